What follows belongs to an exercise in optimizing a design on an open flow for small area; a production flow would make more cautious choices.
RTL that was checked went through simulation tests only; none was proved equivalent to the original.
Order is by start time. A run may have started before the one above it ended, and the first run may already hold edits.
The series may have gaps, and a smaller design here may also do less where the tests do not look.
For runs 1 and 8, only the layout was checked, not whether the RTL still works.
The clock cells of runs 8 to 15 come from the design's own scripts or RTL, not from TritonCTS.
No driver is modelled on the clock port, so clock power and skew are understated where the tree is cut down; a real chip needs a root buffer or a tree.
Power is estimated from default activity; no workload was simulated.

==> flow/design.v <==
`timescale 1ns/1ps
module bcd2sseg (
        input  wire  [3:0] bcd,
        output logic [6:0] sseg
    );
    localparam SSEG_0 = 7'b1000000;
    localparam SSEG_1 = 7'b1111001;
    localparam SSEG_2 = 7'b0100100;
    localparam SSEG_3 = 7'b0110000;
    localparam SSEG_4 = 7'b0011001;
    localparam SSEG_5 = 7'b0010010;
    localparam SSEG_6 = 7'b0000010;
    localparam SSEG_7 = 7'b1111000;
    localparam SSEG_8 = 7'b0000000;
    localparam SSEG_9 = 7'b0010000;
    localparam SSEG_X = SSEG_2 | SSEG_5;
    always_comb
        case(bcd)
            4'd0 : sseg    = SSEG_0;
            4'd1 : sseg    = SSEG_1;
            4'd2 : sseg    = SSEG_2;
            4'd3 : sseg    = SSEG_3;
            4'd4 : sseg    = SSEG_4;
            4'd5 : sseg    = SSEG_5;
            4'd6 : sseg    = SSEG_6;
            4'd7 : sseg    = SSEG_7;
            4'd8 : sseg    = SSEG_8;
            4'd9 : sseg    = SSEG_9;
            default : sseg = SSEG_X;
        endcase
endmodule
`timescale 1ns / 1ps
module bin2bcd (
        input  wire  [15:0] bin,   
        output logic [3:0]  bcd0,  
        output logic [3:0]  bcd1,
        output logic [3:0]  bcd2,   
        output logic [3:0]  bcd3
    );
    integer i;
    always_comb begin
        bcd0 = 0;
        bcd1 = 0;
        bcd2 = 0;
        bcd3 = 0;
        for ( i = 15; i >= 0; i = i - 1 ) begin
            if( bcd0 > 4 ) bcd0 = bcd0 + 3;
            if( bcd1 > 4 ) bcd1 = bcd1 + 3;
            if( bcd2 > 4 ) bcd2 = bcd2 + 3;
            if( bcd3 > 4 ) bcd3 = bcd3 + 3;
            { bcd3[3:0], bcd2[3:0], bcd1[3:0], bcd0[3:0] } =
            { bcd3[2:0],bcd2[3:0], bcd1[3:0], bcd0[3:0],bin[i] };
        end
    end
endmodule
`timescale 1ns / 1ns
module clk_divider
    #(
        parameter TARGET_FREQ = 0,  
        parameter BASE_COUNT  = 1_000_000  
    )
    (
        input  wire  clk100MHz,  
        input  wire  rst,        
        output logic clk_div,    
        output wire  tick        
    );
    localparam LOOP_COUNTER_AT = BASE_COUNT / (TARGET_FREQ * 2) ;
    logic [$clog2(LOOP_COUNTER_AT+1)-1:0] count;
    assign tick = (count == (LOOP_COUNTER_AT - 1)) && !clk_div;
    always_ff @(posedge clk100MHz, posedge rst) begin
        if(rst) begin : counter_reset
            count   <= '0;
            clk_div <= 1'b0;
        end
        else begin : counter_operate
            if (count == (LOOP_COUNTER_AT - 1)) begin : counter_loop
                count   <= '0;
                clk_div <= ~clk_div;
            end
            else begin : counter_increment
                count   <= count + 1;
                clk_div <= clk_div;
            end
        end
    end
endmodule
`timescale 1ns / 1ps
module top_clk_divider
    #(
        parameter BASE_COUNT = 1_000_000  
    )
    (
    input wire clk100MHz,  
    input wire rst,        
    output logic clk_logic,  
    output logic clk_disp,   
    output wire tick_logic,  
    output wire tick_disp    
    );
    clk_divider 
    #(
        .TARGET_FREQ(1),
        .BASE_COUNT(BASE_COUNT)  
    ) u_clk_divider_main (
        .clk100MHz(clk100MHz),
        .rst(rst),
        .clk_div(clk_logic),  
        .tick(tick_logic)
    );
    clk_divider 
    #(
        .TARGET_FREQ(8),
        .BASE_COUNT(BASE_COUNT)  
    ) u_clk_divider_dis (
        .clk100MHz(clk100MHz),
        .rst(rst),
        .clk_div(clk_disp),  
        .tick(tick_disp)
    );
endmodule
`timescale 1ns / 1ps
module counter
    #(parameter N = 16)
    (
        input  wire          clk,     
        input  wire          rst,     
        input  wire          en,      
        input  wire          start,   
        input  wire          stop,    
        output logic [N-1:0] counter_value
    ) ;
    typedef enum bit { STATE_IDLE, STATE_COUNT } STATE_T;
    STATE_T state;
    STATE_T state_nxt;
    always_ff @(posedge clk, posedge rst) begin : state_blk
        if(rst) begin
            state <= STATE_IDLE;
        end
        else if(en) begin
            state <= state_nxt;
        end
    end
    always_comb begin : state_nxt_blk
        case({start,stop})
            2'b00: state_nxt   = state;
            2'b10: state_nxt   = STATE_COUNT;
            2'b01: state_nxt   = STATE_IDLE;
            default: state_nxt = state;  
        endcase
    end
    logic [N-1:0] counter_value_nxt;
    always_ff @(posedge clk, posedge rst) begin : counter_blk
        if(rst) begin
            counter_value <= '0;
        end
        else if(en) begin
            counter_value <= counter_value_nxt;
        end
    end
    always_comb begin : counter_value_nxt_blk
        case(state_nxt)  
            STATE_IDLE:  counter_value_nxt = counter_value;
            STATE_COUNT: counter_value_nxt = N'(counter_value + 1);
        endcase
    end
endmodule
`timescale 1ns/1ps
module ring_counter
    # ( parameter
        SIZE     = 4,  
        INIT_VAL = 1   
    )
    (
        input  wire             clk,  
        input  wire             rst,  
        input  wire             en,   
        output logic [SIZE-1:0] ring  
    );
    always_ff @(posedge clk, posedge rst)
        if(rst)
            ring <= INIT_VAL;                                    
        else if(en)
            ring <= { ring[SIZE-2:0], ring[SIZE-1] };  
endmodule
`timescale 1ns/1ps
module sseg_mux (
        input  wire  [3:0] sel,          
        input  wire  [3:0] bcd0,
        input  wire  [3:0] bcd1,
        input  wire  [3:0] bcd2,
        input  wire  [3:0] bcd3,
        output logic [3:0] bcd_selected
    );
    always_comb
        case(sel)
            4'b1110: bcd_selected = bcd0;
            4'b1101: bcd_selected = bcd1;
            4'b1011: bcd_selected = bcd2;
            4'b0111: bcd_selected = bcd3;
            default: bcd_selected = 4'bxxxx;
        endcase
endmodule
`timescale 1ns / 1ps
module sseg_x4 (
        input  wire       clk,  
        input  wire       rst,        
        input  wire       en,         
        input  wire [3:0] bcd0,       
        input  wire [3:0] bcd1,
        input  wire [3:0] bcd2,
        input  wire [3:0] bcd3,
        output wire [6:0] sseg_ca,    
        output wire [3:0] sseg_an     
    );
    wire [3:0] bcd_selected;  
    ring_counter
    #(
        .SIZE(4),           
        .INIT_VAL(4'b1110)  
    )
    u_ring_counter
    (
        .clk(clk),
        .rst(rst),
        .en(en),
        .ring(sseg_an)
    );
    sseg_mux u_sseg_mux
    (
        .sel(sseg_an),
        .bcd0(bcd0),
        .bcd1(bcd1),
        .bcd2(bcd2),
        .bcd3(bcd3),
        .bcd_selected(bcd_selected)
    );
    bcd2sseg u_bcd2sseg
    (
        .bcd (bcd_selected),
        .sseg(sseg_ca)
    );
endmodule
`timescale 1ns / 1ps
module pwm_module (
    input wire clk,             
    input wire rst,             
    input wire en,              
    input wire [7:0] duty_cycle,  
    output reg pwm_out          
);
    reg [7:0] counter;      
    always @(posedge clk or posedge rst) begin
        if (rst) begin
            counter <= 0;
            pwm_out <= 0;
        end else if (en) begin
            if (counter < duty_cycle) begin
                pwm_out <= 1;
            end else begin
                pwm_out <= 0;
            end
            if (counter >= 255) begin
                counter <= 0;
            end else begin
                counter <= counter + 1;
            end
        end
    end
endmodule
`timescale 1ns / 1ps
module anode_pwm_control(
    input wire [3:0] sseg_an_control,  
    input wire pwm,                    
    output wire [3:0] sseg_an          
);
    assign sseg_an[0] = sseg_an_control[0] | pwm;
    assign sseg_an[1] = sseg_an_control[1] | pwm;
    assign sseg_an[2] = sseg_an_control[2] | pwm;
    assign sseg_an[3] = sseg_an_control[3] | pwm;
endmodule
`timescale 1ns / 1ps
module minutes_counter(
    input wire clk,          
    input wire rst,          
    input wire en,           
    output reg [9:0] minutes_led   
);
    reg [12:0] minute_count;   
   always @(posedge clk or posedge rst) begin
    if (rst) begin
        minute_count <= 0;
        minutes_led <= 0;
    end else if (!en) begin
        minute_count <= minute_count;
    end else if (minute_count >= 6000) begin   
        minute_count <= 0;
        minutes_led <= minutes_led << 1 | 1'b1;   
        if (minutes_led == 8'b11111111) begin   
            minutes_led <= 0;   
        end
    end else begin
        minute_count <= minute_count + 1;
    end
end
endmodule
`timescale 1ns / 1ps
module stopwatch
    (
        input  wire       clk100MHz,  
        input  wire       rst,        
        input  wire       start,      
        input  wire       stop,       
        input  wire [7:0] sw,
        output wire [6:0] sseg_ca,    
        output wire [3:0] sseg_an,     
        output wire [9:0]   LED
    );
    wire        clk100Hz;     
    wire        clk400Hz;
    wire        tick100Hz;    
    wire        tick400Hz;    
    top_clk_divider #(.BASE_COUNT(64)) u_clk_divider_top
    (
        .clk100MHz(clk100MHz),  
        .rst (rst),             
        .clk_logic (clk100Hz),
        .clk_disp (clk400Hz),
        .tick_logic (tick100Hz),
        .tick_disp (tick400Hz)
    );
    wire [15:0] counter_bin;  
    counter #(.N(16)) u_counter
    (
        .clk (clk100MHz),  
        .rst (rst),       
        .en (tick100Hz),
        .start (start),   
        .stop (stop),     
        .counter_value(counter_bin)
    );
    wire [3:0]  bcd0;         
    wire [3:0]  bcd1;
    wire [3:0]  bcd2;         
    wire [3:0]  bcd3;
    bin2bcd u_bin2bcd
    (
        .bin (counter_bin),
        .bcd0(bcd0),
        .bcd1(bcd1),
        .bcd2(bcd2),
        .bcd3(bcd3)
    );
    wire [3:0] sseg_an_control;
    sseg_x4 u_sseg_x4
    (
        .clk (clk100MHz),  
        .rst (rst),       
        .en (tick400Hz),
        .bcd0 (bcd0),     
        .bcd1 (bcd1),
        .bcd2 (bcd2),
        .bcd3 (bcd3),
        .sseg_ca(sseg_ca),
        .sseg_an(sseg_an_control)
    );
    wire pwm;
    pwm_module u_pwm
    (
        .clk (clk100MHz),
        .rst (rst),
        .en (tick400Hz),
        .duty_cycle (sw),
        .pwm_out (pwm)
    );
    anode_pwm_control u_anode
    (
        .sseg_an_control (sseg_an_control),
        .pwm (pwm),
        .sseg_an (sseg_an)
    );
    minutes_counter u_minutes
    (
        .clk (clk100MHz),
        .rst (rst),
        .en (tick100Hz),
        .minutes_led (LED)
    );         
endmodule
==> flow/run.sh <==
#!/bin/bash
# synth_recipe.tcl (not shown) runs the flow's synth.tcl, then flattens the netlist and writes it again
# the make line also repeats each setting of config.mk as NAME=value (left out here)
make -C /OpenROAD-flow-scripts/flow DESIGN_CONFIG=/design/flow/config.mk WORK_HOME=/design/flow/orfs CLKGATE_MAP_FILE= SYNTH_SCRIPT=/design/flow/synth_recipe.tcl finish
==> flow/config.mk <==
export PLATFORM = sky130hd
export DESIGN_NAME = stopwatch
export DESIGN_NICKNAME = stopwatch
export VERILOG_FILES = /design/flow/design.v
export SDC_FILE = /design/flow/constraint.sdc
export NUM_CORES = 4
export LEC_CHECK = 0
export CAP_MARGIN = 20
export CORE_MARGIN = 2
export CORE_UTILIZATION = 40
export SLEW_MARGIN = 20
==> flow/constraint.sdc <==
create_clock -name core_clock -period 12.5 [get_ports {clk100MHz}]
set_input_delay 2.5000 -clock core_clock [delete_from_list [all_inputs] [get_ports {clk100MHz}]]
set_output_delay 2.5000 -clock core_clock [all_outputs]
set_load 0.01 [all_outputs]
==> results of run 1 <==
[cell usage after synthesis, types with 16 or more instances]
master / n
xnor2_1: 40
dfrtp_1: 61
nor4_1: 20
a31oi_1: 24
nand2b_1: 17
buf_2: 20
and3_1: 16
inv_1: 52
nor2_1: 100
clkbuf_1: 28
ha_1: 46
a21oi_1: 50
o211ai_1: 17
mux2i_1: 25
nand4_1: 24
nand3_1: 43
nor3_1: 42
o21ai_0: 54
nand2_1: 95
[state kept, by name, indices dropped and copies added (netlist names), 3 cells and up]
| register | count |
|---|---|
| u_clk_divider_top.u_clk_divider_dis.count | 3 |
| u_minutes.minutes_led | 10 |
| u_pwm.counter | 8 |
| u_minutes.minute_count | 13 |
| u_sseg_x4.u_ring_counter.ring | 4 |
| u_clk_divider_top.u_clk_divider_main.count | 6 |
| u_counter.counter_value | 16 |
[final timing paths]
| kind | start | to | slack [ns] | cells after the start |
|---|---|---|---|---|
| min in group asynchronous | rst | u_clk_divider_top.u_clk_divider_main.count[0] | 2.73 | 3 |
| min reg2reg | u_clk_divider_top.u_clk_divider_dis.count[0] | u_clk_divider_top.u_clk_divider_dis.count[0] | 0.42 | 1 |
| min | u_clk_divider_top.u_clk_divider_dis.count[0] | u_clk_divider_top.u_clk_divider_dis.count[0] | 0.42 | 1 |
| max in group asynchronous | rst | u_counter.counter_value[8] | 9.24 | 3 |
| max reg2reg | u_clk_divider_top.u_clk_divider_main.count[0] | u_counter.counter_value[15] | 9.38 | 9 |
| max | u_counter.counter_value[13] | sseg_ca[4] | 0.71 | 40 |
[placed cells by master (no fill, tap or decap), types with 17 or more instances in the layout]
master / netlist / layout
nand4_1: 24 / 24
o21ai_0: 54 / 53
nand2b_1: 17 / 17
nand3_1: 43 / 43
xnor2_1: 40 / 38
nand2_1: 95 / 94
a31oi_1: 24 / 23
a21oi_1: 50 / 49
mux2i_1: 25 / 22
buf_4: 5 / 45
inv_1: 52 / 51
nor4_1: 20 / 19
nor3_1: 42 / 40
nor2_1: 100 / 99
o211ai_1: 17 / 17
dfrtp_1: 61 / 61
clkdlybuf4s50_1: 0 / 32
ha_1: 46 / 43
[critical path: cells and delay by family (launching register included)]
family,cells,cell delay [ns]
AOI/OAI and AO/OA,16,4.05
muxes,2,0.29
xor gates and xnor gates,1,0.16
DFF,1,0.34
buffers and inverters,8,1.38
adders and majority gates,5,1.30
and+or+nand+nor,8,1.43
[timing repair]
action                                 CTS  global route
setup endpoints to repair                3             7
endpoints found under the hold margin    0             0
pin swaps                                0             4
setup buffers                            0            10
resized for setup                        1            27
[routing by layer]
metal,wire length (microns),vias up,GRT usage (%),share of wire [%]
met2,9730,293,30.3,46
li1,-,4295,-,-
met1,10100,4000,26.5,48
met3,947,29,1.21,4.5
met5,0,-,0,0
met4,325,0,5.38,1.5
[metrics by stage]
stage	util (%)	hold WS [ns]
global placement	43.7	0.420
finish	46.2	0.425
detailed placement	43.7	0.423
floorplan	-	0.406
global route	46.2	0.477
CTS	45.2	0.430
[power by group through the flow]
stage          combinational [mW]  clock, mW  sequential [mW]
6_report                   0.0503      0.267            0.210
3_5_place_dp               0.0490          0            0.214
2_1_floorplan              0.0297          0            0.213
3_3_place_gp               0.0486          0            0.214
4_1_cts                    0.0493      0.274            0.210
5_1_grt                    0.0569      0.281            0.210
[layout make-up]
cell class                 count  area, sq um
timing repair buffer          77          658
tap                          275          344
inverter                      54          203
multi-input combinational    934         6590
fill                        2032        11300
sequential                    64         1610
clock inverter                 6         82.6
clock buffer                  10          239
[kinds of logic (layout without fill, tap and decap cells)]
logic type,Yosys count,count (layout),synth area share [%]
xor gates and xnor gates,53,53,5.49
buffers and inverters,115,147,6.23
DFF,64,64,18.7
muxes,41,41,5.10
AOI/OAI and AO/OA,361,361,32.1
adders and majority gates,46,46,6.70
and+or+nand+nor,433,433,25.7
==> impl_metrics.ini, run 1 <==
[detailed_routing]
drt_wl_total_microns = 21100
vias = 8617
wire_per_inst_microns = 14.9
drt_iter0_markers = 891
drtAntennaViolNets = 0
dr.pass1.iters = 5
drc = 0
routed_via_density = 6.07

[cells_and_area]
antenna-diode-count = 0
final_area_sq_um = 9720
drive_gt1_share_pct = 14.5
finalNetCount = 1198
stdcell_count = 1420
syn2layout_area_growth_pct = 13.1

[timing]
timing.fmax_mhz = 84.8
relSlewSlack_pct = 44.6
hold_violations = 0
finalSetupTns_ns = 0
worstMarginPinSlew_ns = 0.824
min_period_ns = 11.79
setup_viol = 0
worst_slack_ns = 0.714
final_max_slew_viol_count = 0
post-route-period-util_pct = 94.3
final.setup_skew_ns = 0.00441

[run_status]
status = no timing/DRC/antenna violations

[synthesis]
synth_cell_type_count = 109
ys_top_cells_by_area = dfrtp_1 18%, ha_1 6.7%, nor2_1 4.4%, nand2_1 4.2%, xnor2_1 4.1%
syn_area_per_cell_sq_um = 7.72
synth_edf_count = 0
yosysTopAreaCell = dfrtp_1
synth_seq_cells = 64
syn_inst = 1113
synth-main-ff-cell = dfrtp_1
yosysWarnings = 9
synth_top_area_share_pct = 17.8
ys_seq_area_share_pct = 18.7
async_flop_share_pct = 100
synthesis.area_sq_um = 8590

[global_routing]
antenna_found_initial = 0
grt_pass1_wl_microns = 36300
grt_usage_pct = 18.6
grt_pass1_vias = 7784
grt.overflow.total = 0
grt_max_degree = 65

[worst_setup_path]
worstSetupEndpointType = output pin
critPathMaxFanout = 14
cpPeakStageDelay_ns = 0.52
required_ns = 10.00
arrival_ns = 9.29
path_class = flop to output pin
slowest_stage = clkdlybuf4s50_1
critPathMostFrequentCell = inv_1
cp-start-kind = flop

[floorplanning]
io_pins = 33
core_sq_um = 21000
fp.dieH_microns = 151
rows = 53
die_w_microns = 151
fp.dieArea_sq_um = 22700
initial_utilization_pct = 40.9

[power_and_ir_drop]
p_int_mw = 0.414
p_switching_mw = 0.114
p_sw_share_pct = 21.5
power_density_nw_per_um2 = 54.3
combinationalPowerShare_pct = 9.5
p_clk_share_pct = 50.6
ir_drop_mv = 0.0905
power_mw = 0.528
pwr-share-seq_pct = 39.8
p_leak_nw = 3.89

[clocking]
hold_buffers = 0
numClockSinks = 64
path_clk_slew_ns = 0.05
clk_latency_ns = 0.32
cts_buffers = 9
cts_tree = built
cts_max_level = 3
ctsLongestPathBuffers = 2
cts_root_buf = clkbuf_16

[place]
place_ws_ns = 0.262
portBuffers = 32
gp_congestion = 0.939
dp_hpwl_microns = 15400
post_dp_cell_area_sq_um = 9180
placed_cells = 1394

[job]
cap_viol_max_count = 0

[min_path]
hp-class = flop to flop
==> run 2: changes to the inputs <==
==> flow/design.v (replaced) <==
`timescale 1ns/1ps
module bcd2sseg (
        input  wire  [3:0] bcd,
        output logic [6:0] sseg
    );
    localparam SSEG_0 = 7'b1000000;
    localparam SSEG_1 = 7'b1111001;
    localparam SSEG_2 = 7'b0100100;
    localparam SSEG_3 = 7'b0110000;
    localparam SSEG_4 = 7'b0011001;
    localparam SSEG_5 = 7'b0010010;
    localparam SSEG_6 = 7'b0000010;
    localparam SSEG_7 = 7'b1111000;
    localparam SSEG_8 = 7'b0000000;
    localparam SSEG_9 = 7'b0010000;
    localparam SSEG_X = SSEG_2 | SSEG_5;
    always_comb
        case(bcd)
            4'd0 : sseg    = SSEG_0;
            4'd1 : sseg    = SSEG_1;
            4'd2 : sseg    = SSEG_2;
            4'd3 : sseg    = SSEG_3;
            4'd4 : sseg    = SSEG_4;
            4'd5 : sseg    = SSEG_5;
            4'd6 : sseg    = SSEG_6;
            4'd7 : sseg    = SSEG_7;
            4'd8 : sseg    = SSEG_8;
            4'd9 : sseg    = SSEG_9;
            default : sseg = SSEG_X;
        endcase
endmodule
`timescale 1ns / 1ps
module stopwatch
    (
        input  wire       clk100MHz,  
        input  wire       rst,        
        input  wire       start,      
        input  wire       stop,       
        input  wire [7:0] sw,         
        output wire [6:0] sseg_ca,    
        output wire [3:0] sseg_an,    
        output wire [9:0] LED         
    );
    logic [10:0] t;
    wire tick_disp  = &t[2:0];
    wire tick_count = (t[5:0] == 6'd35);
    always_ff @(posedge clk100MHz, posedge rst)
        if (rst) t <= 11'd4;
        else     t <= t + 11'd1;
    logic       running;
    logic [3:0] d0, d1, d2, d3;   
    logic [2:0] d4;               
    wire run_nxt = (start & ~stop) | (running & ~(stop & ~start));
    wire inc     = tick_count & run_nxt;
    wire c0   = inc & (d0 == 4'd9);
    wire c1   = c0 & (d1 == 4'd9);
    wire c2   = c1 & (d2 == 4'd9);
    wire c3   = c2 & (d3 == 4'd9);
    wire wrap = (d4 == 3'd6) & (d3 == 4'd5) & (d2 == 4'd5) & (d1 == 4'd3) & (d0 == 4'd5);
    always_ff @(posedge clk100MHz, posedge rst)
        if (rst) running <= 1'b0;
        else if (tick_count) running <= run_nxt;
    always_ff @(posedge clk100MHz, posedge rst)
        if (rst) begin
            d0 <= '0; d1 <= '0; d2 <= '0; d3 <= '0; d4 <= '0;
        end
        else if (inc) begin
            if (wrap) begin
                d0 <= '0; d1 <= '0; d2 <= '0; d3 <= '0; d4 <= '0;
            end
            else begin
                d0 <= c0 ? 4'd0 : d0 + 4'd1;
                if (c0) d1 <= c1 ? 4'd0 : d1 + 4'd1;
                if (c1) d2 <= c2 ? 4'd0 : d2 + 4'd1;
                if (c2) d3 <= c3 ? 4'd0 : d3 + 4'd1;
                if (c3) d4 <= d4 + 3'd1;
            end
        end
    wire [1:0] pos = t[4:3];
    logic [3:0] digit;
    always_comb
        case (pos)
            2'd0: digit = d0;
            2'd1: digit = d1;
            2'd2: digit = d2;
            default: digit = d3;
        endcase
    bcd2sseg u_bcd2sseg (.bcd(digit), .sseg(sseg_ca));
    logic pwm_flag;
    always_ff @(posedge clk100MHz, posedge rst)
        if (rst) pwm_flag <= 1'b0;
        else if (tick_disp) pwm_flag <= (t[10:3] < sw);
    assign sseg_an[0] = ~(pos == 2'd0) | pwm_flag;
    assign sseg_an[1] = ~(pos == 2'd1) | pwm_flag;
    assign sseg_an[2] = ~(pos == 2'd2) | pwm_flag;
    assign sseg_an[3] = ~(pos == 2'd3) | pwm_flag;
    logic [12:0] minute_count;
    logic [3:0]  step;           
    always_ff @(posedge clk100MHz, posedge rst)
        if (rst) begin
            minute_count <= '0;
            step         <= '0;
        end
        else if (tick_count) begin
            if (minute_count == 13'd6000) begin
                minute_count <= '0;
                step         <= step[3] ? 4'd0 : step + 4'd1;
            end
            else
                minute_count <= minute_count + 13'd1;
        end
    genvar i;
    generate
        for (i = 0; i < 8; i = i + 1) begin : g_led
            assign LED[i] = (step > i);
        end
    endgenerate
    assign LED[9:8] = 2'b00;
endmodule
==> run 2 against run 1 <==
Maximum frequency grew 130%. First-iteration DRC count shrank 81%. Core utilization grew 0.53 points. Critical path depth shrank 34. Worst hold slack gained 0.040 ns. Largest power group is now sequential cells. Still clean on timing, DRC and antenna. Clock power shrank 63%. Register-to-register slack gained 0.22 ns. Non-clock buffer count shrank 47. Combinational power shrank about 80%.
==> impl_metrics.ini, run 2 <==
[timing]
final_max_slew_viol_count = 0
finalSetupTns_ns = 0
min_period_ns = 5.21
hold_violations = 0
setup_viol = 0
rsz0062_at_grt = false
relSlewSlack_pct = 41.9
timing.fmax_mhz = 192
holdWs_ns = 0.465
worstMarginPinSlew_ns = 0.870
final.setup_skew_ns = 0.00671
post-route-period-util_pct = 41.7

[worst_setup_path]
reg2reg_slack_ns = 9.60
cpPeakStageDelay_ns = 0.69
worst-path-buf-inv = 2
crit_chain = mux4_2 -> inv_1 -> ha_1 -> nor2_1 -> a211oi_1 -> clkdlybuf4s50_1
required_ns = 10.00
worstSetupEndpointType = output pin
crit_path_start = t[4]
crit_family = flip-flops
reg2reg_from = t[4]
cp-start-kind = flop
critPathMaxFanout = 12
slowest_stage = dfrtp_1
path_class = flop to output pin
arrival_ns = 2.71

[clocking]
cts_root_buf = clkbuf_8
cts_resized = 0
ctsLongestPathBuffers = 2
numClockSinks = 49
path_clk_slew_ns = 0.10
hold_buffers = 0
cts_max_level = 2
postCtsSetupRepairBufs = 0
cts_tree = built
cts_buffers = 5
clk_latency_ns = 0.31

[power_and_ir_drop]
power_density_nw_per_um2 = 74.6
power_mw = 0.267
ir_drop_mv = 0.0316
p_leak_nw = 1.54

[min_path]
hp-start = t[0]
hp-class = flop to flop

[floorplanning]
fp.dieH_microns = 92.3
io_pins = 33
die_w_microns = 92.3
initial_utilization_pct = 40.8
rows = 32
core_sq_um = 7650
fp.dieArea_sq_um = 8520

[synthesis]
synth-main-ff-cell = dfrtp_1
muxShareOfSynthArea_pct = 3.53
syn_area_per_cell_sq_um = 9.31
ys_top_cells_by_area = dfrtp_1 39%, ha_1 11%, nand2_1 3.9%, nor2_1 3.5%, o21ai_0 3.4%
synth_top_area_share_pct = 38.5
synth_seq_cells = 49
async_flop_share_pct = 100
synth.most_common_cell = dfrtp_1
syn_inst = 335
synth_xor_area_share_pct = 4.49
yosysTopAreaCell = dfrtp_1
yosysWarnings = 2
synth_top_family_by_area = simple AND/OR/NAND/NOR gates
synth_cell_type_count = 51
synth_edf_count = 0
synth_compound_area_share_pct = 12.4
ys_seq_area_share_pct = 39.4
synthAdderAreaFrac_pct = 11.2
synth-simple-area-share_pct = 23.8
synthesis.area_sq_um = 3120
ys_top_cells_by_count = 48 x dfrtp_1, 32 x nand2_1, 29 x nor2_1, 28 x ha_1, 24 x inv_1

[global_routing]
grt_pass1_vias = 2352
grt_max_degree = 50
grt.overflow.total = 0
antenna_found_initial = 0
grt_pass1_wl_microns = 10800
grt_usage_pct = 15.6

[cells_and_area]
finalNetCount = 401
antenna-diode-count = 0
drive_gt1_share_pct = 5.80
stdcell_count = 464
final_common_cell = dfrtp_1
syn2layout_area_growth_pct = 14.6
post-route-util_pct = 46.8
regMostFlops = minute_count
largest_reg_flops = 13
final_cell_mix = 48 x dfrtp_1, 32 x nand2_1, 30 x clkdlybuf4s50_1, 29 x nor2_1, 28 x ha_1
top_regs = minute_count (13), t (11)

[detailed_routing]
drt_iter0_markers = 172
vias = 2441
dr.pass1.iters = 4
wire_per_inst_microns = 13.0
drtAntennaViolNets = 0
drc = 0
routed_via_density = 5.26
drt_wl_total_microns = 6010

[job]
cap_viol_max_count = 0

[place]
placed_cells = 456
dp_hpwl_microns = 4290
portBuffers = 30
gp_congestion = 0.826

[run_status]
status = no timing/DRC/antenna violations
-- run 2: changes by cell type after synthesis, moves of 18 or more --
cell	change
a31oi_1	-20
buf_2	-18
clkbuf_1	-22
mux2i_1	-23
ha_1	-18
inv_1	-28
nor2_1	-71
a21oi_1	-43
nand3_1	-23
nand2_1	-63
nor3_1	-37
o21ai_0	-33
xnor2_1	-31
-- run 2: per-layer routing --
layer,wire [microns],vias to the layer above,GRT usage [%]
met1,3090,1154,22.2
met2,2650,45,24.1
li1,-,1234,-
met4,88,0,4.98
met3,177,8,2.93
met5,0,-,0
-- run 2: kinds of logic after synthesis --
family	after synthesis
AND/OR/NAND/NOR	135
AO/OA/AOI/OAI	64
flip-flops	49
buffers and inverters	36
adder cells (fa/ha/maj)	28
XOR/XNOR	16
multiplexers	6
other	1
-- run 2: power breakdown --
part / total [mW] / switching [mW] / internal (mW)
Clock: 0.0975 / 0.0577 / 0.0398
Sequential: 0.159 / 0.000445 / 0.159
Combinational: 0.00994 / 0.00534 / 0.00460
-- run 2: final cells by class --
| type | count | area (sq um) |
|---|---|---|
| Sequential cell | 49 | 1230 |
| Timing Repair Buffer | 30 | 300 |
| Clock inverter | 3 | 21.3 |
| Tap cell | 102 | 128 |
| Multi-Input combinational cell | 251 | 1740 |
| Fill cell | 751 | 4070 |
| Clock buffer | 5 | 68.8 |
| Inverter | 24 | 91.3 |
-- run 2: final timing paths --
| path | end | depth (start not counted) |
|---|---|---|
| max in group asynchronous | step[1] | 2 |
| setup / recovery | sseg_ca[3] | 6 |
| hold / removal | t[0] | 1 |
| setup reg to reg | d2[0] | 5 |
| min in group asynchronous | d3[1] | 2 |
| hold reg to reg | t[0] | 1 |
-- run 2: stage by stage --
step	instance area (sq um)	worst slack (ns)
2_1_floorplan	3120	8.15
3_3_place_gp	3480	7.66
3_5_place_dp	3480	7.61
4_1_cts	3570	7.25
5_1_grt	3580	7.08
6_report	3580	7.29
==> run 3: changes to the inputs <==
==> flow/design.v (replaced) <==
`timescale 1ns/1ps
module bcd2sseg (
        input  wire  [3:0] bcd,
        output logic [6:0] sseg
    );
    wire a = bcd[3], b = bcd[2], c = bcd[1], d = bcd[0];
    wire seg_a = a | c | (b & d) | (~b & ~d);
    wire seg_b = ~b | (~c & ~d) | (c & d);
    wire seg_c = b | ~c | d;
    wire seg_d = a | (~b & ~d) | (~b & c) | (c & ~d) | (b & ~c & d);
    wire seg_e = (~b & ~d) | (c & ~d);
    wire seg_f = a | (~c & ~d) | (b & ~c) | (b & ~d);
    wire seg_g = a | (b & ~c) | (~b & c) | (c & ~d);
    assign sseg = ~{seg_g, seg_f, seg_e, seg_d, seg_c, seg_b, seg_a};
endmodule
`timescale 1ns / 1ps
module stopwatch
    (
        input  wire       clk100MHz,  
        input  wire       rst,        
        input  wire       start,      
        input  wire       stop,       
        input  wire [7:0] sw,         
        output wire [6:0] sseg_ca,    
        output wire [3:0] sseg_an,    
        output wire [9:0] LED         
    );
    logic [10:0] t;
    wire tick_disp  = &t[2:0];
    wire tick_count = t[5] & ~t[4] & ~t[3] & ~t[2] & t[1] & t[0];  
    always_ff @(posedge clk100MHz, posedge rst)
        if (rst) t <= 11'd4;
        else     t <= t + 11'd1;
    logic       running;
    logic [3:0] d0, d1, d2, d3;   
    logic [2:0] d4;               
    wire run_nxt = (start & ~stop) | (running & ~(stop & ~start));
    wire inc     = tick_count & run_nxt;
    wire c0 = inc & d0[3] & d0[0];
    wire c1 = c0  & d1[3] & d1[0];
    wire c2 = c1  & d2[3] & d2[0];
    wire c3 = c2  & d3[3] & d3[0];
    wire wrap = inc & d4[2] & d4[1] & (d3 == 4'd5) & (d2 == 4'd5) & (d1 == 4'd3) & (d0 == 4'd5);
    function automatic [3:0] dec_inc(input [3:0] d);
        dec_inc[0] = ~d[0];
        dec_inc[1] = d[1] ^ (d[0] & ~d[3]);
        dec_inc[2] = d[2] ^ (d[0] & d[1]);
        dec_inc[3] = (d[3] & ~d[0]) | (d[2] & d[1] & d[0]);
    endfunction
    always_ff @(posedge clk100MHz, posedge rst)
        if (rst) running <= 1'b0;
        else if (tick_count) running <= run_nxt;
    always_ff @(posedge clk100MHz, posedge rst)
        if (rst) begin
            d0 <= '0; d1 <= '0; d2 <= '0; d3 <= '0; d4 <= '0;
        end
        else if (wrap) begin
            d0 <= '0; d1 <= '0; d2 <= '0; d3 <= '0; d4 <= '0;
        end
        else begin
            if (inc) d0 <= dec_inc(d0);
            if (c0)  d1 <= dec_inc(d1);
            if (c1)  d2 <= dec_inc(d2);
            if (c2)  d3 <= dec_inc(d3);
            if (c3)  d4 <= d4 + 3'd1;
        end
    wire [1:0] pos = t[4:3];
    logic [3:0] digit;
    always_comb
        case (pos)
            2'd0: digit = d0;
            2'd1: digit = d1;
            2'd2: digit = d2;
            default: digit = d3;
        endcase
    bcd2sseg u_bcd2sseg (.bcd(digit), .sseg(sseg_ca));
    logic pwm_flag;
    always_ff @(posedge clk100MHz, posedge rst)
        if (rst) pwm_flag <= 1'b0;
        else if (tick_disp) pwm_flag <= (t[10:3] < sw);
    assign sseg_an[0] =  t[4] |  t[3] | pwm_flag;
    assign sseg_an[1] =  t[4] | ~t[3] | pwm_flag;
    assign sseg_an[2] = ~t[4] |  t[3] | pwm_flag;
    assign sseg_an[3] = ~t[4] | ~t[3] | pwm_flag;
    logic [12:0] minute_count;   
    logic [3:0]  step;           
    wire [13:0] minute_sum = {1'b0, minute_count} + {13'd0, tick_count};
    wire        minute_wrap = minute_sum[13];
    always_ff @(posedge clk100MHz, posedge rst)
        if (rst) begin
            minute_count <= 13'd2191;
            step         <= '0;
        end
        else begin
            minute_count <= minute_sum[12:0] | (minute_wrap ? 13'd2191 : 13'd0);
            if (minute_wrap) step <= step[3] ? 4'd0 : step + 4'd1;
        end
    assign LED[0] = step[3] | step[2] | step[1] | step[0];
    assign LED[1] = step[3] | step[2] | step[1];
    assign LED[2] = step[3] | step[2] | (step[1] & step[0]);
    assign LED[3] = step[3] | step[2];
    assign LED[4] = step[3] | (step[2] & (step[1] | step[0]));
    assign LED[5] = step[3] | (step[2] & step[1]);
    assign LED[6] = step[3] | (step[2] & step[1] & step[0]);
    assign LED[7] = step[3];
    assign LED[9:8] = 2'b00;
endmodule
==> run 3 against run 2 <==
Still clean. Cell count shrank 12%. Register-to-register slack gained 0.18 ns. Die area shrank 9.6%. First-iteration DRC count shrank 44%.
==> impl_metrics.ini, run 3 <==
[clocking]
ctsLongestPathBuffers = 2
cts_buffers = 5
cts_max_level = 2
numClockSinks = 49
postCtsSetupRepairBufs = 0
hold_buffers = 0
clk_latency_ns = 0.30
cts_resized = 0
path_clk_slew_ns = 0.10
cts_root_buf = clkbuf_8
cts_tree = built

[detailed_routing]
drc = 0
dr.pass1.iters = 4
routed_via_density = 5.02
drt_wl_total_microns = 5180
drtAntennaViolNets = 0
wire_per_inst_microns = 12.6
drt_iter0_markers = 96
vias = 2057

[timing]
final_max_slew_viol_count = 0
rsz0062_at_grt = false
holdWs_ns = 0.469
worstMarginPinSlew_ns = 0.852
min_period_ns = 5.04
finalSetupTns_ns = 0
hold_violations = 0
final.setup_skew_ns = 0.00485
setup_viol = 0
timing.fmax_mhz = 198
relSlewSlack_pct = 43.2
post-route-period-util_pct = 40.4

[global_routing]
grt_max_degree = 50
antenna_found_initial = 0
grt_pass1_wl_microns = 9160
grt_usage_pct = 14.6
grt.overflow.total = 0
grt_pass1_vias = 1993

[cells_and_area]
final_area_sq_um = 3250
drive_gt1_share_pct = 8.92
post-route-util_pct = 47.9
final_cell_mix = 42 x dfrtp_1, 36 x nand2_1, 30 x clkdlybuf4s50_1, 18 x inv_1
final_common_cell = dfrtp_1
largest_reg_flops = 13
syn2layout_area_growth_pct = 15.9
finalNetCount = 339
regMostFlops = minute_count
antenna-diode-count = 0
top_regs = minute_count (13), t (11)

[floorplanning]
die_w_microns = 87.7
io_pins = 33
fp.dieArea_sq_um = 7700
fp.dieH_microns = 87.7
core_sq_um = 6790
rows = 30
initial_utilization_pct = 41.3

[synthesis]
muxShareOfSynthArea_pct = 3.35
ys_seq_area_share_pct = 44.0
synth_top_area_share_pct = 37.5
synth_compound_area_share_pct = 11.3
synth.most_common_cell = dfrtp_1
yosysWarnings = 1
yosysTopAreaCell = dfrtp_1
syn_area_per_cell_sq_um = 9.64
synthAdderAreaFrac_pct = 6.24
synth-main-ff-cell = dfrtp_1
synth_edf_count = 0
synth_seq_cells = 49
ys_top_cells_by_area = dfrtp_1 37%, dfstp_2 6.6%, ha_1 6.2%, xnor2_1 5.3%, nand2_1 4.8%
async_flop_share_pct = 100
ys_top_cells_by_count = 42 x dfrtp_1, 36 x nand2_1, 19 x inv_1
synth_xor_area_share_pct = 7.49
synthesis.area_sq_um = 2810
syn_inst = 291
synth_cell_type_count = 48
synth-simple-area-share_pct = 21.5
synth_top_family_by_area = simple AND/OR/NAND/NOR gates

[worst_setup_path]
slowest_stage = mux4_2
path_class = flop to output pin
cp-start-kind = flop
required_ns = 10.00
worstSetupEndpointType = output pin
reg2reg_slack_ns = 9.78
worst-path-buf-inv = 1
reg2reg_to = step[0]
rr_worst_depth = 9
reg2reg_from = t[3]
critPathMaxFanout = 12
arrival_ns = 2.54
cpPeakStageDelay_ns = 0.66
crit_chain = mux4_2 -> xor2_1 -> nand2_1 -> a21oi_1 -> clkdlybuf4s50_1
crit_family = multiplexers

[place]
dp_hpwl_microns = 3610
post_dp_cell_area_sq_um = 3140
portBuffers = 30
gp_congestion = 0.842

[power_and_ir_drop]
p_switching_mw = 0.0629
pwr-share-seq_pct = 55.6
p_sw_share_pct = 22.0
power_density_nw_per_um2 = 88.1
ir_drop_mv = 0.0388
p_int_mw = 0.223
p_leak_nw = 1.54
power_mw = 0.286
p_clk_share_pct = 41.0
combinationalPowerShare_pct = 3.4

[run_status]
status = no timing/DRC/antenna violations

[min_path]
hp-start = minute_count[8]
hold_depth = 1
holdPathEnd = minute_count[8]
hp-class = flop to flop

[job]
cap_viol_max_count = 0
-- run 3: cell count changes after synthesis, sizes merged, moves of 8 or more --
| cell | change |
|---|---|
| ha | -14 |
| o21ai | -13 |
| nor2 | -12 |
| xnor2 | +8 |
-- run 3: worst max-delay path by stage --
stage | start | endpoint | slack (ns) | cells past startpoint
after floorplan | t[3] | sseg_ca[3] | 8.39 | 5
after global placement | t[3] | sseg_ca[3] | 7.82 | 5
after detailed placement | t[3] | sseg_ca[3] | 7.80 | 5
after CTS | t[3] | sseg_ca[3] | 7.43 | 5
after global routing | t[3] | sseg_ca[3] | 7.28 | 5
final | t[3] | sseg_ca[3] | 7.46 | 5
-- run 3: cell families after synthesis --
kind of cell	after synthesis
AND/OR/NAND/NOR	115
AO/OA/AOI/OAI	49
flip-flops	49
buffers and inverters	35
XOR/XNOR	24
adder cells (fa/ha/maj)	14
multiplexers	4
other	1
-- run 3: per-stage QoR --
step / worst slack (ns) / std cells
3_3_place_gp: 7.82 / 402
3_5_place_dp: 7.80 / 402
6_report: 7.46 / 410
4_1_cts: 7.43 / 410
5_1_grt: 7.28 / 410
2_1_floorplan: 8.39 / 292
-- run 3: final cells by class --
type                    instances  area [sq um]
flip-flops and latches         49          1230
fillers                       658          3540
multi-input cells             208          1410
inverters                      19          72.6
repair buffers                 30           300
well taps                      96           120
clock buffers                   5          68.8
clock inverters                 3          46.3
-- run 3: layer usage --
metal  track usage [%]  routed length (microns)  vias up
met1              20.1                     2720      971
met3              2.83                      169        4
met2              24.0                     2250       33
met4              3.36                       46        0
li1                  -                        -     1049
met5                 0                        0        -
-- run 3: power groups by stage --
| stage | combinational, mW | sequential [mW] | clock, mW |
|---|---|---|---|
| floorplan | 0.00554 | 0.162 | 0 |
| global placement | 0.0101 | 0.162 | 0 |
| detailed placement | 0.0102 | 0.162 | 0 |
| CTS | 0.0103 | 0.159 | 0.123 |
| global route | 0.0116 | 0.159 | 0.129 |
| finish | 0.00981 | 0.159 | 0.117 |
==> run 4: changes to the inputs <==
==> flow/flow/run.sh (new file) <==
#!/bin/bash
# Standard layout, logged.
bash standard.sh > standard.log 2>&1
==> flow/standard.sh (new file) <==
#!/bin/bash
# synth_recipe.tcl (not shown) runs the flow's synth.tcl, then flattens the netlist and writes it again
# the make line also repeats each setting of config.mk as NAME=value (left out here)
make -C /OpenROAD-flow-scripts/flow DESIGN_CONFIG=/design/flow/config.mk WORK_HOME=/design/flow/orfs CLKGATE_MAP_FILE= SYNTH_SCRIPT=/design/flow/synth_recipe.tcl "${@:-finish}"
removed: flow/run.sh
==> run 4 against run 3 <==
Total power did not move. Worst hold slack did not move. First-iteration DRC count is the same. Die area unchanged. Synthesized area unchanged. Largest cell class unchanged. Setup slack did not move. Critical path depth unchanged. Synthesized cell count stayed put. Cell count is the same. Still clean. Sequential cell count stayed put. Clock skew stayed put.
==> impl_metrics.ini, run 4 <==
[synthesis]
ys_seq_area_share_pct = 44.0
ys_top_cells_by_area = dfrtp_1 37%, dfstp_2 6.6%, ha_1 6.2%, xnor2_1 5.3%, nand2_1 4.8%
yosysTopAreaCell = dfrtp_1
synth_seq_cells = 49
ys_top_cells_by_count = 42 x dfrtp_1, 36 x nand2_1, 19 x inv_1
synthesis.area_sq_um = 2810
synth_top_area_share_pct = 37.5
syn_area_per_cell_sq_um = 9.64
synth-main-ff-cell = dfrtp_1
async_flop_share_pct = 100
synth.most_common_cell = dfrtp_1
syn_inst = 291
synth_edf_count = 0
yosysWarnings = 1
synth_cell_type_count = 48

[detailed_routing]
drc = 0
dr.pass1.iters = 4
wire_per_inst_microns = 12.6
drtAntennaViolNets = 0
routed_via_density = 5.02
drt_iter0_markers = 96
drt_wl_total_microns = 5180
vias = 2057

[place]
post_dp_cell_area_sq_um = 3140
gp_congestion = 0.842
dp_hpwl_microns = 3610
portBuffers = 30

[clocking]
hold_buffers = 0
postCtsSetupRepairBufs = 0
cts_max_level = 2
cts_buffers = 5
path_clk_slew_ns = 0.10
numClockSinks = 49
cts_root_buf = clkbuf_8
ctsLongestPathBuffers = 2
cts_resized = 0
clk_latency_ns = 0.30
cts_tree = built

[global_routing]
grtUsageMet2_pct = 24.0
use_met1_pct = 20.1
grt.overflow.total = 0
grt_max_degree = 50
busiest_layer = met2
grt_pass1_wl_microns = 9160
grt_usage_pct = 14.6
grt_pass1_vias = 1993
use_met3_pct = 2.83
antenna_found_initial = 0

[cells_and_area]
drive_gt1_share_pct = 8.92
top_regs = minute_count (13), t (11)
multiInputGateArea_sq_um = 1410
seqCellArea_sq_um = 1230
largest_reg_flops = 13
final_area_sq_um = 3250
final_common_cell = dfrtp_1
antenna-diode-count = 0
fillers = 658
final_cell_mix = 42 x dfrtp_1, 36 x nand2_1, 30 x clkdlybuf4s50_1, 18 x inv_1
syn2layout_area_growth_pct = 15.9
finalNetCount = 339
regMostFlops = minute_count

[run_status]
status = no timing/DRC/antenna violations

[power_and_ir_drop]
p_leak_nw = 1.54
ir_drop_mv = 0.0388
power_mw = 0.286
power_density_nw_per_um2 = 88.1

[worst_setup_path]
critPathMaxFanout = 12
reg2reg_from = t[3]
arrival_ns = 2.54
path_class = flop to output pin
reg2reg_to = step[0]
worstSetupEndpointType = output pin
rr_worst_depth = 9
required_ns = 10.00
cp-start-kind = flop
reg2reg_slack_ns = 9.78

[timing]
post-route-period-util_pct = 40.4
final_max_slew_viol_count = 0
rsz0062_at_grt = false
min_period_ns = 5.04
relSlewSlack_pct = 43.2
hold_violations = 0
finalSetupTns_ns = 0
final.setup_skew_ns = 0.00485
setup_viol = 0
timing.fmax_mhz = 198
worstMarginPinSlew_ns = 0.852

[floorplanning]
core_sq_um = 6790
rows = 30
io_pins = 33
die_w_microns = 87.7
initial_utilization_pct = 41.3
fp.dieH_microns = 87.7
fp.dieArea_sq_um = 7700

[min_path]
hp-start = minute_count[8]
hold_depth = 1
hp-class = flop to flop
holdPathEnd = minute_count[8]

[job]
cap_viol_max_count = 0
run 4: stage by stage:
stage | cells | hold slack, ns | setup WS, ns | util (%)
6_report | 410 | 0.469 | 7.46 | 47.9
5_1_grt | 410 | 0.493 | 7.28 | 47.9
4_1_cts | 410 | 0.474 | 7.43 | 47.8
3_5_place_dp | 402 | 0.456 | 7.80 | 46.2
3_3_place_gp | 402 | 0.462 | 7.82 | 46.2
2_1_floorplan | 292 | 0.438 | 8.39 | -
run 4: where the power goes:
group | switching, mW | internal [mW]
combinational | 0.00522 | 0.00460
sequential | 0.000363 | 0.159
clock | 0.0574 | 0.0600
total | 0.0629 | 0.223
run 4: cell families after synthesis:
kind of cell | share of synthesized area, %
AOI/OAI and AO/OA | 11.3
xor gates and xnor gates | 7.49
adders and majority gates | 6.24
buffers and inverters | 5.89
DFF | 44.0
muxes | 3.35
other | 0.134
and+or+nand+nor | 21.5
run 4: metal layers:
| metal | vias up | share of wire, % |
|---|---|---|
| li1 | 1049 | - |
| met1 | 971 | 52 |
| met2 | 33 | 43 |
| met3 | 4 | 3.3 |
| met4 | 0 | 0.89 |
| met5 | - | 0 |
run 4: critical path, cell delays in order, from the launching register on:
cell and delay, ns:
dfrtp_1 0.64, mux4_2 0.66, xor2_1 0.18, nand2_1 0.08, a21oi_1 0.14, clkdlybuf4s50_1 0.54
run 4: layout make-up:
class | instances | share of cell area (%)
clock buffer | 5 | 2.12
clock inverter | 3 | 1.42
inverter | 19 | 2.23
multi-input combinational | 208 | 43.3
sequential | 49 | 38.0
tap | 96 | 3.69
timing repair buffer | 30 | 9.23
run 4: worst max path at each step:
stage,from,endpoint,cells after the start
floorplan,t[3],sseg_ca[3],5
global placement,t[3],sseg_ca[3],5
detailed placement,t[3],sseg_ca[3],5
CTS,t[3],sseg_ca[3],5
global route,t[3],sseg_ca[3],5
finish,t[3],sseg_ca[3],5
==> run 5: changes to the inputs <==
==> flow/flow/run.sh (replaced) <==
#!/bin/bash
# Standard ORFS layout with area-oriented changes:
#  - synthesis: the standard synthesis script, with an area-oriented ABC script
#  - port buffers: buf_1 instead of the default buffer
#  - CTS: clkbuf_4/clkbuf_8 tree, no dummy loads
#  - after CTS: downsize gates that have slack
set -euo pipefail
here=$(pwd)
rm -rf "$here/scripts_area"
cp -r "$FLOW_HOME/scripts" "$here/scripts_area"
cp "$here/flow/abc_area.script" "$here/scripts_area/abc_speed.script"
bash standard.sh synth SCRIPTS_DIR="$here/scripts_area" > "$here/synth.log" 2>&1
bash standard.sh finish \
  BUFFER_PORTS_ARGS="-buffer_cell sky130_fd_sc_hd__buf_1" \
  CTS_ARGS="-sink_clustering_enable -repair_clock_nets -buf_list {sky130_fd_sc_hd__clkbuf_4 sky130_fd_sc_hd__clkbuf_8} -dont_use_dummy_load" \
  POST_CTS_TCL="$here/flow/post_cts.tcl" > "$here/layout.log" 2>&1
==> flow/flow/abc_area.script (new file) <==
strash
balance
rewrite
refactor
balance
rewrite
rewrite -z
balance
refactor -z
rewrite -z
balance
dch -f
map -a
==> flow/flow/post_cts.tcl (new file) <==
# Downsize cells off the critical path (there is ample slack), then re-legalize.
estimate_parasitics -placement
repair_timing -recover_power 100 -verbose
detailed_placement
check_placement -verbose
==> run 5 against run 4 <==
Maximum frequency increased by 3.1%. Count of clock-buffer cells in the layout stayed put. Combinational power is 14% lower. Synthesized area shrank 7.5%. Setup slack gained 0.15 ns. Worst hold slack better by 0.0072 ns. Cell count up 2.2%. First-iteration DRC count is 31% lower. Critical path type unchanged. Total power is 12% lower. Wire length fell by 0.25%. Largest power group unchanged. Largest cell class is now sequential cells. Die area fell by 7.2%. Clock skew rose by 0.015 ns.
==> impl_metrics.ini, run 5 <==
[global_routing]
antenna_found_initial = 0
grt_max_degree = 50
grt_pass1_wl_microns = 9000
grt_pass1_vias = 1954
grt.overflow.total = 0
grt_usage_pct = 15.5

[place]
gp_congestion = 0.839
portBuffers = 30
place_ws_ns = 7.65
dp_hpwl_microns = 3900
post_dp_cell_area_sq_um = 2780

[timing]
setup_viol = 0
rsz0062_at_grt = false
relSlewSlack_pct = 60.0
timing.fmax_mhz = 204
holdWs_ns = 0.476
min_period_ns = 4.89
worstMarginPinSlew_ns = 0.594
final.setup_skew_ns = 0.0203
post-route-period-util_pct = 39.2
worst_slack_ns = 7.61
finalSetupTns_ns = 0
final_max_slew_viol_count = 0
hold_violations = 0

[clocking]
numClockSinks = 49
clk_latency_ns = 0.30
path_clk_slew_ns = 0.09
cts_tree = built

[worst_setup_path]
required_ns = 10.00
critPathMostFrequentCell = clkinv_1
arrival_ns = 2.39
cpPeakStageDelay_ns = 0.47
critPathMaxFanout = 7
path_class = flop to output pin
reg2reg_to = d4[1]
rr_worst_depth = 13
crit_family = compound AO/OA/AOI/OAI gates
worst-path-buf-inv = 4
cp-start-kind = flop
reg2reg_slack_ns = 9.29
reg2reg_from = t[4]
crit_chain = clkinv_1 -> nor2_1 -> clkinv_1 -> o221ai_1 -> o21a_1 -> clkinv_1 -> a21oi_1 -> a21oi_1 -> nor3_1 -> buf_1
worstSetupEndpointType = output pin
slowest_stage = dfrtp_1

[cells_and_area]
regMostFlops = minute_count
final_common_cell = clkinv_1
finalNetCount = 370
largest_reg_flops = 13
top_regs = minute_count (13), t (11)
post-route-util_pct = 45.5
antenna-diode-count = 0
final_area_sq_um = 2870
drive_gt1_share_pct = 5.26
final_cell_mix = 49 x clkinv_1, 42 x dfrtp_1, 41 x nor2_1, 39 x nand2_1, 30 x buf_1
syn2layout_area_growth_pct = 10.8

[min_path]
holdPathEnd = t[10]
hp-start = t[10]
hold_depth = 1
hp-class = flop to flop

[synthesis]
ys_seq_area_share_pct = 47.6
async_flop_share_pct = 100
yosysWarnings = 1
synth_seq_cells = 49
syn_inst = 308
ys_top_cells_by_count = 50 x clkinv_1, 42 x dfrtp_1, 41 x nor2_1, 39 x nand2_1, 22 x a21oi_1
synth_cell_type_count = 28
synthesis.area_sq_um = 2590
syn_area_per_cell_sq_um = 8.42
synth.most_common_cell = clkinv_1
synth_edf_count = 0
ys_top_cells_by_area = dfrtp_1 41%, clkinv_1 7.2%, dfstp_2 7.1%, ha_1 6.8%, nor2_1 5.9%
yosysTopAreaCell = dfrtp_1
synth-main-ff-cell = dfrtp_1
synth_top_area_share_pct = 40.5

[job]
cap_viol_max_count = 0

[power_and_ir_drop]
power_density_nw_per_um2 = 87.7
ir_drop_mv = 0.0383
p_leak_nw = 1.17

[floorplanning]
die_w_microns = 84.5
fp.dieArea_sq_um = 7140
rows = 29
initial_utilization_pct = 41.1
io_pins = 33
core_sq_um = 6310
fp.dieH_microns = 84.5

[run_status]
status = no timing/DRC/antenna violations

[detailed_routing]
drc = 0
dr.pass1.iters = 6
routed_via_density = 4.99
drt_iter0_markers = 66
vias = 2090
drt_wl_total_microns = 5170
drtAntennaViolNets = 0
wire_per_inst_microns = 12.3
==> run 5: changes by cell type in the layout (fill, tap and decap cells not counted), moves of 5 or more <==
cell             change
and3_1               -9
inv_1               -18
buf_1               +30
nand2b_1             -6
o22ai_1              +5
a21o_1               -9
nor3_1               +8
xnor2_1             -10
clkdlybuf4s50_1     -30
nor2_1              +24
clkinv_1            +49
a21oi_1             +15
==> run 5: area by class of cell <==
cell class                      instances  area, sq um
Fill cell                             652         3440
Sequential cell                        49         1230
Multi-Input combinational cell        207         1150
Inverter                               50          189
Timing Repair Buffer                   31          133
Tap cell                               77         96.3
Clock buffer                            5         68.8
==> run 5: cell families (layout without fill, tap and decap cells) <==
| kind of cell | Yosys count | in the layout | share of synthesized area, % |
|---|---|---|---|
| XOR/XNOR | 14 | 14 | 4.73 |
| other | 1 | 2 | 0.145 |
| flip-flops | 49 | 49 | 47.6 |
| buffers and inverters | 53 | 86 | 8.10 |
| adder cells (fa/ha/maj) | 14 | 14 | 6.75 |
| AO/OA/AOI/OAI | 61 | 61 | 13.4 |
| AND/OR/NAND/NOR | 116 | 116 | 19.3 |
==> run 5: worst max path at each step <==
stage / startpoint / to / slack [ns] / depth (start not counted)
floorplan: start / d4[1] / 8.07 / 12
global placement: start / d4[1] / 7.72 / 13
detailed placement: start / d4[1] / 7.65 / 13
global route: t[4] / sseg_ca[3] / 7.40 / 10
finish: t[4] / sseg_ca[3] / 7.61 / 10
==> run 5: worst reg2reg max path, stage by stage, from the launching register on <==
cell and delay [ns]:
dfrtp_1 0.46, nor2_1 0.29, clkinv_1 0.20, nor2_1 0.22, nand2_1 0.14, nor3_1 0.17
clkinv_1 0.14, nor3_1 0.25, clkinv_1 0.13, nor3_1 0.30, clkinv_1 0.14, nor3_1 0.31
nor2_1 0.13, a22o_2 0.22
==> run 5: through the flow <==
stage | power (mW) | std cells
after global placement | 0.170 | 413
after detailed placement | 0.170 | 413
after global routing | 0.264 | 419
final | 0.252 | 419
after floorplan | 0.168 | 309
==> run 5: report_power, final <==
group | internal (mW) | switching [mW] | total [mW] | leakage (nW)
combinational | 0.00279 | 0.00567 | 0.00846 | 0.539
sequential | 0.159 | 0.000200 | 0.159 | 0.591
clock | 0.0362 | 0.0484 | 0.0846 | 0.0359
==> run 5: layer usage <==
layer | share of wire, % | vias up | global-route usage (%) | wire, microns
met5 | 0 | - | 0 | 0
met4 | 0.79 | 0 | 4.33 | 41
met3 | 3.4 | 2 | 2.95 | 176
met2 | 45 | 40 | 24.2 | 2340
met1 | 50 | 963 | 22.0 | 2610
li1 | - | 1085 | - | -
==> run 6: changes to the inputs <==
==> flow/flow/run.sh (replaced) <==
#!/bin/bash
# Standard ORFS layout (standard.sh) with area-oriented changes:
#  - synthesis: the standard synthesis script, with an area-oriented ABC
#    script (flow/abc_area.script) in place of the speed-oriented one
#  - port buffers: buf_1 instead of the default buffer
#  - CTS: small clock buffers, no dummy loads
#  - after CTS: downsize gates that have slack (flow/post_cts.tcl)
# Each tool's output goes to ORFS's logs plus synth.log / layout.log here.
set -euo pipefail
here=$(pwd)
CTS_BUFS="sky130_fd_sc_hd__clkbuf_16"
CTS_EXTRA="-sink_clustering_size 50 -sink_clustering_max_diameter 500"
rm -rf "$here/scripts_area"
cp -r "$FLOW_HOME/scripts" "$here/scripts_area"
cp "$here/flow/abc_area.script" "$here/scripts_area/abc_speed.script"
bash standard.sh synth SCRIPTS_DIR="$here/scripts_area" > "$here/synth.log" 2>&1
bash standard.sh finish \
  BUFFER_PORTS_ARGS="-buffer_cell sky130_fd_sc_hd__buf_1" \
  CTS_ARGS="-sink_clustering_enable -repair_clock_nets -buf_list {$CTS_BUFS} -dont_use_dummy_load $CTS_EXTRA" \
  POST_CTS_TCL="$here/flow/post_cts.tcl" > "$here/layout.log" 2>&1
==> flow/flow/abc_area.script (replaced) <==
strash
balance
rewrite
refactor
balance
rewrite
rewrite -z
balance
refactor -z
rewrite -z
balance
dc2
dch -f
map -a
==> run 6 against run 5 <==
Critical path type unchanged. Largest cell class unchanged. Register-to-register slack got worse by 0.70 ns. Clock skew shrank 0.0048 ns. Design area is 0.83% higher. Setup slack lost 0.21 ns. Wire length decreased by 7.5%. Global-route usage down 1.2 points.
==> impl_metrics.ini, run 6 <==
[run_status]
status = no timing/DRC/antenna violations

[worst_setup_path]
critPathMostFrequentCell = clkinv_1
crit_chain = clkinv_1 -> nor2_1 -> clkinv_1 -> o21ai_0 -> clkinv_1 -> o21ai_0 -> nor3_1 -> buf_1
critPathMaxFanout = 8
worst-path-buf-inv = 4
arrival_ns = 2.60
crit_family = compound AO/OA/AOI/OAI gates
cpPeakStageDelay_ns = 0.51
worstSetupEndpointType = output pin
reg2reg_to = step[3]
required_ns = 10.00
path_class = flop to output pin
rr_worst_depth = 14
reg2reg_from = t[3]
slowest_stage = o21ai_0
reg2reg_slack_ns = 8.59
cp-start-kind = flop

[synthesis]
muxShareOfSynthArea_pct = 0
synth_xor_area_share_pct = 4.79
syn_inst = 299
synth_top_family_by_area = simple AND/OR/NAND/NOR gates
synth.most_common_cell = clkinv_1
synth-simple-area-share_pct = 18.3
ys_top_cells_by_count = 49 x clkinv_1, 42 x dfrtp_1, 36 x nor2_1, 35 x nand2_1, 23 x a21oi_1
async_flop_share_pct = 100
syn_area_per_cell_sq_um = 8.57
synth_cell_type_count = 27
synthesis.area_sq_um = 2560
synth_edf_count = 0
yosysWarnings = 1
yosysTopAreaCell = dfrtp_1
synth-main-ff-cell = dfrtp_1
synth_top_area_share_pct = 41.0
synth_seq_cells = 49
ys_seq_area_share_pct = 48.2
synth_compound_area_share_pct = 13.6
ys_top_cells_by_area = dfrtp_1 41%, clkinv_1 7.2%, dfstp_2 7.2%, ha_1 6.8%, nor2_1 5.3%
synthAdderAreaFrac_pct = 6.84

[power_and_ir_drop]
p_sw_share_pct = 19.6
p_clk_share_pct = 42.1
p_switching_mw = 0.0569
pwr-share-seq_pct = 55.0
power_mw = 0.290
p_int_mw = 0.233
p_leak_nw = 1.22
combinationalPowerShare_pct = 2.9
ir_drop_mv = 0.0564
power_density_nw_per_um2 = 99.9

[global_routing]
grt.overflow.total = 0
grt_max_degree = 50
grt_pass1_wl_microns = 8230
grt_pass1_vias = 1853
grt_usage_pct = 14.3
antenna_found_initial = 0

[timing]
finalSetupTns_ns = 0
final.setup_skew_ns = 0.0155
rsz0062_at_grt = false
final_max_slew_viol_count = 0
relSlewSlack_pct = 47.1
post-route-period-util_pct = 40.8
hold_violations = 0
timing.fmax_mhz = 196
worstMarginPinSlew_ns = 0.788
min_period_ns = 5.10
setup_viol = 0

[detailed_routing]
dr.pass1.iters = 4
drc = 0
drt_iter0_markers = 131
drt_wl_total_microns = 4780
vias = 2017
drtAntennaViolNets = 0
routed_via_density = 4.92
wire_per_inst_microns = 11.7

[place]
portBuffers = 30
post_dp_cell_area_sq_um = 2750
dp_hpwl_microns = 3630
gp_congestion = 0.841

[clocking]
cts_tree = built
path_clk_slew_ns = 0.07
numClockSinks = 49
clk_latency_ns = 0.29

[floorplanning]
io_pins = 33
fp.dieH_microns = 84.0
initial_utilization_pct = 40.8
core_sq_um = 6280
fp.dieArea_sq_um = 7060
die_w_microns = 84.0
rows = 29

[min_path]
holdPathEnd = t[10]
hp-class = flop to flop
hold_depth = 1
hp-start = t[10]

[cells_and_area]
antenna-diode-count = 0
final_common_cell = clkinv_1
finalNetCount = 361
largest_reg_flops = 13
regMostFlops = minute_count
final_cell_mix = 48 x clkinv_1, 42 x dfrtp_1, 36 x nor2_1, 35 x nand2_1, 30 x buf_1
syn2layout_area_growth_pct = 13.1
post-route-util_pct = 46.2
drive_gt1_share_pct = 5.71
top_regs = minute_count (13), t (11)
final_area_sq_um = 2900
fillers = 620

[job]
cap_viol_max_count = 0
-- run 6: cell count changes after synthesis, moves of 2 or more --
cell      before  now
nor2_1        41   36
xnor2_1        7    5
o21bai_1       2    0
nand4_1        5    2
and3_2         1    3
a31oi_1        3    1
o21a_1         2    5
xor2_1         7    9
o221ai_1       2    0
nand2_1       39   35
-- run 6: logic make-up (layout without fill, tap and decap cells) --
group                      Yosys count  in the layout
AOI/OAI and AO/OA                   62             62
xor gates and xnor gates            14             14
adders and majority gates           14             14
buffers and inverters               52             85
DFF                                 49             49
other                                1              2
and+or+nand+nor                    107            107
-- run 6: metrics by stage --
| stage | setup WS, ns | hold WS (ns) | cells |
|---|---|---|---|
| final | 7.40 | 0.477 | 410 |
| after global routing | 7.10 | 0.489 | 410 |
| after detailed placement | 7.67 | 0.473 | 404 |
| after global placement | 7.81 | 0.464 | 404 |
| after floorplan | 8.10 | 0.449 | 300 |
-- run 6: worst max path at each step --
stage	to	cells after the start	from
2_1_floorplan	sseg_ca[3]	8	t[3]
5_1_grt	sseg_ca[3]	9	t[3]
3_3_place_gp	d4[0]	14	start
3_5_place_dp	d4[0]	14	start
6_report	sseg_ca[3]	8	t[3]
-- run 6: area by class of cell --
type                       instances  area [sq um]  area share [%]
multi-input combinational        199          1120            38.8
tap                               77          96.3            3.32
sequential                        49          1230            42.6
timing repair buffer              31           133            4.58
clock buffer                       5           125            4.32
inverter                          49           185            6.39
-- run 6: worst reg2reg max path: cells and delay by family, from the launching register on --
family / cells / cell delay [ns]
and+or+nand+nor: 10 / 2.51
DFF: 1 / 0.46
buffers and inverters: 2 / 0.45
adders and majority gates: 1 / 0.30
AOI/OAI and AO/OA: 1 / 0.06
-- run 6: routing by layer --
| metal | part of all wire (%) | global-route usage, % |
|---|---|---|
| met1 | 48 | 18.4 |
| met2 | 46 | 23.4 |
| met3 | 4.7 | 3.76 |
| met4 | 1.6 | 4.69 |
| met5 | 0 | 0 |
-- run 6: power groups by stage --
stage | clock network, mW | registers [mW] | logic (mW)
floorplan | 0 | 0.162 | 0.00555
global placement | 0 | 0.162 | 0.00786
detailed placement | 0 | 0.162 | 0.00796
global route | 0.131 | 0.159 | 0.00978
finish | 0.122 | 0.159 | 0.00833
==> run 7: changes to the inputs <==
==> flow/flow/run.sh (replaced) <==
#!/bin/bash
# Standard ORFS layout (standard.sh) with area-oriented changes:
#  - synthesis: the standard synthesis script, with an area-oriented ABC
#    script (flow/abc_area.script) in place of the speed-oriented one, and
#    without the half/full-adder extraction (ADDER_MAP_FILE empty), so that
#    ABC maps all the logic (register names and types are unchanged)
#  - port buffers: buf_1 instead of the default buffer
#  - CTS: small clock buffers, no dummy loads
#  - after CTS: downsize gates that have slack (flow/post_cts.tcl)
# Each tool's output goes to ORFS's logs plus synth.log / layout.log here.
set -euo pipefail
here=$(pwd)
CTS_BUFS="sky130_fd_sc_hd__clkbuf_8"
CTS_EXTRA=""
rm -rf "$here/scripts_area"
cp -r "$FLOW_HOME/scripts" "$here/scripts_area"
cp "$here/flow/abc_area.script" "$here/scripts_area/abc_speed.script"
bash standard.sh synth SCRIPTS_DIR="$here/scripts_area" ADDER_MAP_FILE= > "$here/synth.log" 2>&1
bash standard.sh finish \
  BUFFER_PORTS_ARGS="-buffer_cell sky130_fd_sc_hd__buf_1" \
  CTS_ARGS="-sink_clustering_enable -repair_clock_nets -buf_list {$CTS_BUFS} -dont_use_dummy_load $CTS_EXTRA" \
  POST_CTS_TCL="$here/flow/post_cts.tcl" > "$here/layout.log" 2>&1
==> flow/flow/abc_area.script (replaced) <==
strash
balance
rewrite
refactor
balance
rewrite
rewrite -z
balance
refactor -z
rewrite -z
balance
dc2
&get -n
&dch -f
&nf -p -R 1000
&put
==> run 7 against run 6 <==
Clock skew fell by 0.0030 ns. Total power shrank 13%. Global-route usage is 0.45 points higher. Sequential power hardly changed. Sequential share of layout area grew 3.8 points. Combinational power increased by 1%. Largest cell class unchanged. Cell count fell by 15%.
==> impl_metrics.ini, run 7 <==
[synthesis]
synth_compound_area_share_pct = 14.7
synth-simple-area-share_pct = 20.1
synth_top_family_by_area = simple AND/OR/NAND/NOR gates
ys_seq_area_share_pct = 51.9
synth_cell_type_count = 37
synth_xor_area_share_pct = 5.89
synthAdderAreaFrac_pct = 0
async_flop_share_pct = 100
syn_inst = 238
ys_top_cells_by_area = dfrtp_1 44%, dfstp_2 7.7%, a21oi_1 5.5%, xnor2_1 4.4%, mux4_2 3.8%
muxShareOfSynthArea_pct = 3.78
yosysWarnings = 1
synth_edf_count = 0
synthesis.area_sq_um = 2380
syn_area_per_cell_sq_um = 10.0
synth-main-ff-cell = dfrtp_1
synth_top_area_share_pct = 44.1
yosysTopAreaCell = dfrtp_1
ys_top_cells_by_count = 42 x dfrtp_1, 26 x a21oi_1, 23 x nor2_1, 16 x clkinv_1, 12 x xnor2_1
synth.most_common_cell = dfrtp_1
synth_seq_cells = 49

[clocking]
path_clk_slew_ns = 0.08
cts_tree = built
numClockSinks = 49
clk_latency_ns = 0.30

[place]
placed_cells = 341
post_dp_cell_area_sq_um = 2570
dp_hpwl_microns = 3130
gp_congestion = 0.767
portBuffers = 30
place_ws_ns = 7.57

[detailed_routing]
dr.pass1.iters = 4
vias = 1799
routed_via_density = 5.18
wire_per_inst_microns = 12.7
drt_iter0_markers = 112
drc = 0
drt_wl_total_microns = 4400
drtAntennaViolNets = 0

[timing]
worst_slack_ns = 7.74
post-route-period-util_pct = 38.1
worstMarginPinSlew_ns = 0.573
setup_viol = 0
finalSetupTns_ns = 0
final.setup_skew_ns = 0.0125
hold_violations = 0
min_period_ns = 4.76
timing.fmax_mhz = 210
holdWs_ns = 0.467
relSlewSlack_pct = 61.7
rsz0062_at_grt = false
final_max_slew_viol_count = 0

[cells_and_area]
regMostFlops = minute_count
final_cell_mix = 42 x dfrtp_1, 30 x buf_1, 26 x a21oi_1, 23 x nor2_1, 15 x clkinv_1
antenna-diode-count = 0
largest_reg_flops = 13
fillers = 553
final_common_cell = dfrtp_1
post-route-util_pct = 45.4
final_area_sq_um = 2660
drive_gt1_share_pct = 6.25
stdcell_count = 347
top_regs = minute_count (13), t (11)
syn2layout_area_growth_pct = 11.7
finalNetCount = 286

[power_and_ir_drop]
power_mw = 0.253
power_density_nw_per_um2 = 95.0
ir_drop_mv = 0.0650
p_leak_nw = 1.15

[floorplanning]
rows = 28
fp.dieArea_sq_um = 6590
fp.dieH_microns = 81.2
die_w_microns = 81.2
core_sq_um = 5850
initial_utilization_pct = 40.7
io_pins = 33

[global_routing]
grt_pass1_wl_microns = 7400
grt_pass1_vias = 1579
grt.overflow.total = 0
grt_usage_pct = 14.7
grt_max_degree = 50
antenna_found_initial = 0

[worst_setup_path]
crit_family = flip-flops
required_ns = 10.00
path_class = flop to output pin
cp-start-kind = flop
worstSetupEndpointType = output pin
reg2reg_slack_ns = 9.00
arrival_ns = 2.26
critPathMaxFanout = 12
cpPeakStageDelay_ns = 0.66
worst-path-buf-inv = 1
crit_chain = mux4_2 -> nor2b_1 -> nor2_1 -> a21oi_1 -> nor3_1 -> buf_1
slowest_stage = dfrtp_1

[run_status]
status = no timing/DRC/antenna violations

[min_path]
hp-class = flop to flop

[job]
cap_viol_max_count = 0
## run 7: cell count changes in the layout (fill, tap and decap cells not counted), sizes merged, moves of 8 or more
cell    change
nand2      -27
nor2       -13
clkinv     -33
o21ai      -12
a21o        +8
ha         -14
nor2b      +10
## run 7: final cells by class
| type | instances | area [sq um] | share of cell area [%] |
|---|---|---|---|
| clock buffers | 5 | 68.8 | 2.59 |
| repair buffers | 31 | 133 | 4.99 |
| flip-flops and latches | 49 | 1230 | 46.4 |
| multi-input cells | 171 | 1070 | 40.1 |
| well taps | 75 | 93.8 | 3.53 |
| inverters | 16 | 61.3 | 2.31 |
## run 7: cell families after synthesis
logic type      count (synthesis)
simple gates                   90
compound gates                 59
flops                          49
buf+inv                        19
xor+xnor                       16
mux                             4
other cells                     1
## run 7: final timing paths
| path | start | cells past startpoint | endpoint |
|---|---|---|---|
| worst max-delay path | t[3] | 6 | sseg_ca[3] |
| worst min-delay path | minute_count[5] | 1 | minute_count[5] |
| worst max register to register | t[3] | 12 | step[3] |
| worst min register to register | minute_count[5] | 1 | minute_count[5] |
| max in group asynchronous | rst | 3 | minute_count[7] |
| min in group asynchronous | rst | 2 | t[7] |
## run 7: metal layers
layer  part of all wire [%]  global-route usage (%)  up-vias  routed length [microns]
li1                       -                       -      914                        -
met1                     46                    20.1      843                     2020
met2                     48                    22.7       34                     2110
met3                    3.9                    3.22        8                      171
met4                    2.2                    6.27        0                       96
met5                      0                       0        -                        0
## run 7: worst reg2reg max path: cells and delay by family, from the launching register on
kind / cells / cell delay [ns]
simple gates: 11 / 2.67
xor+xnor: 1 / 0.18
flops: 1 / 0.56
## run 7: where the power goes
part | leakage (nW) | switching [mW] | total, mW | internal [mW]
Clock | 0.0359 | 0.0474 | 0.0836 | 0.0362
Sequential | 0.621 | 0.00112 | 0.160 | 0.159
Combinational | 0.496 | 0.00548 | 0.00841 | 0.00293
==> run 8: changes to the inputs <==
--- a/flow/design.v
+++ b/flow/design.v
@@ -27,9 +27,11 @@
     );
     logic [10:0] t;
+    logic [10:0] t_q;            
+    assign t = t_q ^ 11'd4;
     wire tick_disp  = &t[2:0];
     wire tick_count = t[5] & ~t[4] & ~t[3] & ~t[2] & t[1] & t[0];  
     always_ff @(posedge clk100MHz, posedge rst)
-        if (rst) t <= 11'd4;
-        else     t <= t + 11'd1;
+        if (rst) t_q <= 11'd0;
+        else     t_q <= (t + 11'd1) ^ 11'd4;
     logic       running;
     logic [3:0] d0, d1, d2, d3;   
@@ -84,4 +86,6 @@
     assign sseg_an[3] = ~t[4] | ~t[3] | pwm_flag;
     logic [12:0] minute_count;   
+    logic [12:0] minute_q;       
+    assign minute_count = minute_q ^ 13'd2191;
     logic [3:0]  step;           
     wire [13:0] minute_sum = {1'b0, minute_count} + {13'd0, tick_count};
@@ -89,9 +93,9 @@
     always_ff @(posedge clk100MHz, posedge rst)
         if (rst) begin
-            minute_count <= 13'd2191;
+            minute_q     <= 13'd0;
             step         <= '0;
         end
         else begin
-            minute_count <= minute_sum[12:0] | (minute_wrap ? 13'd2191 : 13'd0);
+            minute_q     <= (minute_sum[12:0] | (minute_wrap ? 13'd2191 : 13'd0)) ^ 13'd2191;
             if (minute_wrap) step <= step[3] ? 4'd0 : step + 4'd1;
         end
--- a/flow/flow/run.sh
+++ b/flow/flow/run.sh
@@ -6,6 +6,8 @@
 #    ABC maps all the logic (register names and types are unchanged)
 #  - port buffers: buf_1 instead of the default buffer
-#  - CTS: small clock buffers, no dummy loads
-#  - after CTS: downsize gates that have slack (flow/post_cts.tcl)
+#  - CTS: no dummy loads; after CTS (flow/post_cts.tcl) the clock tree is
+#    rebuilt as one level of clock buffers driven by the clock port
+#    (flow/recluster.tcl), the reset inverter is sized to drive all the
+#    reset pins, and gates with slack are downsized
 # Each tool's output goes to ORFS's logs plus synth.log / layout.log here.
 set -euo pipefail
==> flow/flow/post_cts.tcl (replaced) <==
# After CTS (sourced by ORFS's cts.tcl as POST_CTS_TCL).
source [file join [file dirname [info script]] recluster.tcl]

# 1. Clock: one level of clock buffers driven by the clock port, in place of
#    CTS's root buffer plus leaf buffers.
recluster_clock clk100MHz 4 sky130_fd_sc_hd__clkbuf_8

# 2. The inverter that drives the flip-flops' active-low reset pins gets a
#    size that drives them all within the slew limit, so that no buffer is
#    added to that net later.
set block [ord::get_db_block]
foreach inst [$block getInsts] {
  set m [[$inst getMaster] getName]
  if { ![string match "sky130_fd_sc_hd__*inv_*" $m] } { continue }
  set onet [[$inst findITerm Y] getNet]
  if { $onet eq "NULL" } { continue }
  set n 0
  foreach it [$onet getITerms] {
    set p [[$it getMTerm] getName]
    if { $p eq "RESET_B" || $p eq "SET_B" } { incr n }
  }
  if { $n >= 16 } {
    puts "post_cts: [$inst getName] ($m) drives $n reset pins, sized to inv_4"
    replace_cell [get_cells [$inst getName]] sky130_fd_sc_hd__inv_4
  }
}

detailed_placement
check_placement -verbose
estimate_parasitics -placement
repair_timing -recover_power 100
detailed_placement
check_placement -verbose
estimate_parasitics -placement
report_clock_skew
report_check_types -max_slew -max_capacitance -violators
==> flow/flow/recluster.tcl (new file) <==
# Rebuild the clock network that CTS made as K clock buffers, each driven
# directly by the clock port and each driving one cluster of the clock sinks
# (clusters from k-means on the sink locations). All the clock sinks see one
# buffer level, as in the CTS tree.
proc recluster_clock { port_name k buf_master } {
  set block [ord::get_db_block]
  set port_net [$block findNet $port_name]
  # collect the CTS buffers (transitively) and the sinks
  set bufs {}
  set sinks {}
  set todo [list $port_net]
  while { [llength $todo] > 0 } {
    set net [lindex $todo 0]
    set todo [lrange $todo 1 end]
    foreach it [$net getITerms] {
      if { ![$it isInputSignal] && [$it getIoType] ne "INPUT" } { continue }
      set inst [$it getInst]
      set m [[$inst getMaster] getName]
      if { [string match "sky130_fd_sc_hd__clkbuf_*" $m] } {
        lappend bufs $inst
        lappend todo [[$inst findITerm X] getNet]
      } else {
        lappend sinks $it
      }
    }
  }
  # sink locations
  set pts {}
  foreach s $sinks {
    set bb [[$s getInst] getBBox]
    lappend pts [list [expr {([$bb xMin] + [$bb xMax]) / 2}] [expr {([$bb yMin] + [$bb yMax]) / 2}]]
  }
  set n [llength $pts]
  # k-means, seeded with points spread along the sorted x order
  set order [lsort -integer -index 0 [lmap p $pts {lindex $p 0}]]
  set cents {}
  for { set c 0 } { $c < $k } { incr c } {
    set idx [expr {int(($c + 0.5) * $n / $k)}]
    set ys [lsort -integer [lmap p $pts {lindex $p 1}]]
    lappend cents [list [lindex [lsort -integer [lmap p $pts {lindex $p 0}]] $idx] [lindex $ys [expr {$n / 2}]]]
  }
  set assign {}
  for { set iter 0 } { $iter < 50 } { incr iter } {
    set assign {}
    foreach p $pts {
      set best 0; set bd 1e30
      for { set c 0 } { $c < $k } { incr c } {
        set dx [expr {[lindex $p 0] - [lindex $cents $c 0]}]
        set dy [expr {[lindex $p 1] - [lindex $cents $c 1]}]
        set d [expr {double($dx) * $dx + double($dy) * $dy}]
        if { $d < $bd } { set bd $d; set best $c }
      }
      lappend assign $best
    }
    set newc {}
    for { set c 0 } { $c < $k } { incr c } {
      set sx 0; set sy 0; set m 0
      foreach p $pts a $assign {
        if { $a == $c } { incr sx [lindex $p 0]; incr sy [lindex $p 1]; incr m }
      }
      if { $m > 0 } { lappend newc [list [expr {$sx / $m}] [expr {$sy / $m}]] } else { lappend newc [lindex $cents $c] }
    }
    set cents $newc
  }
  # remove the CTS buffers and their nets
  foreach b $bufs {
    set onet [[$b findITerm X] getNet]
    foreach it [$onet getITerms] { $it disconnect }
    [$b findITerm A] disconnect
    odb::dbInst_destroy $b
    odb::dbNet_destroy $onet
  }
  # new buffers
  set master [[ord::get_db] findMaster $buf_master]
  for { set c 0 } { $c < $k } { incr c } {
    set inst [odb::dbInst_create $block $master "clkbuf_cl_${c}_${port_name}"]
    set net [odb::dbNet_create $block "clknet_cl_${c}_${port_name}"]
    $net setSigType CLOCK
    [$inst findITerm A] connect $port_net
    [$inst findITerm X] connect $net
    set cnt 0
    foreach s $sinks a $assign {
      if { $a == $c } { $s connect $net; incr cnt }
    }
    $inst setLocation [lindex $cents $c 0] [lindex $cents $c 1]
    $inst setPlacementStatus PLACED
    puts "recluster_clock: $buf_master clkbuf_cl_${c}_${port_name} drives $cnt sinks"
  }
}
==> run 8 against run 7 <==
Clock power is about 20% lower. Highest routed layer unchanged. First-iteration DRC count is 46% lower. Global-route usage is 0.39 points higher. Core utilization is 1.3 points higher. Synthesized area is 1.2% lower. Via count is 3.8% lower. Sequential cell count stayed put. Largest power group unchanged. Critical path depth is 6 higher. Wire length is 1.2% lower.
==> impl_metrics.ini, run 8 <==
[global_routing]
grt_max_degree = 50
use_met1_pct = 21.0
busiest_layer = met2
use_met3_pct = 4.49
grt_pass1_vias = 1625
grt_usage_pct = 15.1
antenna_found_initial = 0
grt.overflow.total = 0
grtUsageMet2_pct = 23.3
grt_pass1_wl_microns = 7540

[synthesis]
yosysTopAreaCell = dfrtp_1
synth_cell_type_count = 35
synth-main-ff-cell = dfrtp_1
synth_top_area_share_pct = 52.1
async_flop_share_pct = 100
ys_top_cells_by_area = dfrtp_1 52%, nor2_1 5.6%, a21oi_1 5.3%, mux4_2 3.8%, xnor2_1 3.7%
ys_seq_area_share_pct = 52.1
synth.most_common_cell = dfrtp_1
yosysWarnings = 1
syn_inst = 241
synth_edf_count = 0
synthesis.area_sq_um = 2350
syn_area_per_cell_sq_um = 9.76
ys_top_cells_by_count = 49 x dfrtp_1, 35 x nor2_1, 25 x a21oi_1, 15 x clkinv_1
synth_seq_cells = 49

[cells_and_area]
fillers = 554
syn2layout_area_growth_pct = 11.3
regMostFlops = minute_q
final_common_cell = dfrtp_1
top_regs = minute_q (13), t_q (11)
final_cell_mix = 49 x dfrtp_1, 35 x nor2_1, 30 x buf_1, 25 x a21oi_1, 14 x clkinv_1
largest_reg_flops = 13
antenna-diode-count = 0
finalNetCount = 289
drive_gt1_share_pct = 3.64
stdcell_count = 347

[place]
placed_cells = 342
gp_congestion = 0.757
dp_hpwl_microns = 3090
portBuffers = 30
place_ws_ns = 7.69

[timing]
post-route-period-util_pct = 37.5
holdWs_ns = 0.469
worstMarginPinSlew_ns = 0.532
rsz0062_at_grt = false
relSlewSlack_pct = 64.2
final.setup_skew_ns = 0.0305
final_max_slew_viol_count = 0
min_period_ns = 4.69
setup_viol = 0
hold_violations = 0
worst_slack_ns = 7.81
timing.fmax_mhz = 213
finalSetupTns_ns = 0

[clocking]
clk_latency_ns = 0.15
path_clk_slew_ns = 0.09
numClockSinks = 49

[min_path]
hp-class = flop to flop

[floorplanning]
die_w_microns = 80.7
fp.dieH_microns = 80.7
initial_utilization_pct = 41.9
core_sq_um = 5610
io_pins = 33
rows = 27
fp.dieArea_sq_um = 6510

[power_and_ir_drop]
p_sw_share_pct = 18.5
power_density_nw_per_um2 = 89.6
p_clk_share_pct = 28.4
p_switching_mw = 0.0435
combinationalPowerShare_pct = 3.3
pwr-share-seq_pct = 68.3
ir_drop_mv = 0.0584
p_leak_nw = 1.10
p_int_mw = 0.191

[detailed_routing]
drc = 0
drt_iter0_markers = 61
routed_via_density = 4.99
drt_wl_total_microns = 4350
drtAntennaViolNets = 0
vias = 1731
wire_per_inst_microns = 12.5
dr.pass1.iters = 4

[job]
cap_viol_max_count = 0

[worst_setup_path]
critPathMaxFanout = 8
path_class = input pin to flop
cp-start-kind = input pin
arrival_ns = 4.69
required_ns = 12.51
worstSetupEndpointType = flop

[run_status]
status = no timing/DRC/antenna violations
==> run 8: changes by cell type in the layout (fill, tap and decap cells not counted), sizes merged, moves of 3 or more <==
cell and delta:
o21ai -4, xor2 +3, nand2 +4, dfrtp +7, a21o -5, nor2b -4
nor2 +12, dfstp -7, a31oi -3
==> run 8: power groups by stage <==
stage	registers, mW	clock network (mW)	logic [mW]
3_3_place_gp	0.163	0	0.00731
3_5_place_dp	0.163	0	0.00731
6_report	0.160	0.0667	0.00785
2_1_floorplan	0.163	0	0.00509
5_1_grt	0.160	0.0750	0.00927
==> run 8: layer usage <==
layer | up-vias | wire [microns] | part of all wire [%]
met2 | 43 | 1880 | 43
met3 | 2 | 205 | 4.7
met1 | 786 | 2220 | 51
met4 | 0 | 37 | 0.85
met5 | - | 0 | 0
li1 | 900 | - | -
==> run 8: critical path, stage by stage <==
cell and delay (ns):
buf_1 0.09, nor2_1 0.05, nor2_1 0.08, a21oi_1 0.05, nor2_1 0.24, and2_0 0.31
and3_1 0.27, and3_1 0.31, and3_1 0.31, and3_1 0.27, and3_1 0.17, nor3_1 0.04
==> run 8: path summary, 6_finish.rpt <==
path                           end  slack, ns  startpoint  cells after the start
hold / removal              t_q[1]       0.47      t_q[1]                      1
max in group asynchronous    d2[1]       9.65         rst                      3
setup reg to reg           step[3]       8.96      t_q[3]                     13
setup / recovery             d4[2]       7.81       start                     12
min in group asynchronous  step[1]       2.33         rst                      2
hold reg to reg             t_q[1]       0.47      t_q[1]                      1
==> run 8: kinds of logic (layout without fill, tap and decap cells) <==
logic type               Yosys count  count (layout)  synth area share (%)
other                              1               2                 0.159
flip-flops                        49              49                  52.1
multiplexers                       4               4                  3.83
XOR/XNOR                          17              17                  6.33
adder cells (fa/ha/maj)            1               1                 0.426
AO/OA/AOI/OAI                     48              48                  12.1
buffers and inverters             18              51                  3.35
AND/OR/NAND/NOR                  103             103                  21.7
==> run 8: cell type report <==
class / count / area, sq um / area share (%)
buffer: 4 / 55.1 / 2.10
multi-input combinational: 175 / 1050 / 40.1
timing repair buffer: 32 / 136 / 5.21
sequential: 49 / 1230 / 46.8
inverter: 15 / 60.1 / 2.29
tap: 72 / 90.1 / 3.44
==> run 8: through the flow <==
stage | utilization, % | instance area [sq um] | power, mW
2_1_floorplan | - | 2360 | 0.168
3_3_place_gp | 45.4 | 2540 | 0.171
3_5_place_dp | 45.4 | 2540 | 0.171
5_1_grt | 46.7 | 2620 | 0.245
6_report | 46.7 | 2620 | 0.235
==> run 9: changes to the inputs <==
--- a/flow/design.v
+++ b/flow/design.v
@@ -43,5 +43,6 @@
     wire c2 = c1  & d2[3] & d2[0];
     wire c3 = c2  & d3[3] & d3[0];
-    wire wrap = inc & d4[2] & d4[1] & (d3 == 4'd5) & (d2 == 4'd5) & (d1 == 4'd3) & (d0 == 4'd5);
+    wire wrap = inc & d4[2] & d4[1] & d3[2] & d3[0] & d2[2] & d2[0]
+                    & d1[1] & d1[0] & d0[2] & d0[0];
     function automatic [3:0] dec_inc(input [3:0] d);
         dec_inc[0] = ~d[0];
--- a/flow/flow/post_cts.tcl
+++ b/flow/flow/post_cts.tcl
@@ -4,7 +4,12 @@
 # 1. Clock: one level of clock buffers driven by the clock port, in place of
 #    CTS's root buffer plus leaf buffers.
-recluster_clock clk100MHz 4 sky130_fd_sc_hd__clkbuf_8
+recluster_clock_sized clk100MHz {sky130_fd_sc_hd__clkbuf_4 sky130_fd_sc_hd__clkbuf_8 sky130_fd_sc_hd__clkbuf_16} 0.110
+detailed_placement
+estimate_parasitics -placement
 
-# 2. The inverter that drives the flip-flops' active-low reset pins gets a
+# 2. Downsize gates that have slack.
+repair_timing -recover_power 100
+
+# 3. The inverter that drives the flip-flops' active-low reset pins gets a
 #    size that drives them all within the slew limit, so that no buffer is
 #    added to that net later.
@@ -29,8 +34,4 @@
 check_placement -verbose
 estimate_parasitics -placement
-repair_timing -recover_power 100
-detailed_placement
-check_placement -verbose
-estimate_parasitics -placement
 report_clock_skew
 report_check_types -max_slew -max_capacitance -violators
--- a/flow/flow/recluster.tcl
+++ b/flow/flow/recluster.tcl
@@ -88,2 +88,46 @@
   }
 }
+
+# Largest clock-pin slew among the sinks driven by buffer instance $inst.
+proc cluster_worst_slew { inst } {
+  set net [[$inst findITerm X] getNet]
+  set w 0
+  foreach it [$net getITerms] {
+    if { [$it getInst] == $inst } { continue }
+    set pin [get_pins "[[$it getInst] getName]/[[$it getMTerm] getName]"]
+    set s [get_property $pin slew_max]
+    if { $s > $w } { set w $s }
+  }
+  return $w
+}
+
+# Try K = 1..4 clusters; size each cluster's buffer as the smallest of
+# $masters that keeps its sinks' clock slew at most $target (ns); keep the
+# K with the least buffer area.
+proc recluster_clock_sized { port_name masters target } {
+  set block [ord::get_db_block]
+  set best_k 0; set best_area 1e30; set best_sizes {}
+  for { set k 1 } { $k <= 4 } { incr k } {
+    recluster_clock $port_name $k [lindex $masters 0]
+    set area 0; set sizes {}; set ok 1
+    for { set c 0 } { $c < $k } { incr c } {
+      set inst [$block findInst "clkbuf_cl_${c}_${port_name}"]
+      set chosen ""
+      foreach m $masters {
+        replace_cell [get_cells [$inst getName]] $m
+        estimate_parasitics -placement
+        if { [cluster_worst_slew $inst] <= $target } { set chosen $m; break }
+      }
+      if { $chosen eq "" } { set ok 0; break }
+      lappend sizes $chosen
+      set area [expr {$area + [[[ord::get_db] findMaster $chosen] getWidth] * [[[ord::get_db] findMaster $chosen] getHeight]}]
+    }
+    puts "recluster_clock_sized: k=$k ok=$ok sizes=$sizes area=$area"
+    if { $ok && $area < $best_area } { set best_k $k; set best_area $area; set best_sizes $sizes }
+  }
+  recluster_clock $port_name $best_k [lindex $masters 0]
+  for { set c 0 } { $c < $best_k } { incr c } {
+    replace_cell [get_cells "clkbuf_cl_${c}_${port_name}"] [lindex $best_sizes $c]
+  }
+  puts "recluster_clock_sized: chose k=$best_k sizes=$best_sizes"
+}
==> run 9 against run 8 <==
Largest power group unchanged. Worst hold slack better by 0.0067 ns. Still clean on timing, DRC and antenna. Critical path type unchanged. Clock power decreased by 11%. Cell count decreased by 1.7%. Critical endpoint unchanged. Via count increased by 0.64%. Combinational power down 7.4%. Setup slack got worse by 0.089 ns. Total power fell by 3.3%. Sequential cell count stayed put. Largest cell class unchanged. Clock skew shrank 0.025 ns. Synthesized cell count is 1.2% lower. Global-route usage down 1.5 points. Design area fell by 1.6%.
==> impl_metrics.ini, run 9 <==
[detailed_routing]
drt_iter0_markers = 111
drtAntennaViolNets = 0
drt_wl_total_microns = 4080
vias = 1742
dr.pass1.iters = 4
drc = 0
routed_via_density = 5.11
wire_per_inst_microns = 12.0

[global_routing]
antenna_found_initial = 0
grt_pass1_wl_microns = 7020
grt_pass1_vias = 1570
grt.overflow.total = 0
grt_usage_pct = 13.6
grt_max_degree = 50

[cells_and_area]
seqCellArea_sq_um = 1230
antenna-diode-count = 0
regMostFlops = minute_q
final_cell_mix = 49 x dfrtp_1, 35 x nor2_1, 30 x buf_1, 29 x a21oi_1, 14 x clkinv_1
multiInputGateArea_sq_um = 1050
drive_gt1_share_pct = 2.97
top_regs = minute_q (13), t_q (11)
fillers = 540
final_common_cell = dfrtp_1
finalNetCount = 283
post-route-util_pct = 46.2
syn2layout_area_growth_pct = 9.69
largest_reg_flops = 13

[floorplanning]
fp.dieArea_sq_um = 6500
die_w_microns = 80.6
rows = 27
initial_utilization_pct = 42.2
fp.dieH_microns = 80.6
core_sq_um = 5570
io_pins = 33

[worst_setup_path]
arrival_ns = 4.79
path_class = input pin to flop
cp-start-kind = input pin
critPathMaxFanout = 9
worstSetupEndpointType = flop
required_ns = 12.52

[clocking]
path_clk_slew_ns = 0.09
clk_latency_ns = 0.15
numClockSinks = 49

[timing]
final.setup_skew_ns = 0.00536
timing.fmax_mhz = 209
hold_violations = 0
final_max_slew_viol_count = 0
relSlewSlack_pct = 59.2
min_period_ns = 4.77
rsz0062_at_grt = false
finalSetupTns_ns = 0
post-route-period-util_pct = 38.2
setup_viol = 0
worstMarginPinSlew_ns = 0.613

[min_path]
hp-class = flop to flop

[synthesis]
synth-main-ff-cell = dfrtp_1
synth_seq_cells = 49
synth.most_common_cell = dfrtp_1
ys_top_cells_by_count = 49 x dfrtp_1, 35 x nor2_1, 29 x a21oi_1, 15 x clkinv_1, 12 x nor3_1
synthesis.area_sq_um = 2350
syn_inst = 238
ys_seq_area_share_pct = 52.2
yosysWarnings = 1
ys_top_cells_by_area = dfrtp_1 52%, a21oi_1 6.2%, nor2_1 5.6%, mux4_2 3.8%, xnor2_1 2.6%
async_flop_share_pct = 100
synth_top_area_share_pct = 52.2
yosysTopAreaCell = dfrtp_1
synth_edf_count = 0
syn_area_per_cell_sq_um = 9.87
synth_cell_type_count = 33

[power_and_ir_drop]
power_density_nw_per_um2 = 88.0
p_clk_share_pct = 26.2
pwr-share-seq_pct = 70.6
p_int_mw = 0.184
p_sw_share_pct = 19.0
ir_drop_mv = 0.0703
p_leak_nw = 1.08
p_switching_mw = 0.0431
combinationalPowerShare_pct = 3.2

[run_status]
status = no timing/DRC/antenna violations

[place]
portBuffers = 30
dp_hpwl_microns = 2950
gp_congestion = 0.790

[job]
cap_viol_max_count = 0
run 9: changes by cell type after synthesis, sizes merged, moves of 2 or more:
| cell | delta |
|---|---|
| a21oi | +4 |
| nand2 | -4 |
| o21ai | -4 |
| a311oi | +3 |
| xnor2 | -3 |
| maj3 | +2 |
| nor2b | -2 |
| nor4b | -2 |
| o22ai | +2 |
| or3 | -2 |
| or3b | +2 |
run 9: per-stage QoR:
step	worst slack [ns]	cells	hold WS, ns	area [sq um]	power, mW
detailed placement	7.56	338	0.465	2530	0.171
floorplan	8.00	239	0.441	2350	0.168
global route	7.36	341	0.500	2580	0.239
global placement	7.68	338	0.459	2530	0.171
finish	7.73	341	0.476	2580	0.227
run 9: logic make-up (layout without fill, tap and decap cells):
family / count (synthesis) / in the layout / share of synthesized area, %
other: 1 / 2 / 0.160
AO/OA/AOI/OAI: 50 / 50 / 12.8
flip-flops: 49 / 49 / 52.2
XOR/XNOR: 14 / 14 / 5.22
AND/OR/NAND/NOR: 98 / 98 / 20.7
buffers and inverters: 18 / 48 / 3.35
multiplexers: 5 / 5 / 4.31
adder cells (fa/ha/maj): 3 / 3 / 1.28
run 9: critical path, stage by stage:
cell and delay (ns):
buf_1 0.09, nor2_1 0.05, nor2_1 0.08, a21oi_1 0.04
nor2_1 0.20, and2_0 0.36, and3_1 0.36, and3_1 0.33
and3_1 0.27, and3_1 0.27, and3_1 0.18, nor3_1 0.05
run 9: per-layer routing:
layer  vias up  part of all wire, %  track usage, %
met4         0                 0.59            2.03
li1        887                    -               -
met5         -                    0               0
met2        27                   45            22.5
met3         3                  3.8            2.81
met1       825                   50            19.0
run 9: path summary, 6_finish.rpt:
path,from,endpoint,slack (ns),cells past startpoint
worst max-delay path,start,d4[2],7.73,12
max in group asynchronous,rst,d4[0],9.70,2
worst min register to register,t_q[1],t_q[1],0.48,1
worst max register to register,t_q[3],step[3],8.97,13
min in group asynchronous,rst,minute_q[6],2.40,2
worst min-delay path,t_q[1],t_q[1],0.48,1
run 9: power by group through the flow:
stage | clock, mW | sequential (mW) | combinational [mW]
2_1_floorplan | 0 | 0.163 | 0.00540
3_3_place_gp | 0 | 0.163 | 0.00744
3_5_place_dp | 0 | 0.163 | 0.00753
5_1_grt | 0.0700 | 0.160 | 0.00884
6_report | 0.0594 | 0.160 | 0.00727
run 9: cell type report:
type                            instances  area share [%]
Timing Repair Buffer                   30            4.37
Multi-Input combinational cell        172            40.7
Inverter                               15            2.28
Tap cell                               72            3.50
Buffer                                  3            1.60
Sequential cell                        49            47.6
==> run 10: changes to the inputs <==
--- a/flow/config.mk
+++ b/flow/config.mk
@@ -8,4 +8,5 @@
 export CAP_MARGIN = 20
 export CORE_MARGIN = 2
-export CORE_UTILIZATION = 40
+export CORE_UTILIZATION = 60
+export PLACE_DENSITY = 0.75
 export SLEW_MARGIN = 20
==> run 10 against run 9 <==
Still clean on timing, DRC and antenna. Sequential power hardly changed. Critical path type unchanged. Wire length rose by 3.4%. Largest cell class unchanged. Clock power up 14%. Core utilization up 23 points. Sequential share of layout area grew 0.40 points.
==> impl_metrics.ini, run 10 <==
[power_and_ir_drop]
combinationalPowerShare_pct = 3.1
p_sw_share_pct = 18.8
p_leak_nw = 1.09
p_clk_share_pct = 28.8
p_int_mw = 0.191
p_switching_mw = 0.0443
ir_drop_mv = 0.109
power_mw = 0.235
pwr-share-seq_pct = 68.1
power_density_nw_per_um2 = 92.0

[global_routing]
grt_usage_pct = 21.8
busiest_layer = met2
use_met1_pct = 28.5
use_met3_pct = 3.38
grt_pass1_vias = 1678
grtUsageMet2_pct = 38.1
grt.overflow.total = 0
antenna_found_initial = 0
grt_pass1_wl_microns = 7500
grt_max_degree = 50

[timing]
min_period_ns = 4.79
timing.fmax_mhz = 209
final_max_slew_viol_count = 0
worstMarginPinSlew_ns = 0.623
holdWs_ns = 0.470
relSlewSlack_pct = 58.5
rsz0062_at_grt = false
hold_violations = 0
post-route-period-util_pct = 38.3
final.setup_skew_ns = 0.00267
setup_viol = 0
finalSetupTns_ns = 0
worst_slack_ns = 7.71

[synthesis]
ys_top_cells_by_area = dfrtp_1 52%, a21oi_1 6.2%, nor2_1 5.6%, mux4_2 3.8%, xnor2_1 2.6%
ys_top_cells_by_count = 49 x dfrtp_1, 35 x nor2_1, 29 x a21oi_1, 15 x clkinv_1, 12 x nor3_1
yosysWarnings = 1
synth_cell_type_count = 33
synth.most_common_cell = dfrtp_1
syn_area_per_cell_sq_um = 9.87
syn_inst = 238
async_flop_share_pct = 100
synth_top_area_share_pct = 52.2
synth-main-ff-cell = dfrtp_1
yosysTopAreaCell = dfrtp_1
synth_edf_count = 0
ys_seq_area_share_pct = 52.2
synth_seq_cells = 49
synthesis.area_sq_um = 2350

[place]
portBuffers = 30
post_dp_cell_area_sq_um = 2500
place_ws_ns = 7.60
placed_cells = 314
dp_hpwl_microns = 2950
gp_congestion = 0.789

[cells_and_area]
syn2layout_area_growth_pct = 8.79
final_common_cell = dfrtp_1
stdcell_count = 316
top_regs = minute_q (13), t_q (11)
final_cell_mix = 49 x dfrtp_1, 35 x nor2_1, 30 x buf_1, 29 x a21oi_1, 14 x clkinv_1
final_area_sq_um = 2560
largest_reg_flops = 13
drive_gt1_share_pct = 2.61
post-route-util_pct = 68.8
antenna-diode-count = 0
regMostFlops = minute_q
finalNetCount = 282

[min_path]
hp-class = flop to flop

[floorplanning]
io_pins = 33
die_w_microns = 66.6
core_sq_um = 3720
fp.dieH_microns = 66.6
initial_utilization_pct = 63.2
rows = 22
fp.dieArea_sq_um = 4430

[worst_setup_path]
required_ns = 12.52
cp-start-kind = input pin
arrival_ns = 4.80
worstSetupEndpointType = flop
critPathMaxFanout = 9
path_class = input pin to flop

[run_status]
status = no timing/DRC/antenna violations

[detailed_routing]
drtAntennaViolNets = 0
drc = 0
vias = 1771
drt_iter0_markers = 135
dr.pass1.iters = 4
wire_per_inst_microns = 13.3
routed_via_density = 5.60
drt_wl_total_microns = 4220

[job]
cap_viol_max_count = 0

[clocking]
path_clk_slew_ns = 0.09
numClockSinks = 49
clk_latency_ns = 0.15
-- run 10: cell families (layout without fill, tap and decap cells) --
group / after synthesis / after routing / synth area share [%]
fa+ha+maj: 3 / 3 / 1.28
buf+inv: 18 / 47 / 3.35
flops: 49 / 49 / 52.2
other cells: 1 / 2 / 0.160
simple gates: 98 / 98 / 20.7
mux: 5 / 5 / 4.31
compound gates: 50 / 50 / 12.8
xor+xnor: 14 / 14 / 5.22
-- run 10: metal layers --
metal | wire, microns | share of wire [%]
met5 | 0 | 0
met4 | 73 | 1.7
met3 | 143 | 3.4
met2 | 2100 | 50
met1 | 1900 | 45
-- run 10: final cells by class --
type	count	area, sq um
fillers	304	1160
flip-flops and latches	49	1230
well taps	48	60.1
repair buffers	30	113
multi-input cells	172	1050
inverters	15	58.8
plain buffers	2	50.0
-- run 10: path summary, 6_finish.rpt --
path | startpoint | end | cells past startpoint | slack [ns]
setup / recovery | start | d4[2] | 12 | 7.71
setup reg to reg | t_q[3] | step[3] | 13 | 8.96
min in group asynchronous | rst | t_q[0] | 2 | 2.40
max in group asynchronous | rst | step[2] | 2 | 9.71
hold reg to reg | t_q[1] | t_q[1] | 1 | 0.47
hold / removal | t_q[1] | t_q[1] | 1 | 0.47
-- run 10: power by group through the flow --
stage          Sequential, mW  Combinational (mW)  Clock, mW
6_report                0.160             0.00727     0.0678
5_1_grt                 0.160             0.00864     0.0747
3_5_place_dp            0.163             0.00742          0
3_3_place_gp            0.163             0.00734          0
2_1_floorplan           0.163             0.00540          0
-- run 10: critical path, stage by stage --
cell	delay [ns]
buf_1	0.09
nor2_1	0.05
nor2_1	0.08
a21oi_1	0.04
nor2_1	0.19
and2_0	0.37
and3_1	0.38
and3_1	0.35
and3_1	0.27
and3_1	0.26
and3_1	0.18
nor3_1	0.05
==> run 11: changes to the inputs <==
--- a/flow/config.mk
+++ b/flow/config.mk
@@ -8,5 +8,5 @@
 export CAP_MARGIN = 20
 export CORE_MARGIN = 2
-export CORE_UTILIZATION = 60
-export PLACE_DENSITY = 0.75
+export CORE_UTILIZATION = 75
+export PLACE_DENSITY = 0.9
 export SLEW_MARGIN = 20
==> run 11 against run 10 <==
Global-route usage grew 6.0 points. Via count grew 2.0%. Clock power shrank 12%. Critical path depth is the same. Sequential cell count is the same. Largest cell class unchanged. Largest power group unchanged.
==> impl_metrics.ini, run 11 <==
[synthesis]
synth.most_common_cell = dfrtp_1
syn_inst = 238
syn_area_per_cell_sq_um = 9.87
async_flop_share_pct = 100
synthesis.area_sq_um = 2350
yosysTopAreaCell = dfrtp_1
yosysWarnings = 1
synth_edf_count = 0
synth-main-ff-cell = dfrtp_1
ys_seq_area_share_pct = 52.2
ys_top_cells_by_area = dfrtp_1 52%, a21oi_1 6.2%, nor2_1 5.6%, mux4_2 3.8%, xnor2_1 2.6%
synth_cell_type_count = 33
synth_top_area_share_pct = 52.2
synth_seq_cells = 49
ys_top_cells_by_count = 49 x dfrtp_1, 35 x nor2_1, 29 x a21oi_1, 15 x clkinv_1, 12 x nor3_1

[worst_setup_path]
critPathMaxFanout = 9
crit_family = simple AND/OR/NAND/NOR gates
worst-path-buf-inv = 1
cp-start-kind = input pin
crit_chain = buf_1 -> nor2_1 -> nor2_1 -> a21oi_1 -> nor2_1 -> and2_0 -> and3_1 -> and3_1 -> and3_1 -> and3_1 -> and3_1 -> nor3_1
path_class = input pin to flop
arrival_ns = 4.99
slowest_stage = and2_0
critPathMostFrequentCell = and3_1
reg2reg_slack_ns = 8.83
required_ns = 12.54
cpPeakStageDelay_ns = 0.38
worstSetupEndpointType = flop

[timing]
setup_viol = 0
rsz0062_at_grt = false
final_max_slew_viol_count = 0
relSlewSlack_pct = 58.9
min_period_ns = 4.95
hold_violations = 0
timing.fmax_mhz = 202
post-route-period-util_pct = 39.6
worstMarginPinSlew_ns = 0.616
finalSetupTns_ns = 0
final.setup_skew_ns = 0.0231

[detailed_routing]
dr.pass1.iters = 4
drtAntennaViolNets = 0
vias = 1806
drt_iter0_markers = 100
routed_via_density = 5.77
wire_per_inst_microns = 14.1
drc = 0
drt_wl_total_microns = 4410

[run_status]
status = no timing/DRC/antenna violations

[cells_and_area]
fillers = 191
final_common_cell = dfrtp_1
antenna-diode-count = 0
drive_gt1_share_pct = 2.97
syn2layout_area_growth_pct = 8.20
top_regs = minute_q (13), t_q (11)
largest_reg_flops = 13
multiInputGateArea_sq_um = 1050
stdcell_count = 313
post-route-util_pct = 84.0
regMostFlops = minute_q
finalNetCount = 283
seqCellArea_sq_um = 1230
final_cell_mix = 49 x dfrtp_1, 35 x nor2_1, 30 x buf_1, 29 x a21oi_1, 14 x clkinv_1

[clocking]
clk_latency_ns = 0.17
path_clk_slew_ns = 0.11
numClockSinks = 49

[floorplanning]
rows = 20
die_w_microns = 60.0
fp.dieArea_sq_um = 3600
initial_utilization_pct = 77.6
io_pins = 33
core_sq_um = 3030
fp.dieH_microns = 60.0

[power_and_ir_drop]
power_density_nw_per_um2 = 89.5
p_leak_nw = 1.08
ir_drop_mv = 0.0977

[global_routing]
grt_usage_pct = 27.8
grt_pass1_vias = 1596
grt_pass1_wl_microns = 7410
grt_max_degree = 50
antenna_found_initial = 0
grt.overflow.total = 0

[job]
cap_viol_max_count = 0

[place]
placed_cells = 310
gp_congestion = 0.786
portBuffers = 30
dp_hpwl_microns = 3150

[min_path]
hp-class = flop to flop
run 11: report_power, final:
part / internal, mW / switching, mW / leakage [nW] / total [mW]
logic: 0.00232 / 0.00510 / 0.432 / 0.00742
clock network: 0.0223 / 0.0378 / 0.0216 / 0.0600
registers: 0.159 / 0.000863 / 0.630 / 0.160
total: 0.184 / 0.0437 / 1.08 / 0.228
run 11: cell families after synthesis:
family	share of synthesized area [%]
and+or+nand+nor	20.7
adders and majority gates	1.28
AOI/OAI and AO/OA	12.8
buffers and inverters	3.35
other	0.160
muxes	4.31
xor gates and xnor gates	5.22
DFF	52.2
run 11: through the flow:
step	cell area (sq um)	power (mW)	hold WS, ns	setup WS, ns
global route	2540	0.234	0.507	7.33
global placement	2500	0.170	0.456	7.68
finish	2540	0.228	0.482	7.55
detailed placement	2500	0.171	0.472	7.45
floorplan	2350	0.168	0.441	8.00
run 11: path summary, 6_finish.rpt:
check                      cells after the start           to    start
max                                           12        d4[2]    start
min                                            1      t_q[10]  t_q[10]
max reg2reg                                   13      step[3]   t_q[3]
min reg2reg                                    1      t_q[10]  t_q[10]
max in group asynchronous                      2       t_q[5]      rst
min in group asynchronous                      2  minute_q[3]      rst
run 11: metal layers:
layer  global-route usage [%]  share of wire, %  wire length (microns)  vias up
met1                     38.3                44                   1960      858
met2                     46.7                50                   2220       58
met3                     6.06               5.3                    235        0
met4                     4.13                 0                      0        0
met5                        0                 0                      0        -
li1                         -                 -                      -      890
run 11: cell type report:
class | count | area share, %
flip-flops and latches | 49 | 48.2
inverters | 15 | 2.31
well taps | 44 | 2.17
repair buffers | 30 | 4.43
plain buffers | 3 | 1.62
multi-input cells | 172 | 41.2
==> run 12: changes to the inputs <==
--- a/flow/design.v
+++ b/flow/design.v
@@ -28,10 +28,11 @@
     logic [10:0] t;
     logic [10:0] t_q;            
-    assign t = t_q ^ 11'd4;
+    localparam [10:0] T_INV = 11'b11111000100;
+    assign t = t_q ^ T_INV;
     wire tick_disp  = &t[2:0];
     wire tick_count = t[5] & ~t[4] & ~t[3] & ~t[2] & t[1] & t[0];  
     always_ff @(posedge clk100MHz, posedge rst)
-        if (rst) t_q <= 11'd0;
-        else     t_q <= (t + 11'd1) ^ 11'd4;
+        if (rst) t_q <= 11'd4 ^ T_INV;
+        else     t_q <= (t + 11'd1) ^ T_INV;
     logic       running;
     logic [3:0] d0, d1, d2, d3;   
--- a/flow/flow/post_cts.tcl
+++ b/flow/flow/post_cts.tcl
@@ -4,5 +4,5 @@
 # 1. Clock: one level of clock buffers driven by the clock port, in place of
 #    CTS's root buffer plus leaf buffers.
-recluster_clock_sized clk100MHz {sky130_fd_sc_hd__clkbuf_4 sky130_fd_sc_hd__clkbuf_8 sky130_fd_sc_hd__clkbuf_16} 0.110
+recluster_clock_sized clk100MHz {sky130_fd_sc_hd__clkbuf_4 sky130_fd_sc_hd__clkbuf_8 sky130_fd_sc_hd__clkbuf_16} 0.105
 detailed_placement
 estimate_parasitics -placement
--- a/flow/config.mk
+++ b/flow/config.mk
@@ -8,5 +8,4 @@
 export CAP_MARGIN = 20
 export CORE_MARGIN = 2
-export CORE_UTILIZATION = 75
-export PLACE_DENSITY = 0.9
+export CORE_UTILIZATION = 40
 export SLEW_MARGIN = 20
==> run 12 against run 11 <==
Still clean. Largest cell class unchanged. Setup slack improved by 0.31 ns. Highest routed layer is now met4. Synthesized cell count decreased by 0.42%. Design area increased by 1.3%.
==> impl_metrics.ini, run 12 <==
[min_path]
hp-class = flop to flop

[global_routing]
grt_pass1_wl_microns = 7250
grt_pass1_vias = 1595
grt_max_degree = 50
grt.overflow.total = 0
antenna_found_initial = 0
grt_usage_pct = 14.3

[cells_and_area]
syn2layout_area_growth_pct = 10.6
finalNetCount = 282
regMostFlops = minute_q
final_cell_mix = 44 x dfrtp_1, 34 x nor2_1, 30 x buf_1, 29 x a21oi_1, 16 x nor3_1
fillers = 541
top_regs = minute_q (13), t_q (11)
final_common_cell = dfrtp_1
antenna-diode-count = 0
largest_reg_flops = 13
drive_gt1_share_pct = 4.85
final_area_sq_um = 2580

[worst_setup_path]
crit_family = simple AND/OR/NAND/NOR gates
slowest_stage = and3_1
critPathMostFrequentCell = and3_1
path_class = input pin to flop
crit_chain = buf_1 -> nor2_1 -> nor2_1 -> a21oi_1 -> nor2_1 -> and2_0 -> and3_1 -> and3_1 -> and3_1 -> and3_1 -> and3_1 -> nor3_1
crit_path_start = start
reg2reg_from = t_q[3]
arrival_ns = 4.67
reg2reg_to = step[3]
worstSetupEndpointType = flop
worst-path-buf-inv = 1
cp-start-kind = input pin
required_ns = 12.53
critPathMaxFanout = 9
rr_worst_depth = 13
cpPeakStageDelay_ns = 0.35
critPathCapture = d4[2]
cp.depth = 12
reg2reg_slack_ns = 8.75

[timing]
hold_violations = 0
finalSetupTns_ns = 0
worstMarginPinSlew_ns = 0.724
post-route-period-util_pct = 37.1
timing.fmax_mhz = 215
min_period_ns = 4.64
final_max_slew_viol_count = 0
rsz0062_at_grt = false
worst_slack_ns = 7.86
final.setup_skew_ns = 0.00851
relSlewSlack_pct = 51.7
setup_viol = 0

[place]
dp_hpwl_microns = 3040
gp_congestion = 0.798
portBuffers = 30
post_dp_cell_area_sq_um = 2530
place_ws_ns = 7.72

[detailed_routing]
drt_wl_total_microns = 4220
vias = 1734
wire_per_inst_microns = 12.4
drc = 0
drt_iter0_markers = 99
drtAntennaViolNets = 0
dr.pass1.iters = 4
routed_via_density = 5.10

[power_and_ir_drop]
ir_drop_mv = 0.0703
p_switching_mw = 0.0445
combinationalPowerShare_pct = 2.9
p_leak_nw = 1.12
p_clk_share_pct = 29.1
power_mw = 0.235
pwr-share-seq_pct = 68.1
power_density_nw_per_um2 = 91.3
p_int_mw = 0.191
p_sw_share_pct = 18.9

[synthesis]
synthesis.area_sq_um = 2330
ys_top_cells_by_count = 44 x dfrtp_1, 34 x nor2_1, 29 x a21oi_1, 16 x nor3_1, 13 x clkinv_1
async_flop_share_pct = 100
syn_inst = 237
syn_area_per_cell_sq_um = 9.83
synth.most_common_cell = dfrtp_1
synth-main-ff-cell = dfrtp_1
synth_seq_cells = 49
ys_seq_area_share_pct = 52.9
ys_top_cells_by_area = dfrtp_1 47%, a21oi_1 6.2%, dfstp_2 5.6%, nor2_1 5.5%, mux4_2 3.9%
yosysTopAreaCell = dfrtp_1
synth_cell_type_count = 34
synth_edf_count = 0
yosysWarnings = 1
synth_top_area_share_pct = 47.3

[clocking]
clk_latency_ns = 0.16
path_clk_slew_ns = 0.10
numClockSinks = 49

[floorplanning]
fp.dieH_microns = 80.3
initial_utilization_pct = 41.8
core_sq_um = 5570
fp.dieArea_sq_um = 6450
die_w_microns = 80.3
rows = 27
io_pins = 33

[run_status]
status = no timing/DRC/antenna violations

[job]
cap_viol_max_count = 0
## run 12: worst min-delay path by stage
stage,startpoint,end,slack [ns],depth (start not counted)
final,t_q[1],t_q[1],0.47,1
after global routing,t_q[1],t_q[1],0.50,1
after detailed placement,t_q[1],t_q[1],0.47,1
after global placement,t_q[1],t_q[1],0.45,1
after floorplan,t_q[1],t_q[1],0.44,1
## run 12: cells by family (layout without fill, tap and decap cells)
group           Yosys count  after routing  synth area share [%]
xor+xnor                 17             17                  6.39
flops                    49             49                  52.9
buf+inv                  16             46                  3.06
compound gates           53             53                  13.3
other cells               1              2                 0.161
simple gates             97             97                  20.4
mux                       4              4                  3.87
## run 12: final cells by class
| cell class | instances | area, sq um | area share (%) |
|---|---|---|---|
| timing repair buffer | 31 | 116 | 4.52 |
| multi-input combinational | 173 | 1040 | 40.2 |
| buffer | 2 | 50.0 | 1.94 |
| tap | 72 | 90.1 | 3.50 |
| sequential | 49 | 1230 | 47.8 |
| inverter | 13 | 51.3 | 1.99 |
## run 12: layer usage
layer | global-route usage, % | up-vias | wire [microns]
met5 | 0 | - | 0
met4 | 2.54 | 0 | 24
met3 | 2.81 | 2 | 149
met2 | 23.3 | 25 | 1940
met1 | 20.1 | 814 | 2110
li1 | - | 893 | -
## run 12: worst reg2reg max path, stage by stage, from the launching register on
cell,delay [ns]
dfrtp_1,0.56
nor3_1,0.25
nand3_1,0.24
nor3_1,0.39
nand2b_1,0.15
nor2_1,0.26
nand4_1,0.20
nor2_1,0.16
and2_0,0.25
nand3_1,0.16
nor2_1,0.15
and2_0,0.61
xnor2_1,0.19
nor3_1,0.06
## run 12: stage by stage
| step | util (%) | std cells | hold WS [ns] |
|---|---|---|---|
| 6_report | 46.2 | 340 | 0.475 |
| 5_1_grt | 46.2 | 340 | 0.503 |
| 3_5_place_dp | 45.3 | 338 | 0.468 |
| 3_3_place_gp | 45.3 | 338 | 0.452 |
| 2_1_floorplan | - | 238 | 0.439 |
## run 12: power by group through the flow
| stage | sequential [mW] | clock [mW] | combinational, mW |
|---|---|---|---|
| floorplan | 0.163 | 0 | 0.00486 |
| global placement | 0.163 | 0 | 0.00690 |
| detailed placement | 0.163 | 0 | 0.00690 |
| global route | 0.160 | 0.0754 | 0.00813 |
| finish | 0.160 | 0.0683 | 0.00671 |
==> run 13: changes to the inputs <==
--- a/flow/flow/post_cts.tcl
+++ b/flow/flow/post_cts.tcl
@@ -4,5 +4,5 @@
 # 1. Clock: one level of clock buffers driven by the clock port, in place of
 #    CTS's root buffer plus leaf buffers.
-recluster_clock_sized clk100MHz {sky130_fd_sc_hd__clkbuf_4 sky130_fd_sc_hd__clkbuf_8 sky130_fd_sc_hd__clkbuf_16} 0.105
+recluster_clock_sized clk100MHz {sky130_fd_sc_hd__clkbuf_4 sky130_fd_sc_hd__clkbuf_8 sky130_fd_sc_hd__clkbuf_16} 0.110
 detailed_placement
 estimate_parasitics -placement
--- a/flow/flow/recluster.tcl
+++ b/flow/flow/recluster.tcl
@@ -3,5 +3,5 @@
 # (clusters from k-means on the sink locations). All the clock sinks see one
 # buffer level, as in the CTS tree.
-proc recluster_clock { port_name k buf_master } {
+proc recluster_clock { port_name k buf_master {init 0} } {
   set block [ord::get_db_block]
   set port_net [$block findNet $port_name]
@@ -32,11 +32,21 @@
   }
   set n [llength $pts]
-  # k-means, seeded with points spread along the sorted x order
-  set order [lsort -integer -index 0 [lmap p $pts {lindex $p 0}]]
+  # k-means, seeded with the points at the cluster quantiles along one of
+  # four projections (x, y, x+y, x-y), chosen by $init
+  set proj {}
+  foreach p $pts {
+    set x [lindex $p 0]; set y [lindex $p 1]
+    switch -- [expr {$init % 4}] {
+      0 { lappend proj [list $x $p] }
+      1 { lappend proj [list $y $p] }
+      2 { lappend proj [list [expr {$x + $y}] $p] }
+      3 { lappend proj [list [expr {$x - $y}] $p] }
+    }
+  }
+  set sorted [lsort -integer -index 0 $proj]
   set cents {}
   for { set c 0 } { $c < $k } { incr c } {
     set idx [expr {int(($c + 0.5) * $n / $k)}]
-    set ys [lsort -integer [lmap p $pts {lindex $p 1}]]
-    lappend cents [list [lindex [lsort -integer [lmap p $pts {lindex $p 0}]] $idx] [lindex $ys [expr {$n / 2}]]]
+    lappend cents [lindex $sorted $idx 1]
   }
   set assign {}
@@ -107,27 +117,34 @@
 proc recluster_clock_sized { port_name masters target } {
   set block [ord::get_db_block]
-  set best_k 0; set best_area 1e30; set best_sizes {}
+  set best_k 0; set best_init 0; set best_area 1e30; set best_slew 1e30; set best_sizes {}
   for { set k 1 } { $k <= 4 } { incr k } {
-    recluster_clock $port_name $k [lindex $masters 0]
-    set area 0; set sizes {}; set ok 1
-    for { set c 0 } { $c < $k } { incr c } {
-      set inst [$block findInst "clkbuf_cl_${c}_${port_name}"]
-      set chosen ""
-      foreach m $masters {
-        replace_cell [get_cells [$inst getName]] $m
-        estimate_parasitics -placement
-        if { [cluster_worst_slew $inst] <= $target } { set chosen $m; break }
+    for { set init 0 } { $init < 4 } { incr init } {
+      recluster_clock $port_name $k [lindex $masters 0] $init
+      set area 0; set sizes {}; set ok 1; set wslew 0
+      for { set c 0 } { $c < $k } { incr c } {
+        set inst [$block findInst "clkbuf_cl_${c}_${port_name}"]
+        set chosen ""
+        foreach m $masters {
+          replace_cell [get_cells [$inst getName]] $m
+          estimate_parasitics -placement
+          set sl [cluster_worst_slew $inst]
+          if { $sl <= $target } { set chosen $m; break }
+        }
+        if { $chosen eq "" } { set ok 0; break }
+        if { $sl > $wslew } { set wslew $sl }
+        lappend sizes $chosen
+        set mm [[ord::get_db] findMaster $chosen]
+        set area [expr {$area + [$mm getWidth] * [$mm getHeight]}]
       }
-      if { $chosen eq "" } { set ok 0; break }
-      lappend sizes $chosen
-      set area [expr {$area + [[[ord::get_db] findMaster $chosen] getWidth] * [[[ord::get_db] findMaster $chosen] getHeight]}]
+      puts "recluster_clock_sized: k=$k init=$init ok=$ok sizes=$sizes area=$area worst_slew=$wslew"
+      if { $ok && ($area < $best_area || ($area == $best_area && $wslew < $best_slew)) } {
+        set best_k $k; set best_init $init; set best_area $area; set best_slew $wslew; set best_sizes $sizes
+      }
     }
-    puts "recluster_clock_sized: k=$k ok=$ok sizes=$sizes area=$area"
-    if { $ok && $area < $best_area } { set best_k $k; set best_area $area; set best_sizes $sizes }
   }
-  recluster_clock $port_name $best_k [lindex $masters 0]
+  recluster_clock $port_name $best_k [lindex $masters 0] $best_init
   for { set c 0 } { $c < $best_k } { incr c } {
     replace_cell [get_cells "clkbuf_cl_${c}_${port_name}"] [lindex $best_sizes $c]
   }
-  puts "recluster_clock_sized: chose k=$best_k sizes=$best_sizes"
+  puts "recluster_clock_sized: chose k=$best_k init=$best_init sizes=$best_sizes worst_slew=$best_slew"
 }
==> run 13 against run 12 <==
Synthesized cell count unchanged. Sequential share of layout area increased by 0.16 points. Via count shrank 0.58%. Clock power shrank 9.8%. Wire length grew 0.17%. Highest routed layer unchanged. Design area fell by 0.34%. Largest power group unchanged. Sequential cell count is the same. Still clean on timing, DRC and antenna. Sequential power is essentially flat.
==> impl_metrics.ini, run 13 <==
[global_routing]
grt_pass1_wl_microns = 7270
antenna_found_initial = 0
grt.overflow.total = 0
grt_max_degree = 50
grt_pass1_vias = 1597
grt_usage_pct = 14.7

[synthesis]
synth_edf_count = 0
syn_inst = 237
ys_top_cells_by_area = dfrtp_1 47%, a21oi_1 6.2%, dfstp_2 5.6%, nor2_1 5.5%, mux4_2 3.9%
ys_seq_area_share_pct = 52.9
syn_area_per_cell_sq_um = 9.83
synth_cell_type_count = 34
async_flop_share_pct = 100
yosysWarnings = 1
synth-main-ff-cell = dfrtp_1
yosysTopAreaCell = dfrtp_1
synth.most_common_cell = dfrtp_1
synth_seq_cells = 49
ys_top_cells_by_count = 44 x dfrtp_1, 34 x nor2_1, 29 x a21oi_1, 16 x nor3_1, 13 x clkinv_1
synth_top_area_share_pct = 47.3
synthesis.area_sq_um = 2330

[floorplanning]
fp.dieArea_sq_um = 6450
io_pins = 33
core_sq_um = 5570
die_w_microns = 80.3
initial_utilization_pct = 41.8
fp.dieH_microns = 80.3
rows = 27

[job]
cap_viol_max_count = 0

[timing]
relSlewSlack_pct = 52.5
worst_slack_ns = 7.86
worstMarginPinSlew_ns = 0.712
min_period_ns = 4.64
post-route-period-util_pct = 37.1
final.setup_skew_ns = 0.00568
setup_viol = 0
holdWs_ns = 0.474
finalSetupTns_ns = 0
hold_violations = 0
rsz0062_at_grt = false
final_max_slew_viol_count = 0
timing.fmax_mhz = 215

[detailed_routing]
routed_via_density = 5.06
drc = 0
drtAntennaViolNets = 0
vias = 1724
dr.pass1.iters = 4
drt_wl_total_microns = 4230
drt_iter0_markers = 92
wire_per_inst_microns = 12.4

[clocking]
clk_latency_ns = 0.16
path_clk_slew_ns = 0.10
numClockSinks = 49

[min_path]
hp-class = flop to flop

[worst_setup_path]
slowest_stage = and3_1
cpPeakStageDelay_ns = 0.35
crit_chain = buf_1 -> nor2_1 -> nor2_1 -> a21oi_1 -> nor2_1 -> and2_0 -> and3_1 -> and3_1 -> and3_1 -> and3_1 -> and3_1 -> nor3_1
cp-start-kind = input pin
required_ns = 12.53
critPathMaxFanout = 9
path_class = input pin to flop
worstSetupEndpointType = flop
critPathMostFrequentCell = and3_1
arrival_ns = 4.67

[cells_and_area]
syn2layout_area_growth_pct = 10.2
final_cell_mix = 44 x dfrtp_1, 34 x nor2_1, 30 x buf_1, 29 x a21oi_1, 16 x nor3_1
finalNetCount = 283
post-route-util_pct = 46.1
final_area_sq_um = 2570
largest_reg_flops = 13
stdcell_count = 341
top_regs = minute_q (13), t_q (11)
antenna-diode-count = 0
regMostFlops = minute_q
final_common_cell = dfrtp_1
drive_gt1_share_pct = 5.20

[power_and_ir_drop]
power_density_nw_per_um2 = 89.0
ir_drop_mv = 0.0601
p_leak_nw = 1.11
power_mw = 0.228

[place]
post_dp_cell_area_sq_um = 2530
gp_congestion = 0.798
dp_hpwl_microns = 3040
portBuffers = 30
placed_cells = 338
place_ws_ns = 7.72

[run_status]
status = no timing/DRC/antenna violations
## run 13: cell counts after synthesis
No cell type changed its count.
## run 13: final timing paths
kind / start / endpoint / slack (ns) / depth (start not counted)
max in group asynchronous: rst / d1[1] / 9.71 / 2
min in group asynchronous: rst / step[3] / 2.39 / 2
setup / recovery: start / d4[2] / 7.86 / 12
hold reg to reg: t_q[1] / t_q[1] / 0.47 / 1
setup reg to reg: t_q[3] / step[3] / 8.78 / 13
hold / removal: t_q[1] / t_q[1] / 0.47 / 1
## run 13: power breakdown
| part | switching (mW) | internal [mW] | total (mW) |
|---|---|---|---|
| Sequential | 0.000856 | 0.159 | 0.160 |
| Clock | 0.0393 | 0.0223 | 0.0616 |
| Combinational | 0.00473 | 0.00197 | 0.00670 |
## run 13: layout make-up
class | instances | area, sq um
plain buffers | 3 | 41.3
fillers | 547 | 3010
inverters | 13 | 51.3
multi-input cells | 173 | 1040
flip-flops and latches | 49 | 1230
well taps | 72 | 90.1
repair buffers | 31 | 116
## run 13: worst max-delay path: cells and delay by family
family / cells / cell delay [ns]
buffers and inverters: 1 / 0.09
AOI/OAI and AO/OA: 1 / 0.04
and+or+nand+nor: 10 / 2.05
## run 13: cells by family after synthesis
kind of cell | count (synthesis) | synth area share, %
AO/OA/AOI/OAI | 53 | 13.3
multiplexers | 4 | 3.87
XOR/XNOR | 17 | 6.39
flip-flops | 49 | 52.9
buffers and inverters | 16 | 3.06
other | 1 | 0.161
AND/OR/NAND/NOR | 97 | 20.4
## run 13: layer usage
metal	wire length [microns]	up-vias	global-route usage, %
li1	-	886	-
met1	2180	810	20.4
met2	1860	24	22.9
met3	137	4	3.48
met4	51	0	4.07
met5	0	-	0
==> run 14: changes to the inputs <==
--- a/flow/config.mk
+++ b/flow/config.mk
@@ -6,6 +6,6 @@
 export NUM_CORES = 4
 export LEC_CHECK = 0
-export CAP_MARGIN = 20
+export CAP_MARGIN = 5
 export CORE_MARGIN = 2
 export CORE_UTILIZATION = 40
-export SLEW_MARGIN = 20
+export SLEW_MARGIN = 5
==> run 14 against run 13 <==
Still clean. Register-to-register slack is essentially flat. Cell count unchanged. Core utilization fell by 0.11 points. Clock power shrank 1%. Wire length rose by 0.52%. Via count is 1.3% higher. Critical path type unchanged. Critical endpoint is now d4[1]. Largest power group unchanged.
==> impl_metrics.ini, run 14 <==
[run_status]
status = no timing/DRC/antenna violations

[place]
gp_congestion = 0.798
portBuffers = 30
post_dp_cell_area_sq_um = 2530
dp_hpwl_microns = 3040

[synthesis]
ys_seq_area_share_pct = 52.9
syn_area_per_cell_sq_um = 9.83
synth_top_area_share_pct = 47.3
async_flop_share_pct = 100
yosysWarnings = 1
yosysTopAreaCell = dfrtp_1
ys_top_cells_by_count = 44 x dfrtp_1, 34 x nor2_1, 29 x a21oi_1, 16 x nor3_1, 13 x clkinv_1
synth_seq_cells = 49
synth_cell_type_count = 34
ys_top_cells_by_area = dfrtp_1 47%, a21oi_1 6.2%, dfstp_2 5.6%, nor2_1 5.5%, mux4_2 3.9%
synth_edf_count = 0
synthesis.area_sq_um = 2330
synth.most_common_cell = dfrtp_1
syn_inst = 237
synth-main-ff-cell = dfrtp_1

[worst_setup_path]
cp-start-kind = input pin
reg2reg_from = t_q[3]
reg2reg_slack_ns = 8.77
required_ns = 12.54
critPathMaxFanout = 11
arrival_ns = 4.74
worstSetupEndpointType = flop
crit_path_start = start
path_class = input pin to flop

[timing]
setup_viol = 0
min_period_ns = 4.70
relSlewSlack_pct = 25.4
final_max_slew_viol_count = 0
finalSetupTns_ns = 0
final.setup_skew_ns = 0.00950
hold_violations = 0
timing.fmax_mhz = 213
worstMarginPinSlew_ns = 1.11
post-route-period-util_pct = 37.6
rsz0062_at_grt = false

[detailed_routing]
drt-met1-wl_microns = 2180
routed_via_density = 5.12
drt_wl_total_microns = 4250
dr.max_layer_used = met4
drtAntennaViolNets = 0
drc = 0
vias = 1747
dr.pass1.iters = 4
drt_iter0_markers = 80
route.met2.wl_microns = 1890
routed-wl-met3_microns = 133
wire_per_inst_microns = 12.5

[cells_and_area]
finalNetCount = 283
final_cell_mix = 44 x dfrtp_1, 34 x nor2_1, 30 x buf_1, 29 x a21oi_1, 16 x nor3_1
largest_reg_flops = 13
final_area_sq_um = 2560
final_common_cell = dfrtp_1
fillers = 546
syn2layout_area_growth_pct = 9.94
top_regs = minute_q (13), t_q (11)
drive_gt1_share_pct = 4.83
antenna-diode-count = 0
regMostFlops = minute_q

[min_path]
hp-class = flop to flop
hp-start = t_q[1]

[power_and_ir_drop]
ir_drop_mv = 0.0601
power_density_nw_per_um2 = 88.9
p_leak_nw = 1.11

[global_routing]
grt_pass1_vias = 1597
grt_max_degree = 50
grt_pass1_wl_microns = 7270
grt_usage_pct = 14.7
antenna_found_initial = 0
grt.overflow.total = 0

[floorplanning]
die_w_microns = 80.3
rows = 27
fp.dieArea_sq_um = 6450
io_pins = 33
initial_utilization_pct = 41.8
core_sq_um = 5570
fp.dieH_microns = 80.3

[clocking]
numClockSinks = 49
clk_latency_ns = 0.16
path_clk_slew_ns = 0.10

[job]
cap_viol_max_count = 0
[run 14: where the power goes]
part | internal [mW] | switching [mW]
sequential | 0.159 | 0.000867
combinational | 0.00197 | 0.00473
clock | 0.0223 | 0.0386
total | 0.183 | 0.0442
[run 14: final cells by class]
class,count,area [sq um],share of cell area (%)
plain buffers,3,41.3,1.61
inverters,13,51.3,2.00
multi-input cells,173,1030,40.2
flip-flops and latches,49,1230,48.1
well taps,72,90.1,3.52
repair buffers,31,116,4.54
[run 14: critical path, stage by stage]
cell	delay [ns]
buf_1	0.09
nor2_1	0.05
nor2_1	0.08
a21oi_1	0.04
nor2_1	0.20
nand2_1	0.15
nor4_1	0.96
clkbuf_1	0.44
o21bai_1	0.18
a21oi_1	0.05
[run 14: metal layers]
layer  global-route usage (%)  vias to the layer above
li1                         -                      888
met1                     20.4                      833
met2                     22.9                       22
met3                     3.48                        4
met4                     4.07                        0
met5                        0                        -
[run 14: final timing paths]
| kind | end | cells past startpoint |
|---|---|---|
| worst min register to register | t_q[1] | 1 |
| worst max-delay path | d4[1] | 10 |
| min in group asynchronous | step[3] | 2 |
| max in group asynchronous | d1[1] | 2 |
| worst max register to register | step[3] | 13 |
| worst min-delay path | t_q[1] | 1 |
[run 14: kinds of logic (layout without fill, tap and decap cells)]
logic type,after synthesis,after routing,synth area share [%]
compound gates,53,53,13.3
xor+xnor,17,17,6.39
buf+inv,16,47,3.06
flops,49,49,52.9
mux,4,4,3.87
other cells,1,2,0.161
simple gates,97,97,20.4
[run 14: metrics by stage]
step / power [mW] / util [%] / hold slack [ns] / cells / setup slack, ns
after global routing: 0.237 / 45.9 / 0.503 / 341 / 7.48
after floorplan: 0.168 / - / 0.439 / 238 / 7.79
after global placement: 0.170 / 45.3 / 0.452 / 338 / 7.79
final: 0.228 / 45.9 / 0.474 / 341 / 7.80
after detailed placement: 0.170 / 45.3 / 0.468 / 338 / 7.72
==> run 15: changes to the inputs <==
--- a/flow/config.mk
+++ b/flow/config.mk
@@ -6,6 +6,6 @@
 export NUM_CORES = 4
 export LEC_CHECK = 0
-export CAP_MARGIN = 5
+export CAP_MARGIN = 0
 export CORE_MARGIN = 2
 export CORE_UTILIZATION = 40
-export SLEW_MARGIN = 5
+export SLEW_MARGIN = 0
==> run 15 against run 14 <==
First-iteration DRC count stayed put. Global-route usage stayed put. Sequential cell count stayed put. Via count stayed put. Maximum frequency stayed put. Core utilization stayed put. Cell count stayed put. Worst hold slack stayed put. Critical endpoint unchanged. Clock skew stayed put.
==> impl_metrics.ini, run 15 <==
[run_status]
status = no timing/DRC/antenna violations

[clocking]
clk_latency_ns = 0.16
numClockSinks = 49
path_clk_slew_ns = 0.10

[global_routing]
grt.overflow.total = 0
grt_pass1_vias = 1597
grt_pass1_wl_microns = 7270
grt_max_degree = 50
antenna_found_initial = 0
grt_usage_pct = 14.7

[floorplanning]
core_sq_um = 5570
fp.dieH_microns = 80.3
rows = 27
die_w_microns = 80.3
initial_utilization_pct = 41.8
io_pins = 33
fp.dieArea_sq_um = 6450

[cells_and_area]
final_common_cell = dfrtp_1
top_regs = minute_q (13), t_q (11)
largest_reg_flops = 13
finalNetCount = 283
antenna-diode-count = 0
final_cell_mix = 44 x dfrtp_1, 34 x nor2_1, 30 x buf_1, 29 x a21oi_1, 16 x nor3_1
stdcell_count = 341
drive_gt1_share_pct = 4.83
seqCellArea_sq_um = 1230
syn2layout_area_growth_pct = 9.94
fillers = 546
regMostFlops = minute_q
multiInputGateArea_sq_um = 1030
post-route-util_pct = 45.9

[power_and_ir_drop]
ir_drop_mv = 0.0601
p_leak_nw = 1.11
power_mw = 0.228
power_density_nw_per_um2 = 88.9

[place]
gp_congestion = 0.798
dp_hpwl_microns = 3040
placed_cells = 338
portBuffers = 30

[worst_setup_path]
required_ns = 12.54
reg2reg_from = t_q[3]
crit_family = simple AND/OR/NAND/NOR gates
arrival_ns = 4.74
worst-path-buf-inv = 2
reg2reg_slack_ns = 8.77
cp.depth = 10
critPathCapture = d4[1]
rr_worst_depth = 13
crit_chain = buf_1 -> nor2_1 -> nor2_1 -> a21oi_1 -> nor2_1 -> nand2_1 -> nor4_1 -> clkbuf_1 -> o21bai_1 -> a21oi_1
path_class = input pin to flop
reg2reg_to = step[3]
worstSetupEndpointType = flop
slowest_stage = nor4_1
critPathMostFrequentCell = nor2_1
cpPeakStageDelay_ns = 0.96
critPathMaxFanout = 11
cp-start-kind = input pin
crit_path_start = start

[detailed_routing]
routed_via_density = 5.12
drtAntennaViolNets = 0
drc = 0
drt_wl_total_microns = 4250
drt_iter0_markers = 80
wire_per_inst_microns = 12.5
dr.pass1.iters = 4
vias = 1747

[synthesis]
ys_top_cells_by_count = 44 x dfrtp_1, 34 x nor2_1, 29 x a21oi_1, 16 x nor3_1, 13 x clkinv_1
syn_inst = 237
synth_top_area_share_pct = 47.3
ys_seq_area_share_pct = 52.9
synth_seq_cells = 49
synth_edf_count = 0
syn_area_per_cell_sq_um = 9.83
synth_cell_type_count = 34
synth-main-ff-cell = dfrtp_1
ys_top_cells_by_area = dfrtp_1 47%, a21oi_1 6.2%, dfstp_2 5.6%, nor2_1 5.5%, mux4_2 3.9%
synth.most_common_cell = dfrtp_1
yosysTopAreaCell = dfrtp_1
async_flop_share_pct = 100
synthesis.area_sq_um = 2330
yosysWarnings = 1

[timing]
setup_viol = 0
finalSetupTns_ns = 0
relSlewSlack_pct = 25.4
final_max_slew_viol_count = 0
rsz0062_at_grt = false
final.setup_skew_ns = 0.00950
post-route-period-util_pct = 37.6
hold_violations = 0
timing.fmax_mhz = 213
worstMarginPinSlew_ns = 1.11
min_period_ns = 4.70

[job]
cap_viol_max_count = 0

[min_path]
hp-class = flop to flop
[run 15: cell counts after synthesis]
No cell type changed its count.
[run 15: through the flow]
step | hold slack, ns | cell area [sq um] | setup WS, ns
floorplan | 0.439 | 2330 | 7.79
global placement | 0.452 | 2530 | 7.79
detailed placement | 0.468 | 2530 | 7.72
global route | 0.503 | 2560 | 7.48
finish | 0.474 | 2560 | 7.80
[run 15: cell families (layout without fill, tap and decap cells)]
group,Yosys count,after routing,share of synthesized area [%]
flops,49,49,52.9
other cells,1,2,0.161
xor+xnor,17,17,6.39
simple gates,97,97,20.4
buf+inv,16,47,3.06
mux,4,4,3.87
compound gates,53,53,13.3
[run 15: worst min path at each step]
stage           start  endpoint  slack [ns]  cells past startpoint
2_1_floorplan  t_q[1]    t_q[1]        0.44                      1
3_3_place_gp   t_q[1]    t_q[1]        0.45                      1
3_5_place_dp   t_q[1]    t_q[1]        0.47                      1
5_1_grt        t_q[1]    t_q[1]        0.50                      1
6_report       t_q[1]    t_q[1]        0.47                      1
[run 15: per-layer routing]
metal | vias up | share of wire (%) | track usage [%]
li1 | 888 | - | -
met1 | 833 | 51 | 20.4
met2 | 22 | 44 | 22.9
met3 | 4 | 3.1 | 3.48
met4 | 0 | 1.2 | 4.07
met5 | - | 0 | 0
[run 15: worst reg2reg max path, delay by kind of cell, from the launching register on]
family | cells | cell delay, ns
AND/OR/NAND/NOR | 12 | 2.87
flip-flops | 1 | 0.56
XOR/XNOR | 1 | 0.19
[run 15: layout make-up]
cell class,count,area share (%)
plain buffers,3,1.61
inverters,13,2.00
multi-input cells,173,40.2
flip-flops and latches,49,48.1
well taps,72,3.52
repair buffers,31,4.54
[run 15: power by group]
group	internal (mW)	leakage (nW)	switching, mW	total, mW
Combinational	0.00197	0.470	0.00473	0.00670
Clock	0.0223	0.0216	0.0386	0.0609
Sequential	0.159	0.621	0.000867	0.160

afterwards: timing with drivers on the ports:
Ports are ideal in the flow. The routed layouts listed here were re-timed in OpenROAD. Step 1, drivers: a clkbuf_16 drives clk100MHz and a buf_2 each remaining input, both assumed. Step 2 times the ports against the registers' clock, not the clock port: input delays grow and output delays shrink by t, the midpoint of the rising clock arrivals with the driver on. Slacks: ideal ports / drivers / drivers and shift; pairs: ideal ports / drivers.
| run | shift t [ns] | setup WS [ns] | worst setup path after step 2 | clock arrival spread, ns | slew at the worst register clock pin (ns) |
|---|---|---|---|---|---|
| run 1 | 0.358 | 0.714 / 0.678 / 1.037 | register to output | 0.004 / 0.005 | 0.05 / 0.05 |
| run 2 | 0.338 | 7.288 / 7.258 / 7.595 | register to output | 0.007 / 0.007 | 0.10 / 0.10 |
| run 3 | 0.328 | 7.456 / 7.431 / 7.759 | register to output | 0.005 / 0.006 | 0.10 / 0.10 |
| run 4 | 0.328 | 7.456 / 7.431 / 7.759 | register to output | 0.005 / 0.006 | 0.10 / 0.10 |
| run 5 | 0.312 | 7.605 / 7.578 / 7.567 | input to register | 0.020 / 0.021 | 0.09 / 0.09 |
| run 6 | 0.310 | 7.396 / 7.363 / 7.656 | input to register | 0.015 / 0.016 | 0.07 / 0.07 |
| run 7 | 0.320 | 7.739 / 7.709 / 7.547 | input to register | 0.012 / 0.012 | 0.09 / 0.09 |
| run 8 | 0.189 | 7.815 / 7.849 / 7.660 | input to register | 0.031 / 0.030 | 0.09 / 0.09 |
| run 9 | 0.195 | 7.726 / 7.749 / 7.554 | input to register | 0.006 / 0.006 | 0.10 / 0.10 |
| run 10 | 0.197 | 7.714 / 7.734 / 7.538 | input to register | 0.003 / 0.003 | 0.09 / 0.09 |
| run 11 | 0.199 | 7.548 / 7.566 / 7.367 | input to register | 0.024 / 0.023 | 0.11 / 0.11 |
| run 12 | 0.201 | 7.858 / 7.839 / 7.681 | input to register | 0.009 / 0.008 | 0.10 / 0.10 |
| run 13 | 0.204 | 7.859 / 7.832 / 7.681 | input to register | 0.006 / 0.006 | 0.10 / 0.10 |
| run 14 | 0.202 | 7.800 / 7.826 / 7.624 | input to register | 0.010 / 0.010 | 0.10 / 0.10 |
| run 15 | 0.202 | 7.800 / 7.826 / 7.624 | input to register | 0.010 / 0.010 | 0.10 / 0.10 |
After both steps every run listed still meets setup and hold. For run 7, which loses most, drivers alone change the setup slack by -0.030 ns; drivers and shift together by -0.192 ns.
